From an optimization exercise on the open Yosys and OpenROAD flow, aimed at small area; shortcuts taken in it are not production practice. Function was checked by simulation only, so behaviour that the tests miss may differ from the original. The runs stand in the order in which they began. Some may have run side by side, so a run need not build on the results above it, and the first need not be the original design. The series may have gaps, and a smaller design here may also do less where the tests do not look. In runs 9 and 10 the design's own scripts or RTL, not TritonCTS, make the clock network. The clock port is modelled as an ideal driver, which makes a skipped or thinned clock tree look cheaper than it is; a real chip needs a root buffer or a tree.

**flow/config.mk**
```make
export PLATFORM = sky130hd
export DESIGN_NAME = top
export DESIGN_NICKNAME = top
export VERILOG_FILES = /design/flow/design.v
export SDC_FILE = /design/flow/constraint.sdc
export NUM_CORES = 4
export LEC_CHECK = 0
export CAP_MARGIN = 20
export CORE_MARGIN = 2
export CORE_UTILIZATION = 40
export SLEW_MARGIN = 20
```
**flow/run.sh**
```bash
#!/bin/bash
# synth_recipe.tcl (not shown) runs the flow's synth.tcl, then flattens the netlist and writes it again
# the make line also repeats each setting of config.mk as NAME=value (left out here)
make -C /OpenROAD-flow-scripts/flow DESIGN_CONFIG=/design/flow/config.mk WORK_HOME=/design/flow/orfs CLKGATE_MAP_FILE= SYNTH_SCRIPT=/design/flow/synth_recipe.tcl finish
```
**flow/constraint.sdc**
```tcl
create_clock -name core_clock -period 5.0 [get_ports {clk}]
set_input_delay 1.0000 -clock core_clock [delete_from_list [all_inputs] [get_ports {clk}]]
set_output_delay 1.0000 -clock core_clock [all_outputs]
set_load 0.01 [all_outputs]
```
**flow/design.v**
```verilog
module receiver(
    input clk,
    input rst,
    input read_enable,
    input uart_rx,
    output reg [9:0] data_out,
    output reg rx_status
);
parameter BIT_TIMER_MAX = 5860;
parameter BIT_TIMER_MAX_HALF = 2930;
parameter BIT_INDEX_MAX = 10;
reg [13:0] bittimer;
wire bitdone;
wire waitdone;
integer bitindex;
wire rxbit;
reg [9:0] rxdata;
reg [1:0] state;
localparam READY     = 2'b00;
localparam WAIT_BIT  = 2'b01;
localparam LOAD_BIT  = 2'b10;
localparam READ_BIT  = 2'b11;
always@(posedge clk) begin 
    if (rst) begin
        state <= READY;
        data_out <= 10'b0000000000;
        rx_status <= 1'b0;
    end else
    case (state)
        READY     : begin
            if (read_enable) begin rx_status <= 1'b0; if(uart_rx == 1'b0) state <= WAIT_BIT; end end
        WAIT_BIT  : begin if(waitdone) begin if(uart_rx == 1'b0) state <= LOAD_BIT; end end
        LOAD_BIT  : state <= READ_BIT;
        READ_BIT  : begin
            if(bitdone) begin 
                if(bitindex == BIT_INDEX_MAX) 
                    begin data_out <= rxdata; state <= READY; rx_status <= 1'b1; end
                else state <= LOAD_BIT;
                end
            end
        default : state <= READY;            
    endcase
end
always@(posedge clk) begin
    if(rst || state == READY) 
        bittimer <= "00000000000000";
    else if (state == WAIT_BIT) begin
        if(waitdone)
            bittimer <= "00000000000000";
        else
            bittimer <= bittimer + 1'b1;
    end
    else begin
        if(bitdone)
            bittimer <= "00000000000000";
        else 
            bittimer <= bittimer + 1'b1;
    end        
end
assign bitdone = (bittimer == BIT_TIMER_MAX)? 1'b1 : 1'b0;
assign waitdone = (bittimer == BIT_TIMER_MAX_HALF)? 1'b1 : 1'b0;
always @(posedge clk) begin
    if(rst) begin
        bitindex <= 0;
        rxdata <= 10'b0000000000;
    end
    else if(state == READY) begin
        bitindex <= 0;
    end
    else if (state == LOAD_BIT) begin
        rxdata[bitindex] <= rxbit;
        bitindex <= bitindex + 1;
    end
end
assign rxbit = uart_rx;
endmodule
module encryptor(
    input clk,
    input rst,
    input encrypt_enable,
    input [9:0] data_in,
    output reg [7:0] data_out,
    output reg cy_status
);
localparam READY = 2'b00;
localparam CRYPT = 2'b01;
localparam SEND  = 2'b10;
localparam LFSR  = 2'b11;
reg [1:0] state;
reg [7:0] lfsr_reg;       
reg [7:0] prev_output;    
always@(posedge clk) begin 
    if (rst) begin
        state <= READY;
        cy_status <= 1'b0;
    end else
    case (state)
        READY : begin cy_status <= 1'b0; if (encrypt_enable) state <= LFSR; end 
        LFSR : state <= CRYPT;
        CRYPT : state <= SEND;
        SEND  : begin state <= READY; cy_status <= 1'b1; end
        default : state <= READY;            
    endcase
end
always @(posedge clk) begin
    if (rst) begin
        data_out <= 8'b00000000;
        prev_output <= 8'b10101110;
    end else
    if(state == CRYPT) begin
        data_out <= lfsr_reg ^ prev_output ^ data_in;
        prev_output <= data_out;
    end  
end
always @(posedge clk) begin
    if (rst)
        lfsr_reg <= 8'b10111011;
    else
    if(state == LFSR) begin
        lfsr_reg <= {lfsr_reg[6:0], lfsr_reg[7] ^ lfsr_reg[5] ^ lfsr_reg[4] ^ lfsr_reg[3] };
    end  
end
endmodule
module transmitter(
    input clk,
    input rst,
    input send_enable,
    input [7:0] data,
    output reg uart_tx,
    output reg tx_status
);
parameter BIT_TIMER_MAX = 14'd10416;
parameter BIT_INDEX_MAX = 10;
reg [13:0] bittimer;
wire bitdone;
integer bitindex;
reg [9:0] txdata;
reg [1:0] state;
localparam READY    = 2'b00;
localparam LOAD_BIT = 2'b01;
localparam SEND_BIT = 2'b10;
always@(posedge clk) begin 
    if (rst) begin
        state <= READY;
        tx_status <= 1'b0;
    end else
    case (state)
        READY    : begin   
            tx_status <= 1'b0;
            if(send_enable == 1'b1)
                begin
                    tx_status <= 1'b0;
                    state <= LOAD_BIT;
                end
            end         
        LOAD_BIT : state <= SEND_BIT;
        SEND_BIT : begin
            if(bitdone) begin 
                if(bitindex == BIT_INDEX_MAX) 
                    begin
                        state <= READY;
                        tx_status <= 1'b1;
                    end
                else
                    state <= LOAD_BIT;
                end
            end
        default : state <= READY;            
    endcase
end
always@(posedge clk) begin
    if(rst || state == READY) 
        bittimer <= 14'b0;
    else begin
        if(bitdone)
            bittimer <= 14'b0;
        else 
            bittimer <= bittimer + 1;
    end        
end 
assign bitdone = (bittimer == BIT_TIMER_MAX)? 1'b1 : 1'b0 ;
always @(posedge clk) begin
    if(send_enable) 
        txdata <= {1'b1, data, 1'b0};
    end
always @(posedge clk) begin
    if(rst || state == READY) begin
        uart_tx <= 1'b1;
        bitindex <= 0;
    end 
    else if (state == LOAD_BIT) begin
        uart_tx <= txdata[bitindex];
        bitindex <= bitindex +1;
    end 
end
endmodule
module top(
    input clk,
    input rst,
    input read_enable,
    input uart_rx,
    output uart_tx,
    output status
);
wire send_enable;
wire encrypt_enable;
wire [9:0] received_data;
wire [7:0] encrypted_data;
receiver    rx (clk, rst, read_enable,     uart_rx,         received_data,   encrypt_enable);
encryptor   cy (clk, rst, encrypt_enable,  received_data,   encrypted_data,  send_enable);
transmitter tx (clk, rst, send_enable,     encrypted_data,  uart_tx,         status);
endmodule
```
==> qor.yml, run 1 <==
outcome: "complete, no violations"
postCtsSetupBuffers: 0
grt_antenna_before_repair: 0
syn_inst: 923
num_rows: 51
die_area_um2: 21200
vias_per_cell: 5.24
yosys_warnings: 3
die_h_um: 146
fin_util_pct: 44.2
critPathCaptureType: "flip-flop"
hp-class: "reg2reg"
timing.rr.start: "rx.bitindex[0]$_SDFFE_PP0P_"
wl_per_cell_um: 13.6
worst-r2r-cell-count: 11
grt_pass1_vias: 5662
syn2layout_area_growth_pct: 7.96
synth_seq_cells: 150
critPathLaunchType: "flip-flop"
crit_type: "reg2reg"
r2r_setup_slack_ns: 1.37
drt_wl_total_mm: 15.9
period_needed_ns: 3.63
cts-root-buf: "clkbuf_16"
cts_tree: "yes"
layout.nets: 912
synth_edf_count: 8
numCtsBuffers: 17
drv_slew: 0
synth_area_um2: 8020
synth_cell_types: 77
routabilityCongestion: 0.923
setup_violations: 0
synthArstFlopShare_pct: 0
grt_max_degree: 57
avgSynthCellArea_um2: 8.69
dp_hpwl_mm: 11.0
place_area_um2: 8090
clk_pin_slew_worst_paths_ns: 0.07
ant_nets: 0
critPathLaunch: "rx.bitindex[0]$_SDFFE_PP0P_"
synthFlopType: "dfxtp_1"
yosysSeqAreaShare_pct: 38.5
grt_pass1_wl_mm: 27.6
fin_setup_tns_ns: 0
top_regs: "rx.bitindex x32, tx.bitindex x32"
drtIter0Drc: 327
cts_resized: 0
vias: 6136
endpoint: "rx.rxdata[4]$_SDFFE_PP0P_"
core_area_um2: 19600
worst_pin_slew_ns: 1.00
fmax_mhz: 276
dr.pass1.iters: 5
rsz0062_at_grt: "false"
post-route-period-util_pct: 72.6
cp_max_fo: 13
clock_sinks: 150
antenna_cells: 0
r2r-end: "rx.rxdata[4]$_SDFFE_PP0P_"
cts_htree_levels: 4
cp.arrival_ns: 3.92
pin_count: 6
grt_overflow: 0
cts_hold_buf: 0
portBuffers: 5
cp_data_required_time_ns: 5.30
final_area_um2: 8660
post_route_cells_drive_above_1_share_pct: 7.83
drc: 0
grt_util_all_layers_pct: 15.5
hold_violations: 0
hold_path_depth: 1
fp.dieW_um: 146
clock_latency_ns: 0.43
clock_skew_ns: 0.0154
start_util_pct: 40.9
clock_path_buffers: 2
max_cap_violations: 0
relSlewSlack_pct: 33.1
## kinds of logic after synthesis
| group | Yosys count | synth area share, % |
|---|---|---|
| AOI/OAI and AO/OA | 104 | 8.86 |
| xor gates and xnor gates | 107 | 11.7 |
| adders and majority gates | 14 | 2.18 |
| buffers and inverters | 80 | 5.29 |
| DFF | 150 | 38.5 |
| muxes | 37 | 4.82 |
| and+or+nand+nor | 431 | 28.7 |
## synth_stat cells (6+ instances only)
master / count / area share (%)
a211o_1: 10 / 1.1
and4_1: 6 / 0.66
or3_1: 15 / 1.2
nor2b_1: 14 / 1.1
xor2_1: 60 / 6.6
edfxtp_1: 8 / 3.0
nand4_1: 35 / 2.7
a21oi_1: 29 / 1.8
clkbuf_1: 33 / 1.5
nor4b_1: 8 / 0.87
ha_1: 14 / 2.2
mux2i_1: 33 / 4.1
nor3_1: 24 / 1.5
buf_2: 8 / 0.50
nand2b_1: 12 / 0.94
nor4_1: 20 / 1.6
nand2_1: 65 / 3.0
or4_1: 6 / 0.56
xnor2_1: 47 / 5.1
dfxtp_1: 142 / 35
inv_1: 23 / 1.1
nor2_1: 138 / 6.5
nand3_1: 36 / 2.2
and3_1: 12 / 0.94
o21ai_0: 23 / 1.4
buf_6: 7 / 0.98
## layer usage
| metal | GRT usage (%) | vias up | routed length (um) |
|---|---|---|---|
| met5 | 0 | - | 0 |
| li1 | - | 3173 | - |
| met2 | 23.6 | 96 | 7050 |
| met4 | 4.95 | 0 | 197 |
| met3 | 3.89 | 20 | 541 |
| met1 | 21.6 | 2847 | 8120 |
## cell usage in the layout, fill, tap and decap left out, types with 5 or more instances in the layout
| cell type | n |
|---|---|
| nor2_1 | 138 |
| o21ai_0 | 23 |
| inv_1 | 23 |
| mux2i_1 | 33 |
| nand4_1 | 35 |
| nor2b_1 | 14 |
| dfxtp_1 | 142 |
| a21oi_1 | 29 |
| or3_1 | 15 |
| nand2_1 | 65 |
| clkbuf_16 | 17 |
| and3_1 | 12 |
| a211o_1 | 10 |
| nor4_1 | 20 |
| a22oi_1 | 5 |
| xnor2_1 | 47 |
| nand2b_1 | 12 |
| ha_1 | 14 |
| edfxtp_1 | 8 |
| nor3_1 | 24 |
| inv_6 | 5 |
| or4_1 | 6 |
| xor2_1 | 60 |
| nor4b_1 | 8 |
| nand3_1 | 36 |
| and4_1 | 6 |
## how the worst min path moves through the flow
stage                                            from                   endpoint  slack (ns)
after floorplan           cy.data_out[0]$_SDFFE_PP0P_     tx.txdata[1]$_DFFE_PP_        0.43
final                       tx.bittimer[0]$_SDFF_PP0_  tx.bittimer[0]$_SDFF_PP0_        0.46
after global placement      tx.bittimer[0]$_SDFF_PP0_  tx.bittimer[0]$_SDFF_PP0_        0.45
after global routing        tx.bittimer[0]$_SDFF_PP0_  tx.bittimer[0]$_SDFF_PP0_        0.48
after CTS                   tx.bittimer[0]$_SDFF_PP0_  tx.bittimer[0]$_SDFF_PP0_        0.47
after detailed placement    tx.bittimer[0]$_SDFF_PP0_  tx.bittimer[0]$_SDFF_PP0_        0.46
## critical path, cell delays in order (launching register included)
cell     delay [ns]
dfxtp_1        0.46
inv_1          0.19
ha_1           0.36
nor3b_2        0.61
xnor2_1        0.12
or3_1          0.32
a221o_1        0.32
mux2i_1        0.18
nand3_1        0.15
nor4_4         0.45
nand4_1        0.18
mux2i_1        0.15
## final cells by class
cell class / instances / area [um^2]
fill: 1921 / 10900
multi-input combinational: 693 / 4520
sequential: 150 / 3080
clock buffer: 18 / 429
tap: 265 / 332
clock inverter: 14 / 133
inverter: 23 / 86.3
timing repair buffer: 9 / 75.1
## per-stage QoR
stage	setup WS [ns]	hold slack, ns	std cells
finish	1.37	0.464	1172
global route	1.08	0.480	1172
CTS	1.43	0.472	1172
detailed placement	1.48	0.456	1140
global placement	1.50	0.445	1140
floorplan	1.90	0.429	923
Power of run 1 is not shown: the default activity estimate is doubtful for this run.
==> run 2: changes to the inputs <==
==> flow/design.v (replaced) <==
module receiver(
    input clk,
    input rst,
    input read_enable,
    input uart_rx,
    output [7:0] data_out,
    output reg rx_status
);
localparam [13:0] CB = 14'd0;
localparam [13:0] CW = 14'd19;
localparam READY    = 2'b00;
localparam WAIT_BIT = 2'b01;
localparam LOAD_BIT = 2'b10;
localparam READ_BIT = 2'b11;
reg [1:0] state;
reg [13:0] t;
reg [10:0] sr;
wire hit = ~t[0] & ~t[1] & ~t[2] & ~t[3] & ~t[4] & t[5] & ~t[6] & ~t[7] & t[8] &
           t[11] & ~t[12] & ~t[13];
wire ready = (state == READY);
wire wt    = (state == WAIT_BIT);
wire load  = (state == LOAD_BIT);
wire rd    = (state == READ_BIT);
always @(posedge clk) begin
    if (rst) begin
        state <= READY;
        rx_status <= 1'b0;
    end else
    case (state)
        READY    : if (read_enable) begin rx_status <= 1'b0; if (!uart_rx) state <= WAIT_BIT; end
        WAIT_BIT : if (hit && !uart_rx) state <= LOAD_BIT;
        LOAD_BIT : state <= READ_BIT;
        READ_BIT : if (hit) begin
                       if (sr[0]) begin state <= READY; rx_status <= 1'b1; end
                       else state <= LOAD_BIT;
                   end
    endcase
end
wire ldw = ready | (wt & hit & uart_rx);
wire ldb = (wt & hit & ~uart_rx) | (rd & hit);
always @(posedge clk) begin
    if (ldw)
        t <= CW;
    else if (ldb)
        t <= CB;
    else
        t <= ~{t[12:0], t[12] ^ t[13]};
end
always @(posedge clk) begin
    if (wt & hit)
        sr <= 11'b10000000000;
    else if (load)
        sr <= {uart_rx, sr[10:1]};
end
assign data_out = sr[8:1];
endmodule
module encryptor(
    input clk,
    input rst,
    input encrypt_enable,
    input [7:0] data_in,
    output reg [7:0] data_out,
    output cy_status
);
reg [2:0] s;
reg [7:0] lfsr_reg;
reg [7:0] prev_output;
always @(posedge clk) begin
    if (rst)
        s <= 3'b000;
    else begin
        s[0] <= ~s[0] & (s[1] | encrypt_enable);
        s[1] <= s[1] ^ s[0];
        s[2] <= s[1] & s[0];
    end
end
assign cy_status = s[2];
wire [7:0] key = {lfsr_reg[6:0], lfsr_reg[7] ^ lfsr_reg[5] ^ lfsr_reg[4] ^ lfsr_reg[3]};
always @(posedge clk) begin
    if (rst) begin
        lfsr_reg <= 8'b10111011;
        prev_output <= 8'b10101110;
        data_out <= 8'b00000000;
    end else if (cy_status) begin
        lfsr_reg <= key;
        data_out <= key ^ prev_output ^ data_in;
        prev_output <= data_out;
    end
end
endmodule
module transmitter(
    input clk,
    input rst,
    input send_enable,
    input [7:0] data,
    output reg uart_tx,
    output tx_status
);
localparam READY    = 2'b00;
localparam LOAD_BIT = 2'b01;
localparam SEND_BIT = 2'b10;
reg [1:0] state;
reg [13:0] t;
reg [3:0] idx;
wire hit = ~t[0] & t[1] & t[2] & t[3] & ~t[4] & t[5] & ~t[6] & ~t[7] & ~t[8] &
           t[10] & ~t[12] & ~t[13];
wire ready = (state == READY);
wire load  = (state == LOAD_BIT);
wire snd   = (state == SEND_BIT);
always @(posedge clk) begin
    if (rst)
        state <= READY;
    else
    case (state)
        READY    : if (send_enable) state <= LOAD_BIT;
        LOAD_BIT : state <= SEND_BIT;
        default  : if (hit) state <= (idx == 4'd9) ? READY : LOAD_BIT;
    endcase
end
always @(posedge clk) begin
    if (ready | (snd & hit))
        t <= 14'd0;
    else
        t <= ~{t[12:0], t[0] ^ t[13]};
end
always @(posedge clk) begin
    if (rst | ready)
        idx <= 4'd15;
    else if (load)
        idx <= idx + 1'b1;
end
wire bit_out = idx[3] ? ~idx[0] : data[idx[2:0]];
always @(posedge clk) begin
    if (rst)
        uart_tx <= 1'b1;
    else if (load)
        uart_tx <= bit_out;
end
assign tx_status = ready & (idx == 4'd9);
endmodule
module top(
    input clk,
    input rst,
    input read_enable,
    input uart_rx,
    output uart_tx,
    output status
);
wire send_enable;
wire encrypt_enable;
wire [7:0] received_data;
wire [7:0] encrypted_data;
receiver    rx (clk, rst, read_enable,     uart_rx,         received_data,   encrypt_enable);
encryptor   cy (clk, rst, encrypt_enable,  received_data,   encrypted_data,  send_enable);
transmitter tx (clk, rst, send_enable,     encrypted_data,  uart_tx,         status);
endmodule
==> qor.yml, run 2 <==
hold_violations: 0  # unchanged
top_regs: "rx.t x14, tx.t x14, rx.sr x11"
synth.largest_area_cell: "dfxtp_1"
critPathCaptureType: "primary output"
yosysSeqAreaShare_pct: 52.8  # +14 points
synthArstFlopShare_pct: 0  # unchanged
cts_htree_levels: 3  # -1
ant_nets: 0  # unchanged
fp.dieW_um: 88.9  # -39%
cp_data_required_time_ns: 4.00  # -1.30 ns
start_util_pct: 41.9  # +1.0 points
synth_cell_types: 43  # -44%
vias: 1890  # -69%
drtIter0Drc: 125  # -62%
drc: 0  # unchanged
max_cap_violations: 0  # unchanged
layout_common_cells: "76 x dfxtp_1, 49 x nor2_1, 26 x nand2_1, 19 x xnor2_1, 14 x mux2i_1"
portBuffers: 5  # unchanged
dp_hpwl_mm: 2.89  # -74%
pin_count: 6  # unchanged
cp.arrival_ns: 1.78  # -2.14 ns
clock_sinks: 76  # -49%
core_area_um2: 6870  # -65%
clock_path_buffers: 2  # unchanged
fin_setup_tns_ns: 0  # unchanged
synth_edf_count: 0  # -8
dr.pass1.iters: 4  # -1
drv_slew: 0  # unchanged
synthFlopType: "dfxtp_1"
cp_max_fo: 8  # -5
num_rows: 30  # -41%
mostFrequentLayoutCell: "dfxtp_1"
post_route_cells_drive_above_1_share_pct: 9.24  # +1.4 points
antenna_cells: 0  # unchanged
grt_pass1_wl_mm: 7.69  # -72%
numCtsBuffers: 9  # -8
crit_type: "reg2out"
cts-root-buf: "clkbuf_8"
yosysMostFrequentCell: "dfxtp_1"
critPathLaunchType: "flip-flop"
layout.nets: 305  # -67%
outcome: "complete, no violations"
syn_inst: 296  # -68%
grt_pass1_vias: 1710  # -70%
vias_per_cell: 4.74  # -9.5%
worst_pin_slew_ns: 0.817  # -0.187 ns
die_area_um2: 7900  # -63%
yosys-top-cells-area: "dfxtp_1 53%, nor2_1 6.4%, xnor2_1 5.8%"
r2r_setup_slack_ns: 3.09  # +1.72 ns
synth_common_cells: "76 x dfxtp_1, 49 x nor2_1, 26 x nand2_1"
clock_latency_ns: 0.34  # -0.09 ns
yosys_warnings: 3  # unchanged
wl_per_cell_um: 11.2  # -17%
synth_area_um2: 2880  # -64%
cts_tree: "yes"
synth_seq_cells: 76  # -49%
post-route-period-util_pct: 55.6  # -17 points
setup_violations: 0  # unchanged
grt_util_all_layers_pct: 12.8  # -2.7 points
grt_antenna_before_repair: 0  # unchanged
postCtsSetupBuffers: 0  # unchanged
relSlewSlack_pct: 45.3  # +12 points
grt_overflow: 0  # unchanged
drt_wl_total_mm: 4.47  # -72%
fmax_mhz: 359  # +30%
cts_hold_buf: 0  # unchanged
synth_top_area_share_pct: 52.8  # +17 points
syn2layout_area_growth_pct: 11.6
clk_pin_slew_worst_paths_ns: 0.07  # about the same
hp-class: "reg2reg"
period_needed_ns: 2.78  # -0.846 ns
routabilityCongestion: 0.703  # -24%
fillerInstances: 677  # -65%
rsz0062_at_grt: "false"
grt_max_degree: 39  # -32%
cts_resized: 0  # unchanged
die_h_um: 88.9  # -39%
avgSynthCellArea_um2: 9.73  # +12%
clock_skew_ns: 0.0103  # -0.00515 ns
[run 2: stage by stage]
step	instance area (um^2)	util [%]	std cells	hold WS, ns	setup slack [ns]
final	3220	46.8	399	0.384	2.22
after global placement	2990	43.5	383	0.370	2.59
after global routing	3220	46.8	399	0.396	2.07
after CTS	3220	46.8	399	0.385	2.18
after floorplan	2880	-	296	0.368	2.98
after detailed placement	2990	43.5	383	0.375	2.57
[run 2: worst paths after layout]
path                         endpoint                   start  depth (start not counted)
setup reg to reg   rx.t[0]$_SDFF_PP1_      rx.t[6]$_SDFF_PP0_                          4
hold reg to reg   rx.t[11]$_SDFF_PP0_     rx.t[10]$_SDFF_PP0_                          1
hold / removal    rx.t[11]$_SDFF_PP0_     rx.t[10]$_SDFF_PP0_                          1
setup / recovery               status  tx.idx[0]$_SDFFE_PP1P_                          4
[run 2: cell type report]
type	instances	area, um^2	share of cell area, %
clock buffer	11	131	4.08
clock inverter	5	100	3.11
inverter	7	26.3	0.817
multi-input combinational	197	1250	38.9
sequential	76	1520	47.3
tap	96	120	3.73
timing repair buffer	7	65.1	2.02
[run 2: critical path, cell delays in order (launching register included)]
cell and delay, ns:
dfxtp_1 0.46, ha_1 0.19, nand3b_1 0.10, nor3_1 0.15
clkdlybuf4s50_1 0.56
[run 2: kinds of logic (layout without fill, tap and decap cells)]
group	Yosys count	in the layout	synth area share, %
AND/OR/NAND/NOR	116	116	20.3
flip-flops	76	76	52.8
AO/OA/AOI/OAI	41	41	9.81
buffers and inverters	23	30	3.73
XOR/XNOR	21	21	6.38
multiplexers	16	16	5.64
adder cells (fa/ha/maj)	3	3	1.30
[run 2: layer usage]
| metal | track usage, % | share of wire (%) | up-vias |
|---|---|---|---|
| met2 | 18.7 | 43 | 12 |
| met4 | 6.61 | 2.2 | 0 |
| met3 | 3.92 | 3.0 | 8 |
| li1 | - | - | 992 |
| met1 | 17.0 | 52 | 878 |
| met5 | 0 | 0 | - |
Power of run 2 is not shown: the default activity estimate is doubtful for this run.
==> run 3: changes to the inputs <==
--- a/flow/design.v
+++ b/flow/design.v
@@ -4,7 +4,7 @@
     input read_enable,
     input uart_rx,
     output [7:0] data_out,
-    output reg rx_status
+    output rx_status
 );
 localparam [13:0] CB = 14'd0;
 localparam [13:0] CW = 14'd19;
@@ -14,7 +14,8 @@
 localparam READ_BIT = 2'b11;
 reg [1:0] state;
 reg [13:0] t;
-reg [10:0] sr;
+reg [8:0] sr;
+reg x;
 wire hit = ~t[0] & ~t[1] & ~t[2] & ~t[3] & ~t[4] & t[5] & ~t[6] & ~t[7] & t[8] &
            t[11] & ~t[12] & ~t[13];
 wire ready = (state == READY);
@@ -22,20 +23,23 @@
 wire load  = (state == LOAD_BIT);
 wire rd    = (state == READ_BIT);
 always @(posedge clk) begin
-    if (rst) begin
+    if (rst)
         state <= READY;
-        rx_status <= 1'b0;
-    end else
+    else
     case (state)
-        READY    : if (read_enable) begin rx_status <= 1'b0; if (!uart_rx) state <= WAIT_BIT; end
+        READY    : if (read_enable && !uart_rx) state <= WAIT_BIT;
         WAIT_BIT : if (hit && !uart_rx) state <= LOAD_BIT;
         LOAD_BIT : state <= READ_BIT;
-        READ_BIT : if (hit) begin
-                       if (sr[0]) begin state <= READY; rx_status <= 1'b1; end
-                       else state <= LOAD_BIT;
-                   end
+        READ_BIT : if (hit) state <= (x && !sr[0]) ? READY : LOAD_BIT;
     endcase
 end
+always @(posedge clk) begin
+    if (rst || (ready && read_enable))
+        x <= 1'b0;
+    else if (load && sr[0])
+        x <= 1'b1;
+end
+assign rx_status = ready & x;
 wire ldw = ready | (wt & hit & uart_rx);
 wire ldb = (wt & hit & ~uart_rx) | (rd & hit);
 always @(posedge clk) begin
@@ -48,9 +52,13 @@
 end
 always @(posedge clk) begin
     if (wt & hit)
-        sr <= 11'b10000000000;
-    else if (load)
-        sr <= {uart_rx, sr[10:1]};
+        sr <= 9'b100000000;
+    else if (load) begin
+        if (!sr[0])
+            sr <= {uart_rx, sr[8:1]};
+        else if (x)
+            sr[0] <= 1'b0;
+    end
 end
 assign data_out = sr[8:1];
 endmodule
@@ -96,26 +104,26 @@
     output reg uart_tx,
     output tx_status
 );
-localparam READY    = 2'b00;
-localparam LOAD_BIT = 2'b01;
-localparam SEND_BIT = 2'b10;
-reg [1:0] state;
 reg [13:0] t;
 reg [3:0] idx;
+reg ld;
 wire hit = ~t[0] & t[1] & t[2] & t[3] & ~t[4] & t[5] & ~t[6] & ~t[7] & ~t[8] &
            t[10] & ~t[12] & ~t[13];
-wire ready = (state == READY);
-wire load  = (state == LOAD_BIT);
-wire snd   = (state == SEND_BIT);
+wire ready = idx[3] & ~idx[2] & idx[0];
+wire snd   = ~ready & ~ld;
 always @(posedge clk) begin
-    if (rst)
-        state <= READY;
-    else
-    case (state)
-        READY    : if (send_enable) state <= LOAD_BIT;
-        LOAD_BIT : state <= SEND_BIT;
-        default  : if (hit) state <= (idx == 4'd9) ? READY : LOAD_BIT;
-    endcase
+    if (rst) begin
+        idx <= 4'd11;
+        ld <= 1'b0;
+    end else if (ready) begin
+        idx <= send_enable ? 4'd15 : 4'd11;
+        ld <= send_enable;
+    end else if (ld)
+        ld <= 1'b0;
+    else if (hit) begin
+        idx <= idx + 1'b1;
+        ld <= ~(idx[3] & ~idx[0]);
+    end
 end
 always @(posedge clk) begin
     if (ready | (snd & hit))
@@ -123,20 +131,14 @@
     else
         t <= ~{t[12:0], t[0] ^ t[13]};
 end
-always @(posedge clk) begin
-    if (rst | ready)
-        idx <= 4'd15;
-    else if (load)
-        idx <= idx + 1'b1;
-end
 wire bit_out = idx[3] ? ~idx[0] : data[idx[2:0]];
 always @(posedge clk) begin
     if (rst)
         uart_tx <= 1'b1;
-    else if (load)
+    else if (ld)
         uart_tx <= bit_out;
 end
-assign tx_status = ready & (idx == 4'd9);
+assign tx_status = idx[3] & ~idx[1] & idx[0];
 endmodule
 module top(
     input clk,
==> flow/flow/run.sh (new file) <==
#!/bin/bash
# Own flow: the standard ORFS flow, with ABC's buffers removed at
# floorplan, small port buffers and no CTS dummy loads.
export REMOVE_ABC_BUFFERS=1
export BUFFER_PORTS_ARGS="-buffer_cell sky130_fd_sc_hd__buf_1"
export CTS_ARGS="-sink_clustering_enable -repair_clock_nets -dont_use_dummy_load"
bash standard.sh > standard.log 2>&1
==> flow/standard.sh (new file) <==
#!/bin/bash
# synth_recipe.tcl (not shown) runs the flow's synth.tcl, then flattens the netlist and writes it again
# the make line also repeats each setting of config.mk as NAME=value (left out here)
make -C /OpenROAD-flow-scripts/flow DESIGN_CONFIG=/design/flow/config.mk WORK_HOME=/design/flow/orfs CLKGATE_MAP_FILE= SYNTH_SCRIPT=/design/flow/synth_recipe.tcl "${@:-finish}"
removed: flow/run.sh
==> qor.yml, run 3 <==
yosys_warnings: 3  # unchanged
die_area_um2: 7690  # -2.7%
grt_pass1_wl_mm: 7.57  # -1.6%
routabilityCongestion: 0.722  # +2.8%
worst_pin_slew_ns: 0.442  # -0.375 ns
cp.arrival_ns: 1.24  # -0.54 ns
cts_resized: 0  # unchanged
cts-root-buf: "clkbuf_8"
mostFrequentLayoutCell: "dfxtp_1"
antenna_cells: 0  # unchanged
synth_common_cells: "73 x dfxtp_1, 55 x nor2_1, 23 x mux2i_1"
critPathCaptureType: "primary output"
synth_seq_cells: 73  # -3.9%
clock_path_buffers: 2  # unchanged
worst-r2r-cell-count: 4  # unchanged
numCtsBuffers: 9  # unchanged
timing.rr.start: "rx.t[11]$_SDFF_PP0_"
post-route-period-util_pct: 44.9  # -11 points
dr.pass1.iters: 4  # unchanged
ant_nets: 0  # unchanged
core_area_um2: 6790  # -1.1%
period_needed_ns: 2.24  # -0.538 ns
start_util_pct: 41.2  # -0.73 points
synth.largest_area_cell: "dfxtp_1"
avgSynthCellArea_um2: 10.3  # +5.8%
pin_count: 6  # unchanged
outcome: "complete, no violations"
dp_hpwl_mm: 2.85  # -1.5%
fin_util_pct: 44.1  # -2.7 points
setup_violations: 0  # unchanged
num_rows: 30  # unchanged
critPathLaunchType: "flip-flop"
postCtsSetupBuffers: 0  # unchanged
post_route_cells_drive_above_1_share_pct: 6.99  # -2.3 points
final_area_um2: 3000  # -6.9%
cts_tree: "yes"
fillerInstances: 663  # -2.1%
yosys-top-cells-area: "dfxtp_1 52%, mux2i_1 8.2%, nor2_1 7.4%"
syn_inst: 272  # -8.1%
cp_max_fo: 10  # +2
rsz0062_at_grt: "false"
clk_pin_slew_worst_paths_ns: 0.06  # about the same
timing.hold.ws_ns: 0.383  # -0.000680 ns
cp_data_required_time_ns: 4.00  # about the same
clock_latency_ns: 0.33  # about the same
grt_max_degree: 39  # unchanged
r2r-end: "rx.sr[3]$_SDFFE_PN0P_"
synth_cell_types: 42  # -2.3%
layout.nets: 280  # -8.2%
synthFlopType: "dfxtp_1"
syn2layout_area_growth_pct: 6.97
drt_wl_total_mm: 4.32  # -3.3%
drc: 0  # unchanged
synth_area_um2: 2800  # -2.8%
hold_path_end: "tx.t[12]$_SDFF_PP0_"
place_area_um2: 2870  # -3.8%
relSlewSlack_pct: 70.5  # +25 points
fp.dieW_um: 87.7  # -1.4%
max_cap_violations: 0  # unchanged
yosysMostFrequentCell: "dfxtp_1"
crit_type: "reg2out"
grt_pass1_vias: 1626  # -4.9%
hold_violations: 0  # unchanged
grt_util_all_layers_pct: 12.8  # +0.044 points
clock_skew_ns: 0.0204  # +0.0101 ns
layout_common_cells: "73 x dfxtp_1, 55 x nor2_1, 23 x mux2i_1, 19 x xnor2_1, 15 x nor2b_1"
hp-class: "reg2reg"
synth_edf_count: 0  # unchanged
hold_path_depth: 1  # unchanged
synthArstFlopShare_pct: 0  # unchanged
fmax_mhz: 446  # +24%
vias: 1754  # -7.2%
die_h_um: 87.7  # -1.4%
synth_top_area_share_pct: 52.2  # -0.61 points
wl_per_cell_um: 11.8  # +4.9%
grt_overflow: 0  # unchanged
cts_htree_levels: 3  # unchanged
min_from: "tx.t[11]$_SDFF_PP0_"
r2r_setup_slack_ns: 3.40  # +0.31 ns
vias_per_cell: 4.77  # +0.62%
critPathLaunch: "tx.idx[0]$_SDFFE_PP1P_"
top_regs: "rx.t x14, tx.t x14, rx.sr x9"
portBuffers: 5  # unchanged
drtIter0Drc: 72  # -42%
drv_slew: 0  # unchanged
grt_antenna_before_repair: 0  # unchanged
yosysSeqAreaShare_pct: 52.2  # -0.61 points
clock_sinks: 73  # -3.9%
cts_hold_buf: 0  # unchanged
fin_setup_tns_ns: 0  # unchanged
run 3: cell count changes after synthesis, sizes merged, moves of 4 or more:
| cell | previous run | this run |
|---|---|---|
| a21oi | 15 | 5 |
| buf | 5 | 9 |
| inv | 7 | 3 |
| mux2i | 14 | 23 |
| nand2 | 26 | 2 |
| nor2 | 49 | 55 |
run 3: cell families after synthesis:
group | count (synthesis) | share of synthesized area, %
fa+ha+maj | 2 | 0.894
flops | 73 | 52.2
buf+inv | 20 | 3.62
mux | 25 | 9.83
simple gates | 94 | 17.3
xor+xnor | 21 | 6.57
compound gates | 37 | 9.56
run 3: worst max path at each step:
| stage | cells after the start | slack, ns | endpoint |
|---|---|---|---|
| after floorplan | 3 | 3.08 | rx.sr[8]$_SDFFE_PN1P_ |
| after global placement | 3 | 3.10 | status |
| after CTS | 3 | 2.74 | status |
| final | 3 | 2.76 | status |
| after detailed placement | 3 | 3.09 | status |
| after global routing | 3 | 2.63 | status |
run 3: layout make-up:
cell class	count	area (um^2)	area share (%)
multi-input combinational	179	1240	41.3
tap	96	120	4.01
timing repair buffer	8	41.3	1.38
clock buffer	9	124	4.14
inverter	3	11.3	0.376
sequential	73	1460	48.8
run 3: routing by layer:
layer,GRT usage (%),vias up,share of wire [%]
li1,-,922,-
met1,17.0,809,53
met2,18.5,17,42
met3,5.09,6,2.7
met4,5.87,0,1.8
met5,0,-,0
run 3: through the flow:
| step | instances | setup WS, ns |
|---|---|---|
| after floorplan | 255 | 3.08 |
| after global placement | 359 | 3.10 |
| after detailed placement | 359 | 3.09 |
| after CTS | 368 | 2.74 |
| after global routing | 368 | 2.63 |
| final | 368 | 2.76 |
run 3: critical path, cell delays in order (launching register included):
cell and delay, ns:
dfxtp_1 0.52, nand2_1 0.15, nor2_1 0.11, buf_1 0.15
Power of run 3 is not shown: the default activity estimate is doubtful for this run.
==> run 4: changes to the inputs <==
==> flow/flow/run.sh (replaced) <==
#!/bin/bash
# Own flow: the standard ORFS flow (standard.sh) with three changes:
#  - after the standard synthesis, the combinational logic between the
#    registers is re-mapped by ABC for area (registers, their names and cells
#    are kept as the standard synthesis made them);
#  - port buffers are buf_1 cells;
#  - CTS builds the clock tree of clkbuf_4 cells and inserts no dummy loads.
set -euo pipefail
W=$(pwd)
R=$W/orfs/results/sky130hd/top/base
export REMOVE_ABC_BUFFERS=1
export BUFFER_PORTS_ARGS="-buffer_cell sky130_fd_sc_hd__buf_1"
export CTS_ARGS="${CTS_ARGS_OVERRIDE:--sink_clustering_enable -repair_clock_nets -dont_use_dummy_load -buf_list sky130_fd_sc_hd__clkbuf_4}"
bash standard.sh synth > $W/standard_synth.log 2>&1
cp $R/1_2_yosys.v $W/standard_1_2_yosys.v
LIB=$FLOW_HOME/platforms/sky130hd/lib/sky130_fd_sc_hd__tt_025C_1v80.lib
# sequential cells of the standard synthesis: kept as they are
SEQ=$(grep -o "sky130_fd_sc_hd__[a-z0-9_]*" $W/standard_1_2_yosys.v | sort -u | grep -E "__(df|edf|sdf|sedf|dl)" | tr '\n' ' ')
DU=$(sed -n '/DONT_USE_CELLS +=/,/^#/p' $FLOW_HOME/platforms/sky130hd/config.mk | grep -o "sky130_fd_sc_hd__[a-z0-9_]*" | sed 's/^/-dont_use /' | tr '\n' ' ')
cat > $W/resynth.ys <<EOS
read_liberty -ignore_miss_func $LIB
read_verilog $W/standard_1_2_yosys.v
hierarchy -top top
setattr -mod -set keep_hierarchy 1 $SEQ
flatten
delete t:\\\$scopeinfo
rename -hide w:_*_.*
opt_clean
abc -liberty $LIB $DU -script $W/flow/resynth.abc
opt_clean -purge
hierarchy -top top
blackbox $SEQ
tee -o $W/resynth_stat.txt stat -liberty $LIB
write_verilog -noattr -nohex -nodec $W/resynth_1_2_yosys.v
EOS
yosys -s $W/resynth.ys > $W/resynth.log 2>&1
yosys -p "read_liberty -lib $LIB; read_verilog $W/resynth_1_2_yosys.v; hierarchy -check -top top; check -assert" > $W/resynth_check.log 2>&1
# keep the standard synthesis unless the re-mapped netlist has exactly its
# registers (same instance names and cells) and nothing unmapped
regs() { python3 - "$1" <<'EOP'
import re,sys
t=open(sys.argv[1]).read()
for c,n in sorted(re.findall(r'(sky130_fd_sc_hd__(?:df|edf|sdf|sedf|dl)\w*)\s+(\S+)\s*\(',t)): print(c,n)
EOP
}
if [[ -s $W/resynth_1_2_yosys.v ]] && ! grep -qE "always|reg " $W/resynth_1_2_yosys.v \
   && [[ "$(regs $W/standard_1_2_yosys.v)" == "$(regs $W/resynth_1_2_yosys.v)" ]] \
   && grep -q "No problems found\|Found and reported 0 problems" $W/resynth_check.log; then
  echo "using re-mapped netlist" > $W/resynth_used.txt
  cp $W/resynth_1_2_yosys.v $R/1_2_yosys.v
  touch $R/1_2_yosys.v
else
  echo "using standard netlist" > $W/resynth_used.txt
fi
bash standard.sh > $W/standard.log 2>&1
==> flow/flow/resynth.abc (new file) <==
strash
dch -f
amap -F 10 -A 10 -C 1000
topo
--- a/flow/config.mk
+++ b/flow/config.mk
@@ -7,5 +7,5 @@
 export LEC_CHECK = 0
 export CAP_MARGIN = 20
 export CORE_MARGIN = 2
-export CORE_UTILIZATION = 40
+export CORE_UTILIZATION = 70
 export SLEW_MARGIN = 20
==> qor.yml, run 4 <==
core_area_um2: 3390  # -50%
clock_path_buffers: 2  # unchanged
drt_wl_total_mm: 4.73  # +9.4%
layout.nets: 295  # +5.4%
period_needed_ns: 2.39  # +0.150 ns
clock_skew_ns: 0.0165  # -0.00396 ns
wl_per_cell_um: 14.1  # +20%
rsz0062_at_grt: "false"
r2r_setup_slack_ns: 2.61  # -0.79 ns
drc: 0  # unchanged
cts-root-buf: "clkbuf_4"
drv_slew: 0  # unchanged
post-route-period-util_pct: 47.9  # +3.0 points
cp.arrival_ns: 2.66  # +1.42 ns
fp.dieW_um: 64.0  # -27%
cts_tree: "yes"
grt_overflow: 0  # unchanged
syn_inst: 273  # +0.37%
grt_pass1_wl_mm: 8.38  # +11%
relSlewSlack_pct: 40.4  # -30 points
worst_pin_slew_ns: 0.887  # +0.444 ns
vias: 2011  # +15%
dp_hpwl_mm: 3.36  # +18%
post_route_cells_drive_above_1_share_pct: 3.81  # -3.2 points
place_area_um2: 2610  # -9.0%
fmax_mhz: 418  # -6.3%
portBuffers: 5  # unchanged
dr.pass1.iters: 4  # unchanged
top_regs: "rx.t x14, tx.t x14, rx.sr x9"
setup_violations: 0  # unchanged
hp-class: "reg2reg"
die_h_um: 64.0  # -27%
fin_setup_tns_ns: 0  # unchanged
outcome: "complete, no violations"
final.setup.worst_slack_ns: 2.61  # -0.150 ns
ant_nets: 0  # unchanged
cts_hold_buf: 0  # unchanged
clock_latency_ns: 0.40  # +0.07 ns
num_rows: 21  # -30%
grt_max_degree: 31  # -21%
avgSynthCellArea_um2: 9.24  # -10%
grt_antenna_before_repair: 0  # unchanged
yosys_warnings: 3  # unchanged
final_area_um2: 2680  # -10%
postCtsSetupBuffers: 0  # unchanged
cp_data_required_time_ns: 5.27  # +1.27 ns
max_cap_violations: 0  # unchanged
cp_max_fo: 11  # +1
mostFrequentLayoutCell: "dfxtp_1"
vias_per_cell: 6.00  # +26%
crit_type: "reg2reg"
drtIter0Drc: 131  # +82%
critPathCaptureType: "flip-flop"
syn2layout_area_growth_pct: 6.30
post-place-ws_ns: 2.61  # -0.481 ns
layout_common_cells: "73 x dfxtp_1, 59 x nor2_1, 25 x clkinv_1, 17 x nand2_1"
grt_util_all_layers_pct: 26.7  # +14 points
clk_pin_slew_worst_paths_ns: 0.09  # +0.03 ns
hold_violations: 0  # unchanged
clock_sinks: 73  # unchanged
die_area_um2: 4100  # -47%
synth_area_um2: 2520  # -9.9%
cts_resized: 0  # unchanged
numCtsBuffers: 9  # unchanged
pin_count: 6  # unchanged
critPathLaunchType: "flip-flop"
antenna_cells: 0  # unchanged
start_util_pct: 74.4  # +33 points
cts_htree_levels: 3  # unchanged
routabilityCongestion: 0.794  # +9.9%
grt_pass1_vias: 1901  # +17%
[run 4: cell type report]
type,count,area (um^2)
clock buffers,9,67.6
repair buffers,7,33.8
fillers,245,708
inverters,25,93.8
flip-flops and latches,73,1460
multi-input cells,175,967
well taps,46,57.6
[run 4: critical path, stage by stage, from the launching register on]
cell,delay (ns)
dfxtp_1,0.32
or4b_1,0.51
or3_1,0.43
nor2b_1,0.40
or2_0,0.53
nor2_1,0.09
[run 4: metrics by stage]
| stage | util (%) | hold slack (ns) | instances |
|---|---|---|---|
| 5_1_grt | 79.1 | 0.407 | 335 |
| 4_1_cts | 79.1 | 0.396 | 335 |
| 3_5_place_dp | 77.1 | 0.371 | 326 |
| 3_3_place_gp | 77.1 | 0.372 | 326 |
| 2_1_floorplan | - | 0.368 | 273 |
| 6_report | 79.1 | 0.393 | 335 |
[run 4: path summary, 6_finish.rpt]
path / startpoint / end / depth (start not counted)
worst max register to register: rx.t[1]$_SDFF_PP1_ / rx.t[11]$_SDFF_PP0_ / 5
worst min register to register: tx.t[11]$_SDFF_PP0_ / tx.t[12]$_SDFF_PP0_ / 1
worst max-delay path: rx.t[1]$_SDFF_PP1_ / rx.t[11]$_SDFF_PP0_ / 5
worst min-delay path: tx.t[11]$_SDFF_PP0_ / tx.t[12]$_SDFF_PP0_ / 1
[run 4: layer usage]
layer	GRT usage [%]	up-vias	part of all wire, %
met5	0	-	0
met1	33.3	912	44
li1	-	1034	-
met2	43.0	52	49
met3	7.92	13	4.7
met4	11.4	0	2.1
Power of run 4 is not shown: the default activity estimate is doubtful for this run.
==> run 5: changes to the inputs <==
==> flow/flow/run.sh (replaced) <==
#!/bin/bash
# Own flow: the standard ORFS flow (standard.sh) with these changes:
#  - after the standard synthesis, the combinational logic between the
#    registers is re-mapped by ABC for area with each abc_*.script here; the
#    smallest netlist that keeps the standard synthesis's registers (names
#    and cells) and that Yosys proves equivalent to it is laid out;
#  - ABC's buffers are removed at floorplan (REMOVE_ABC_BUFFERS);
#  - port buffers are buf_1 cells;
#  - CTS builds the clock tree of clkbuf_4 cells and inserts no dummy loads.
# Each tool's output goes to a log file in this folder.
set -euo pipefail
W=$(pwd)
R=$W/orfs/results/sky130hd/top/base
export REMOVE_ABC_BUFFERS=1
export BUFFER_PORTS_ARGS="-buffer_cell sky130_fd_sc_hd__buf_1"
export CTS_ARGS="${CTS_ARGS_OVERRIDE:--sink_clustering_enable -repair_clock_nets -dont_use_dummy_load -buf_list sky130_fd_sc_hd__clkbuf_4}"
bash standard.sh synth > $W/standard_synth.log 2>&1
cp $R/1_2_yosys.v $W/standard_1_2_yosys.v
LIB=$FLOW_HOME/platforms/sky130hd/lib/sky130_fd_sc_hd__tt_025C_1v80.lib
# sequential cells of the standard synthesis: kept as they are
SEQ=$(grep -o "sky130_fd_sc_hd__[a-z0-9_]*" $W/standard_1_2_yosys.v | sort -u | grep -E "__(df|edf|sdf|sedf|dl)" | tr '\n' ' ')
DU=$(sed -n '/DONT_USE_CELLS +=/,/^#/p' $FLOW_HOME/platforms/sky130hd/config.mk | grep -o "sky130_fd_sc_hd__[a-z0-9_]*" | sed 's/^/-dont_use /' | tr '\n' ' ')
regs() { python3 - "$1" <<'EOP'
import re,sys
t=open(sys.argv[1]).read()
for c,n in sorted(re.findall(r'(sky130_fd_sc_hd__(?:df|edf|sdf|sedf|dl)\w*)\s+(\S+)\s*\(',t)): print(c,n)
EOP
}
REGS_STD=$(regs $W/standard_1_2_yosys.v)
best=""; best_area=""
for S in $W/flow/abc_*.script; do
  k=$(basename $S .script)
  cat > $W/resynth_$k.ys <<EOS
read_liberty -ignore_miss_func $LIB
read_verilog $W/standard_1_2_yosys.v
hierarchy -top top
setattr -mod -set keep_hierarchy 1 $SEQ
flatten
delete t:\\\$scopeinfo
rename -hide w:_*_.*
opt_clean
abc -liberty $LIB $DU -script $S
opt_clean -purge
hierarchy -top top
blackbox $SEQ
tee -o $W/resynth_$k.stat stat -liberty $LIB
write_verilog -noattr -nohex -nodec $W/resynth_$k.v
EOS
  yosys -s $W/resynth_$k.ys > $W/resynth_$k.log 2>&1 || continue
  yosys -p "read_liberty -lib $LIB; read_verilog $W/resynth_$k.v; hierarchy -check -top top; check -assert" > $W/resynth_${k}_check.log 2>&1 || continue
  [[ -s $W/resynth_$k.v ]] || continue
  ! grep -qE "always|reg " $W/resynth_$k.v || continue
  [[ "$(regs $W/resynth_$k.v)" == "$REGS_STD" ]] || continue
  # equivalence with the standard synthesis, registers paired by name
  yosys -p "read_liberty -ignore_miss_func $LIB; read_verilog $W/standard_1_2_yosys.v; rename top gold;
    read_verilog $W/resynth_$k.v; rename top gate; hierarchy -check;
    flatten gold gate; rename -hide w:_*; opt_clean gold gate;
    equiv_make gold gate eq; hierarchy -top eq; equiv_simple -seq 2; equiv_induct; equiv_status -assert" > $W/resynth_${k}_equiv.log 2>&1 || continue
  a=$(grep "Chip area" $W/resynth_$k.stat | awk '{print $NF}')
  echo "$k $a" >> $W/resynth_areas.txt
  if [[ -z "$best" ]] || python3 -c "import sys; sys.exit(0 if $a < $best_area else 1)"; then
    best=$k; best_area=$a
  fi
done
if [[ -n "$best" ]]; then
  echo "using re-mapped netlist $best ($best_area)" > $W/resynth_used.txt
  cp $W/resynth_$best.v $R/1_2_yosys.v
  touch $R/1_2_yosys.v
else
  echo "using standard netlist" > $W/resynth_used.txt
fi
bash standard.sh > $W/standard.log 2>&1
==> flow/flow/abc_s1.script (new file) <==
strash
dch -f
amap -F 10 -A 10 -C 1000
topo
==> flow/flow/abc_s12.script (new file) <==
&get -n
&st
&dch -f
&nf -a -F 10 -A 10
&put
mfs2
strash
dch -f
amap -F 10 -A 10 -C 1000
topo
==> flow/flow/abc_s13.script (new file) <==
strash
dch -f
amap -F 10 -A 10 -C 1000
mfs2
strash
dch -f
amap -F 10 -A 10 -C 1000
mfs2
strash
dch -f
amap -F 10 -A 10 -C 1000
topo
==> flow/flow/abc_s15.script (new file) <==
strash
dch -f
amap -F 10 -A 10 -C 1000
mfs2
strash
dch -f
amap -F 10 -A 10 -C 1000
mfs2
strash
dch -f
amap -F 10 -A 10 -C 1000
mfs2
strash
dch -f
amap -F 10 -A 10 -C 1000
mfs2
strash
dch -f
amap -F 10 -A 10 -C 1000
topo
==> flow/flow/abc_s16.script (new file) <==
&get -n
&st
&dch -f
&nf -a -F 10 -A 10
&put
mfs2
strash
dch -f
amap -F 10 -A 10 -C 1000
mfs2
strash
dch -f
amap -F 10 -A 10 -C 1000
mfs2
strash
dch -f
amap -F 10 -A 10 -C 1000
topo
==> flow/flow/abc_s8.script (new file) <==
strash
dc2
strash
dch -f
amap -F 10 -A 10 -C 1000
mfs2 -a
strash
dch -f
amap -F 10 -A 10 -C 1000
topo
removed: flow/flow/resynth.abc
==> qor.yml, run 5 <==
cts_resized: 0  # unchanged
wl_per_cell_um: 14.0  # -0.76%
mostFrequentLayoutCell: "dfxtp_1"
hold_violations: 0  # unchanged
drt_wl_total_mm: 4.60  # -2.8%
r2r-end: "rx.state[1]$_SDFFE_PP0P_"
numCtsBuffers: 9  # unchanged
drtIter0Drc: 164  # +25%
portBuffers: 5  # unchanged
fmax_mhz: 363  # -13%
worst-r2r-cell-count: 8  # +3
avgSynthCellArea_um2: 9.35  # +1.2%
start_util_pct: 73.9  # -0.50 points
final_area_um2: 2650  # -1.4%
synth_area_um2: 2490  # -1.4%
yosys_warnings: 3  # unchanged
place_area_um2: 2580  # -1.4%
crit_type: "reg2reg"
vias_per_cell: 5.92  # -1.4%
syn2layout_area_growth_pct: 6.39  # about the same
cts-root-buf: "clkbuf_4"
fin_util_pct: 78.6  # -0.46 points
syn_inst: 266  # -2.6%
worst_pin_slew_ns: 0.839  # -0.0471 ns
fp.dieW_um: 63.6  # -0.68%
clk_pin_slew_worst_paths_ns: 0.11  # +0.02 ns
post_route_cells_drive_above_1_share_pct: 3.90  # +0.094 points
grt_pass1_vias: 1861  # -2.1%
antenna_cells: 0  # unchanged
top_regs: "rx.t x14, tx.t x14, rx.sr x9"
vias: 1942  # -3.4%
clock_path_buffers: 2  # unchanged
clock_skew_ns: 0.0364  # +0.0200 ns
layout.nets: 288  # -2.4%
grt_overflow: 0  # unchanged
critPathLaunch: "rx.t[12]$_SDFF_PP0_"
cts_tree: "yes"
setup_violations: 0  # unchanged
die_h_um: 63.6  # -0.68%
cts_hold_buf: 0  # unchanged
endpoint: "rx.state[1]$_SDFFE_PP0P_"
critPathCaptureType: "flip-flop"
core_area_um2: 3360  # -0.78%
relSlewSlack_pct: 44.0  # +3.5 points
r2r_setup_slack_ns: 2.24  # -0.36 ns
postCtsSetupBuffers: 0  # unchanged
clock_latency_ns: 0.41  # about the same
period_needed_ns: 2.76  # +0.363 ns
cp_data_required_time_ns: 5.35  # +0.08 ns
fin_setup_tns_ns: 0  # unchanged
timing.hold.ws_ns: 0.371  # -0.0224 ns
cts_htree_levels: 3  # unchanged
grt_max_degree: 27  # -13%
layout_common_cells: "73 x dfxtp_1, 67 x nor2_1, 22 x clkinv_1, 21 x o22ai_1, 18 x a21oi_1"
routabilityCongestion: 0.829  # +4.4%
grt_pass1_wl_mm: 8.14  # -3.0%
timing.rr.start: "rx.t[12]$_SDFF_PP0_"
pin_count: 6  # unchanged
drc: 0  # unchanged
cp_max_fo: 9  # -2
grt_util_all_layers_pct: 26.0  # -0.70 points
max_cap_violations: 0  # unchanged
dr.pass1.iters: 4  # unchanged
die_area_um2: 4040  # -1.4%
clock_sinks: 73  # unchanged
hp-class: "reg2reg"
rsz0062_at_grt: "false"
outcome: "complete, no violations"
num_rows: 21  # unchanged
cp.arrival_ns: 3.11  # +0.45 ns
critPathLaunchType: "flip-flop"
post-route-period-util_pct: 55.1  # +7.3 points
grt_antenna_before_repair: 0  # unchanged
ant_nets: 0  # unchanged
dp_hpwl_mm: 3.19  # -4.8%
drv_slew: 0  # unchanged
-- run 5: changes by cell type in the layout (fill, tap and decap cells not counted), moves of 2 or more --
| cell | delta |
|---|---|
| nand4_1 | -2 |
| nand4b_1 | +2 |
| nor3_1 | -2 |
| a22oi_1 | -4 |
| clkinv_1 | -3 |
| o22ai_1 | +6 |
| nand2_1 | -10 |
| o21ai_0 | -5 |
| a21oi_1 | +4 |
| xor2_1 | +2 |
| a31oi_1 | +2 |
| o221ai_1 | -3 |
| o22a_1 | +2 |
| nor2_1 | +8 |
-- run 5: layout make-up --
type,count,area (um^2)
inverters,22,82.6
flip-flops and latches,73,1460
well taps,46,57.6
fillers,237,718
repair buffers,7,33.8
multi-input cells,171,942
clock buffers,9,67.6
-- run 5: per-layer routing --
layer / vias up / routed length, um / track usage (%) / part of all wire, %
met5: - / 0 / 0 / 0
met4: 0 / 45 / 11.1 / 0.98
met3: 7 / 198 / 6.61 / 4.3
met2: 33 / 2220 / 42.2 / 48
met1: 895 / 2130 / 32.8 / 46
li1: 1007 / - / - / -
-- run 5: worst min path at each step --
stage	cells after the start	startpoint	slack (ns)	end
finish	1	rx.t[10]$_SDFF_PP0_	0.37	rx.t[11]$_SDFF_PP0_
global route	1	rx.t[10]$_SDFF_PP0_	0.41	rx.t[11]$_SDFF_PP0_
global placement	1	rx.t[9]$_SDFF_PP0_	0.38	rx.t[10]$_SDFF_PP0_
floorplan	1	rx.t[9]$_SDFF_PP0_	0.37	rx.t[10]$_SDFF_PP0_
detailed placement	1	rx.t[9]$_SDFF_PP0_	0.38	rx.t[10]$_SDFF_PP0_
CTS	1	rx.t[10]$_SDFF_PP0_	0.38	rx.t[11]$_SDFF_PP0_
-- run 5: per-stage QoR --
step,std cells,worst slack [ns]
6_report,328,2.24
5_1_grt,328,2.04
4_1_cts,328,2.31
3_5_place_dp,319,2.31
3_3_place_gp,318,2.55
2_1_floorplan,266,2.80
-- run 5: critical path, cell delays in order (launching register included) --
cell      delay [ns]
dfxtp_1         0.33
nor2_1          0.16
nand2_1         0.10
or4_1           0.48
nor4_1          0.58
clkinv_1        0.27
nor2_1          0.51
o21ai_0         0.18
nor2_1          0.12
Power of run 5 is not shown: the default activity estimate is doubtful for this run.
==> run 6: changes to the inputs <==
--- a/flow/design.v
+++ b/flow/design.v
@@ -104,32 +104,29 @@
     output reg uart_tx,
     output tx_status
 );
+localparam [13:0] C = 14'd143;
+localparam [13:0] E = 14'd6;
+localparam [13:0] D = C ^ E;
 reg [13:0] t;
 reg [3:0] idx;
-reg ld;
-wire hit = ~t[0] & t[1] & t[2] & t[3] & ~t[4] & t[5] & ~t[6] & ~t[7] & ~t[8] &
-           t[10] & ~t[12] & ~t[13];
+wire same = ((t ^ C) & ~D) == 14'd0;
+wire hit  = same & (((t ^ E) & D) == 14'd0);
+wire atc  = same & (((t ^ C) & D) == 14'd0);
 wire ready = idx[3] & ~idx[2] & idx[0];
-wire snd   = ~ready & ~ld;
+wire ld    = ~ready & atc;
 always @(posedge clk) begin
-    if (rst) begin
+    if (rst)
         idx <= 4'd11;
-        ld <= 1'b0;
-    end else if (ready) begin
+    else if (ready)
         idx <= send_enable ? 4'd15 : 4'd11;
-        ld <= send_enable;
-    end else if (ld)
-        ld <= 1'b0;
-    else if (hit) begin
+    else if (hit)
         idx <= idx + 1'b1;
-        ld <= ~(idx[3] & ~idx[0]);
-    end
 end
 always @(posedge clk) begin
-    if (ready | (snd & hit))
-        t <= 14'd0;
+    if (ready | hit)
+        t <= C;
     else
-        t <= ~{t[12:0], t[0] ^ t[13]};
+        t <= {~t[12:0], t[0] ^ t[4] ^ t[13]};
 end
 wire bit_out = idx[3] ? ~idx[0] : data[idx[2:0]];
 always @(posedge clk) begin
==> qor.yml, run 6 <==
outcome: "complete, no violations"
pin_count: 6  # unchanged
cp.arrival_ns: 2.69  # -0.42 ns
grt_util_all_layers_pct: 25.5  # -0.53 points
period_needed_ns: 2.41  # -0.351 ns
clock_path_buffers: 2  # unchanged
critPathCaptureType: "flip-flop"
vias: 1909  # -1.7%
synth_area_um2: 2480  # -0.30%
syn_inst: 272  # +2.3%
yosys_warnings: 3  # unchanged
cts-root-buf: "clkbuf_4"
crit_type: "reg2reg"
grt_pass1_vias: 1838  # -1.2%
clock_latency_ns: 0.40  # about the same
clock_skew_ns: 0.0261  # -0.0103 ns
ant_nets: 0  # unchanged
numCtsBuffers: 9  # unchanged
relSlewSlack_pct: 30.6  # -13 points
critPathLaunchType: "flip-flop"
grt_pass1_wl_mm: 8.00  # -1.7%
die_h_um: 63.5  # -0.14%
antenna_cells: 0  # unchanged
cts_hold_buf: 0  # unchanged
post-route-period-util_pct: 48.1  # -7.0 points
fin_setup_tns_ns: 0  # unchanged
post_route_cells_drive_above_1_share_pct: 3.48  # -0.42 points
start_util_pct: 73.7  # -0.22 points
worst_pin_slew_ns: 1.03  # +0.193 ns
drt_wl_total_mm: 4.41  # -4.2%
hp-class: "reg2reg"
dr.pass1.iters: 4  # unchanged
cts_resized: 0  # unchanged
postCtsSetupBuffers: 0  # unchanged
setup_violations: 0  # unchanged
fmax_mhz: 416  # +15%
cts_htree_levels: 3  # unchanged
rsz0062_at_grt: "false"
final_area_um2: 2630  # -0.57%
drv_slew: 0  # unchanged
syn2layout_area_growth_pct: 6.11
top_regs: "rx.t x14, tx.t x14, rx.sr x9"
routabilityCongestion: 0.790  # -4.7%
wl_per_cell_um: 13.2  # -5.6%
fp.dieW_um: 63.5  # -0.14%
drc: 0  # unchanged
cts_tree: "yes"
clock_sinks: 72  # -1.4%
cp_max_fo: 25  # +16
grt_max_degree: 27  # unchanged
grt_antenna_before_repair: 0  # unchanged
mostFrequentLayoutCell: "dfxtp_1"
core_area_um2: 3360  # unchanged
max_cap_violations: 0  # unchanged
place_area_um2: 2560  # -0.58%
timing.hold.ws_ns: 0.395  # +0.0238 ns
drtIter0Drc: 145  # -12%
clk_pin_slew_worst_paths_ns: 0.11  # about the same
grt_overflow: 0  # unchanged
layout_common_cells: "72 x dfxtp_1, 60 x nor2_1, 25 x clkinv_1, 22 x o22ai_1, 19 x o21ai_0"
dp_hpwl_mm: 3.13  # -2.2%
die_area_um2: 4030  # -0.28%
vias_per_cell: 5.73  # -3.2%
hold_violations: 0  # unchanged
cp_data_required_time_ns: 5.28  # -0.07 ns
layout.nets: 293  # +1.7%
portBuffers: 5  # unchanged
num_rows: 21  # unchanged
avgSynthCellArea_um2: 9.11  # -2.5%
-- run 6: final timing paths --
check        cells after the start                start  slack [ns]                endpoint
min                              1  rx.t[10]$_SDFF_PP0_        0.39     rx.t[11]$_SDFF_PP0_
max                              3   cy.s[2]$_SDFF_PP0_        2.59  tx.idx[2]$_SDFFE_PP0P_
min reg2reg                      1  rx.t[10]$_SDFF_PP0_        0.39     rx.t[11]$_SDFF_PP0_
max reg2reg                      3   cy.s[2]$_SDFF_PP0_        2.59  tx.idx[2]$_SDFFE_PP0P_
-- run 6: layout make-up --
cell class / instances / area [um^2]
clock buffer: 9 / 67.6
fill: 236 / 733
inverter: 25 / 93.8
multi-input combinational: 175 / 943
sequential: 72 / 1440
tap: 46 / 57.6
timing repair buffer: 6 / 26.3
-- run 6: metal layers --
metal  track usage, %  vias up  share of wire [%]
met5                0        -                  0
met4             11.7        0                1.4
met3             5.89       10                3.2
met2             42.1       36                 49
met1             31.5      865                 46
li1                 -      998                  -
-- run 6: critical path, cell delays in order, from the launching register on --
cell	delay, ns
dfxtp_1	0.84
clkinv_1	0.77
o221a_1	0.49
a211oi_1	0.18
-- run 6: stage by stage --
step	setup WS, ns	std cells	utilization (%)
CTS	2.58	333	78.2
detailed placement	2.61	324	76.2
floorplan	3.14	272	-
global route	2.33	333	78.2
finish	2.59	333	78.2
global placement	2.75	324	76.2
Power of run 6 is not shown: the default activity estimate is doubtful for this run.
==> run 7: changes to the inputs <==
==> flow/flow/abc_s17.script (new file) <==
&get -n
&st
&deepsyn -T 30
&put
strash
dch -f
amap -F 10 -A 10 -C 1000
mfs2
strash
dch -f
amap -F 10 -A 10 -C 1000
mfs2
strash
dch -f
amap -F 10 -A 10 -C 1000
mfs2
strash
dch -f
amap -F 10 -A 10 -C 1000
topo
==> flow/flow/abc_s21.script (new file) <==
&get -n
&st
&deepsyn -T 60 -S 13
&put
strash
dch -f
amap -F 10 -A 10 -C 1000
mfs2
strash
dch -f
amap -F 10 -A 10 -C 1000
mfs2
strash
dch -f
amap -F 10 -A 10 -C 1000
mfs2
strash
dch -f
amap -F 10 -A 10 -C 1000
topo
==> qor.yml, run 7 <==
drv_slew: 0  # unchanged
cts_hold_buf: 0  # unchanged
die_h_um: 63.2  # -0.45%
grt_overflow: 0  # unchanged
clock_path_buffers: 2  # unchanged
grt_antenna_before_repair: 0  # unchanged
critPathCaptureType: "flip-flop"
fp.dieW_um: 63.2  # -0.45%
synth_area_um2: 2450  # -0.96%
relSlewSlack_pct: 45.4  # +15 points
die_area_um2: 4000  # -0.90%
start_util_pct: 73.0  # -0.71 points
wl_per_cell_um: 12.5  # -5.5%
num_rows: 21  # unchanged
vias_per_cell: 5.59  # -2.6%
vias: 1871  # -2.0%
critPathMaxStageDelay_ns: 0.63  # -0.21 ns
top_regs: "rx.t x14, tx.t x14, rx.sr x9"
postCtsSetupBuffers: 0  # unchanged
drtIter0Drc: 81  # -44%
grt_pass1_vias: 1736  # -5.5%
fmax_mhz: 448  # +7.9%
min_from: "rx.t[10]$_SDFF_PP0_"
ant_nets: 0  # unchanged
cts_tree: "yes"
clock_sinks: 72  # unchanged
syn_inst: 274  # +0.74%
core_area_um2: 3360  # unchanged
post_route_cells_drive_above_1_share_pct: 3.46  # -0.024 points
crit_type: "in2reg"
antenna_cells: 0  # unchanged
clock_skew_ns: 0.0328  # +0.00668 ns
stdcell_count: 335  # +0.60%
hp-class: "reg2reg"
post-route-period-util_pct: 44.6  # -3.5 points
portBuffers: 5  # unchanged
mostFrequentLayoutCell: "dfxtp_1"
place_area_um2: 2540  # -0.93%
cp_data_required_time_ns: 5.23  # -0.05 ns
syn2layout_area_growth_pct: 6.17  # about the same
critPathLaunchType: "primary input"
setup_violations: 0  # unchanged
pin_count: 6  # unchanged
dr.pass1.iters: 4  # unchanged
final_area_um2: 2610  # -0.90%
layout.nets: 295  # +0.68%
period_needed_ns: 2.23  # -0.176 ns
path_cells: "buf_1, clkinv_1, nand2_1, or3_1, o221ai_1"
grt_util_all_layers_pct: 23.4  # -2.1 points
rsz0062_at_grt: "false"
drt_wl_total_mm: 4.19  # -5.0%
dpl.cell_count: 326  # +0.62%
drc: 0  # unchanged
critPathLaunch: "rst"
slowest_stage: "nand2_1"
clock_latency_ns: 0.40  # about the same
grt_max_degree: 27  # unchanged
fin_setup_tns_ns: 0  # unchanged
cts_htree_levels: 3  # unchanged
max_cap_violations: 0  # unchanged
cts-root-buf: "clkbuf_4"
grt_pass1_wl_mm: 7.21  # -9.8%
dp_hpwl_mm: 3.01  # -3.6%
avgSynthCellArea_um2: 8.96  # -1.7%
yosys_warnings: 3  # unchanged
routabilityCongestion: 0.845  # +7.0%
cp_max_fo: 26  # +4.0%
clk_pin_slew_worst_paths_ns: 0.11  # about the same
numCtsBuffers: 9  # unchanged
timing.rr.start: "rx.t[0]$_SDFF_PP1_"
worst_pin_slew_ns: 0.811  # -0.222 ns
cp.arrival_ns: 2.47  # -0.22 ns
cts_resized: 0  # unchanged
hold_violations: 0  # unchanged
layout_common_cells: "72 x dfxtp_1, 40 x clkinv_1, 40 x nor2_1, 27 x o22ai_1, 19 x o21ai_0"
outcome: "complete, no violations"
run 7: area by class of cell:
| cell class | count | area (um^2) |
|---|---|---|
| timing repair buffer | 6 | 26.3 |
| inverter | 40 | 150 |
| fill | 262 | 757 |
| sequential | 72 | 1440 |
| clock buffer | 9 | 67.6 |
| multi-input combinational | 162 | 863 |
| tap | 46 | 57.6 |
run 7: final timing paths:
path                                 end  slack [ns]  cells after the start
max          cy.data_out[6]$_SDFFE_PP0P_        2.77                      5
min                  rx.t[11]$_SDFF_PP0_        0.37                      1
max reg2reg        rx.sr[3]$_SDFFE_PN0P_        2.94                      7
min reg2reg          rx.t[11]$_SDFF_PP0_        0.37                      1
run 7: through the flow:
stage | hold WS [ns] | worst slack (ns) | utilization, %
2_1_floorplan | 0.368 | 2.99 | -
3_3_place_gp | 0.369 | 2.43 | 75.5
3_5_place_dp | 0.385 | 2.38 | 75.5
4_1_cts | 0.381 | 2.80 | 77.5
5_1_grt | 0.399 | 2.59 | 77.5
6_report | 0.375 | 2.77 | 77.5
run 7: worst max-delay path: cells and delay by family:
kind | cells | cell delay [ns]
buffers and inverters | 2 | 0.52
AO/OA/AOI/OAI | 1 | 0.10
AND/OR/NAND/NOR | 2 | 0.84
run 7: metal layers:
layer / up-vias / GRT usage, % / share of wire, %
li1: 986 / - / -
met1: 855 / 29.8 / 51
met2: 26 / 36.4 / 44
met3: 4 / 9.11 / 3.8
met4: 0 / 8.15 / 0.91
met5: - / 0 / 0
Power of run 7 is not shown: the default activity estimate is doubtful for this run.
==> run 8: changes to the inputs <==
--- a/flow/design.v
+++ b/flow/design.v
@@ -77,9 +77,9 @@
     if (rst)
         s <= 3'b000;
     else begin
-        s[0] <= ~s[0] & (s[1] | encrypt_enable);
-        s[1] <= s[1] ^ s[0];
-        s[2] <= s[1] & s[0];
+        s[0] <= ~s[1] & (s[0] | encrypt_enable);
+        s[1] <= s[0];
+        s[2] <= s[1] & ~s[0];
     end
 end
 assign cy_status = s[2];
--- a/flow/flow/run.sh
+++ b/flow/flow/run.sh
@@ -27,9 +27,9 @@
 EOP
 }
 REGS_STD=$(regs $W/standard_1_2_yosys.v)
-best=""; best_area=""
-for S in $W/flow/abc_*.script; do
-  k=$(basename $S .script)
+# one re-map per ABC script, four at a time
+remap() {
+  S=$1; k=$(basename $S .script)
   cat > $W/resynth_$k.ys <<EOS
 read_liberty -ignore_miss_func $LIB
 read_verilog $W/standard_1_2_yosys.v
@@ -46,22 +46,27 @@
 tee -o $W/resynth_$k.stat stat -liberty $LIB
 write_verilog -noattr -nohex -nodec $W/resynth_$k.v
 EOS
-  yosys -s $W/resynth_$k.ys > $W/resynth_$k.log 2>&1 || continue
-  yosys -p "read_liberty -lib $LIB; read_verilog $W/resynth_$k.v; hierarchy -check -top top; check -assert" > $W/resynth_${k}_check.log 2>&1 || continue
-  [[ -s $W/resynth_$k.v ]] || continue
-  ! grep -qE "always|reg " $W/resynth_$k.v || continue
-  [[ "$(regs $W/resynth_$k.v)" == "$REGS_STD" ]] || continue
+  timeout 900 yosys -s $W/resynth_$k.ys > $W/resynth_$k.log 2>&1 || return 0
+  yosys -p "read_liberty -lib $LIB; read_verilog $W/resynth_$k.v; hierarchy -check -top top; check -assert" > $W/resynth_${k}_check.log 2>&1 || return 0
+  [[ -s $W/resynth_$k.v ]] || return 0
+  ! grep -qE "always|reg " $W/resynth_$k.v || return 0
+  [[ "$(regs $W/resynth_$k.v)" == "$REGS_STD" ]] || return 0
   # equivalence with the standard synthesis, registers paired by name
-  yosys -p "read_liberty -ignore_miss_func $LIB; read_verilog $W/standard_1_2_yosys.v; rename top gold;
+  timeout 900 yosys -p "read_liberty -ignore_miss_func $LIB; read_verilog $W/standard_1_2_yosys.v; rename top gold;
     read_verilog $W/resynth_$k.v; rename top gate; hierarchy -check;
     flatten gold gate; rename -hide w:_*; opt_clean gold gate;
-    equiv_make gold gate eq; hierarchy -top eq; equiv_simple -seq 2; equiv_induct; equiv_status -assert" > $W/resynth_${k}_equiv.log 2>&1 || continue
-  a=$(grep "Chip area" $W/resynth_$k.stat | awk '{print $NF}')
-  echo "$k $a" >> $W/resynth_areas.txt
-  if [[ -z "$best" ]] || python3 -c "import sys; sys.exit(0 if $a < $best_area else 1)"; then
-    best=$k; best_area=$a
-  fi
+    equiv_make gold gate eq; hierarchy -top eq; equiv_simple -seq 2; equiv_induct; equiv_status -assert" > $W/resynth_${k}_equiv.log 2>&1 || return 0
+  echo "$k $(grep "Chip area" $W/resynth_$k.stat | awk '{print $NF}')" > $W/resynth_$k.ok
+}
+n=0
+for S in $W/flow/abc_*.script; do
+  remap $S &
+  n=$((n+1)); if (( n % 4 == 0 )); then wait; fi
 done
+wait
+cat $W/resynth_*.ok > $W/resynth_areas.txt 2>/dev/null || true
+best=$(sort -k2 -g $W/resynth_areas.txt 2>/dev/null | head -1 | awk '{print $1}')
+best_area=$(sort -k2 -g $W/resynth_areas.txt 2>/dev/null | head -1 | awk '{print $2}')
 if [[ -n "$best" ]]; then
   echo "using re-mapped netlist $best ($best_area)" > $W/resynth_used.txt
   cp $W/resynth_$best.v $R/1_2_yosys.v
==> flow/flow/abc_d1.script (new file) <==
&get -n
&st
&deepsyn -T 45 -S 1
&put
strash
dch -f
amap -F 10 -A 10 -C 1000
mfs2
strash
dch -f
amap -F 10 -A 10 -C 1000
mfs2
strash
dch -f
amap -F 10 -A 10 -C 1000
mfs2
strash
dch -f
amap -F 10 -A 10 -C 1000
topo
==> flow/flow/abc_d2.script (new file) <==
&get -n
&st
&deepsyn -T 45 -S 2
&put
strash
dch -f
amap -F 10 -A 10 -C 1000
mfs2
strash
dch -f
amap -F 10 -A 10 -C 1000
mfs2
strash
dch -f
amap -F 10 -A 10 -C 1000
mfs2
strash
dch -f
amap -F 10 -A 10 -C 1000
topo
==> flow/flow/abc_d3.script (new file) <==
&get -n
&st
&deepsyn -T 45 -S 3
&put
strash
dch -f
amap -F 10 -A 10 -C 1000
mfs2
strash
dch -f
amap -F 10 -A 10 -C 1000
mfs2
strash
dch -f
amap -F 10 -A 10 -C 1000
mfs2
strash
dch -f
amap -F 10 -A 10 -C 1000
topo
==> flow/flow/abc_d4.script (new file) <==
&get -n
&st
&deepsyn -T 45 -S 4
&put
strash
dch -f
amap -F 10 -A 10 -C 1000
mfs2
strash
dch -f
amap -F 10 -A 10 -C 1000
mfs2
strash
dch -f
amap -F 10 -A 10 -C 1000
mfs2
strash
dch -f
amap -F 10 -A 10 -C 1000
topo
==> qor.yml, run 8 <==
top_regs: "rx.t x14, tx.t x14, rx.sr x9"
mostFrequentLayoutCell: "dfxtp_1"
start_util_pct: 73.3  # +0.27 points
antenna_cells: 0  # unchanged
grt_pass1_wl_mm: 7.74  # +7.4%
vias: 1908  # +2.0%
numCtsBuffers: 9  # unchanged
syn2layout_area_growth_pct: 5.89
drt_wl_total_mm: 4.42  # +5.5%
num_rows: 21  # unchanged
outcome: "complete, no violations"
pin_count: 6  # unchanged
setup_violations: 0  # unchanged
cp_max_fo: 15  # -42%
syn_inst: 284  # +3.6%
hp-class: "reg2reg"
path_cells: "buf_1, clkinv_1, nand2_1, clkinv_1, nand2_1, o21ai_0"
die_area_um2: 3980  # -0.38%
cts_hold_buf: 0  # unchanged
avgSynthCellArea_um2: 8.61  # -3.9%
ant_nets: 0  # unchanged
clock_latency_ns: 0.41  # about the same
portBuffers: 5  # unchanged
clk_pin_slew_worst_paths_ns: 0.10  # about the same
wl_per_cell_um: 12.8  # +2.7%
critPathCaptureType: "flip-flop"
rsz0062_at_grt: "false"
cts-root-buf: "clkbuf_4"
slowest_stage: "clkinv_1"
critPathMaxStageDelay_ns: 0.40  # -0.23 ns
layout_common_cells: "72 x dfxtp_1, 52 x nor2_1, 42 x clkinv_1, 28 x a21oi_1, 24 x o21ai_0"
dp_hpwl_mm: 3.24  # +7.5%
clock_skew_ns: 0.0262  # -0.00661 ns
cts_resized: 0  # unchanged
clock_path_buffers: 2  # unchanged
dr.pass1.iters: 5  # +1
fillerInstances: 256  # -2.3%
fp.dieW_um: 63.1  # -0.19%
drv_slew: 0  # unchanged
cp.arrival_ns: 2.54  # +0.07 ns
max_cap_violations: 0  # unchanged
synth_area_um2: 2440  # -0.41%
period_needed_ns: 2.28  # +0.0506 ns
core_area_um2: 3340  # -0.78%
hold_violations: 0  # unchanged
cts_tree: "yes"
yosys_warnings: 3  # unchanged
crit_type: "in2reg"
grt_pass1_vias: 1831  # +5.5%
drtIter0Drc: 114  # +41%
cp_data_required_time_ns: 5.26  # +0.03 ns
grt_util_all_layers_pct: 25.7  # +2.3 points
routabilityCongestion: 0.778  # -7.9%
post_route_cells_drive_above_1_share_pct: 3.02  # -0.44 points
die_h_um: 63.1  # -0.19%
vias_per_cell: 5.55  # -0.69%
grt_max_degree: 25  # -7.4%
postCtsSetupBuffers: 0  # unchanged
clock_sinks: 72  # unchanged
grt_antenna_before_repair: 0  # unchanged
drc: 0  # unchanged
relSlewSlack_pct: 46.5  # +1.1 points
fmax_mhz: 438  # -2.2%
post-route-period-util_pct: 45.6  # +1.0 points
layout.nets: 304  # +3.1%
critPathLaunchType: "primary input"
worst_pin_slew_ns: 0.795  # -0.0160 ns
cts_htree_levels: 3  # unchanged
grt_overflow: 0  # unchanged
fin_setup_tns_ns: 0  # unchanged
run 8: worst max-delay path: cells and delay by family:
family,cells,cell delay [ns]
compound gates,1,0.08
buf+inv,3,0.87
simple gates,2,0.57
run 8: metrics by stage:
stage               hold slack (ns)  setup WS [ns]  instance area (um^2)  std cells  utilization [%]
floorplan                     0.368           3.02                  2440        284                -
global placement              0.370           2.38                  2520        335             75.6
detailed placement            0.377           2.31                  2520        335             75.6
CTS                           0.391           2.73                  2590        344             77.6
global route                  0.415           2.45                  2590        344             77.6
finish                        0.390           2.72                  2590        344             77.6
run 8: final cells by class:
| type | count | area (um^2) | share of cell area [%] |
|---|---|---|---|
| timing repair buffer | 5 | 18.8 | 0.725 |
| sequential | 72 | 1440 | 55.7 |
| clock buffer | 9 | 67.6 | 2.61 |
| multi-input combinational | 170 | 846 | 32.7 |
| tap | 46 | 57.6 | 2.22 |
| inverter | 42 | 158 | 6.09 |
run 8: final timing paths:
| check | start | endpoint | slack (ns) | cells after the start |
|---|---|---|---|---|
| min | rx.t[9]$_SDFF_PP0_ | rx.t[10]$_SDFF_PP0_ | 0.39 | 1 |
| max reg2reg | rx.state[0]$_SDFFE_PP0P_ | rx.sr[1]$_SDFFE_PN0P_ | 2.79 | 7 |
| max | rst | cy.lfsr_reg[2]$_SDFFE_PP0P_ | 2.72 | 6 |
| min reg2reg | rx.t[9]$_SDFF_PP0_ | rx.t[10]$_SDFF_PP0_ | 0.39 | 1 |
run 8: routing by layer:
layer	vias up	track usage, %	part of all wire [%]
met5	-	0	0
met4	0	13.3	2.4
met3	10	7.14	3.5
met2	35	40.0	45
met1	860	32.5	50
li1	1003	-	-
Power of run 8 is not shown: the default activity estimate is doubtful for this run.
==> run 9: changes to the inputs <==
--- a/flow/flow/run.sh
+++ b/flow/flow/run.sh
@@ -6,7 +6,8 @@
 #    and cells) and that Yosys proves equivalent to it is laid out;
 #  - ABC's buffers are removed at floorplan (REMOVE_ABC_BUFFERS);
 #  - port buffers are buf_1 cells;
-#  - CTS builds the clock tree of clkbuf_4 cells and inserts no dummy loads.
+#  - CTS inserts no dummy loads, and its tree is then replaced by four
+#    clkbuf_8 cells fed from the clock port (clock_tree.tcl).
 # Each tool's output goes to a log file in this folder.
 set -euo pipefail
 W=$(pwd)
@@ -14,6 +15,7 @@
 export REMOVE_ABC_BUFFERS=1
 export BUFFER_PORTS_ARGS="-buffer_cell sky130_fd_sc_hd__buf_1"
 export CTS_ARGS="${CTS_ARGS_OVERRIDE:--sink_clustering_enable -repair_clock_nets -dont_use_dummy_load -buf_list sky130_fd_sc_hd__clkbuf_4}"
+export POST_CTS_TCL=$W/flow/clock_tree.tcl
 bash standard.sh synth > $W/standard_synth.log 2>&1
 cp $R/1_2_yosys.v $W/standard_1_2_yosys.v
 LIB=$FLOW_HOME/platforms/sky130hd/lib/sky130_fd_sc_hd__tt_025C_1v80.lib
==> flow/flow/clock_tree.tcl (new file) <==
# POST_CTS hook: replace the clock tree CTS built (clkbuf_4 H-tree) by four
# clkbuf_8 buffers fed from the clock port, each driving one cluster of
# registers (k-means on their locations), then legalize.
set cell_name sky130_fd_sc_hd__clkbuf_8
set K 4
set block [ord::get_db_block]
set db [ord::get_db]
set clk_port_net [[$block findBTerm clk] getNet]
set ::sinks {}; set ::old_insts {}; set ::old_nets {}
proc walk {net} {
  global sinks old_insts old_nets
  foreach it [$net getITerms] {
    if {[$it isOutputSignal]} continue
    set inst [$it getInst]
    set mname [[$inst getMaster] getName]
    if {[string match "*clkbuf*" $mname] || [string match "*clkinv*" $mname]} {
      if {[lsearch $old_insts $inst] >= 0} continue
      lappend old_insts $inst
      foreach ot [$inst getITerms] {
        if {[$ot isOutputSignal]} { set on [$ot getNet]; if {$on != "NULL"} { lappend old_nets $on; walk $on } }
      }
    } else { lappend sinks $it }
  }
}
walk $clk_port_net
set sinks $::sinks; set old_insts $::old_insts; set old_nets $::old_nets
set pts {}
foreach it $sinks { set b [[$it getInst] getBBox]; lappend pts [list [expr {([$b xMin]+[$b xMax])/2}] [expr {([$b yMin]+[$b yMax])/2}]] }
set n [llength $pts]
# k-means, deterministic start: sinks sorted by x then picked evenly

set cents {}
set sorted [lsort -real -index 0 $pts]
for {set k 0} {$k < $K} {incr k} { lappend cents [lindex $sorted [expr {int(($k + 0.5) * $n / $K)}]] }
for {set iter 0} {$iter < 50} {incr iter} {
  set asg {}
  foreach p $pts {
    set best 0; set bd 1e18
    for {set k 0} {$k < $K} {incr k} {
      set c [lindex $cents $k]
      set d [expr {pow([lindex $p 0]-[lindex $c 0],2)+pow([lindex $p 1]-[lindex $c 1],2)}]
      if {$d < $bd} { set bd $d; set best $k }
    }
    lappend asg $best
  }
  set newc {}
  for {set k 0} {$k < $K} {incr k} {
    set sx 0; set sy 0; set m 0
    foreach p $pts a $asg { if {$a == $k} { set sx [expr {$sx+[lindex $p 0]}]; set sy [expr {$sy+[lindex $p 1]}]; incr m } }
    if {$m > 0} { lappend newc [list [expr {$sx/$m}] [expr {$sy/$m}]] } else { lappend newc [lindex $cents $k] }
  }
  set cents $newc
}
foreach it $sinks { $it disconnect }
foreach inst $old_insts { odb::dbInst_destroy $inst }
foreach net $old_nets { if {[$net getITermCount] == 0 && [$net getBTermCount] == 0} { odb::dbNet_destroy $net } }
set master [$db findMaster $cell_name]
for {set k 0} {$k < $K} {incr k} {
  set buf [odb::dbInst_create $block $master clkbuf_k$k]
  set c [lindex $cents $k]
  $buf setLocation [expr {int([lindex $c 0])}] [expr {int([lindex $c 1])}]
  $buf setPlacementStatus PLACED
  set net [odb::dbNet_create $block clknet_k$k]
  $net setSigType CLOCK
  [$buf findITerm A] connect $clk_port_net
  [$buf findITerm X] connect $net
  set bufs($k) $net
}
foreach it $sinks a $asg { $it connect $bufs($a) }
puts "kbuf: $n sinks, [llength $old_insts] old buffers replaced by $K $cell_name"
detailed_placement
check_placement -verbose
estimate_parasitics -placement
report_worst_slack -max
report_worst_slack -min
==> qor.yml, run 9 <==
vias_per_cell: 5.62  # +1.4%
start_util_pct: 73.3  # unchanged
worst_pin_slew_ns: 0.794  # -0.00106 ns
fmax_mhz: 397  # -9.5%
num_rows: 21  # unchanged
drtIter0Drc: 128  # +12%
critPathMaxStageDelay_ns: 0.40  # about the same
layout.nets: 299  # -1.6%
routabilityCongestion: 0.778  # unchanged
top_regs: "rx.t x14, tx.t x14, rx.sr x9"
fp.dieW_um: 63.1  # unchanged
max_cap_violations: 0  # unchanged
dp_hpwl_mm: 3.24  # unchanged
cp.arrival_ns: 2.54  # about the same
die_h_um: 63.1  # unchanged
clock_skew_ns: 0.0244  # -0.00182 ns
drt_wl_total_mm: 4.36  # -1.2%
relSlewSlack_pct: 46.5  # +0.072 points
fin_setup_tns_ns: 0  # unchanged
outcome: "complete, no violations"
grt_pass1_wl_mm: 7.69  # -0.62%
drv_slew: 0  # unchanged
die_area_um2: 3980  # unchanged
mostFrequentLayoutCell: "dfxtp_1"
hold_violations: 0  # unchanged
cp_data_required_time_ns: 5.02  # -0.24 ns
grt_pass1_vias: 1831  # unchanged
grt_max_degree: 25  # unchanged
hp-class: "reg2reg"
dr.pass1.iters: 4  # -1
antenna_cells: 0  # unchanged
slowest_stage: "nand2_1"
synth_area_um2: 2440  # unchanged
cp_max_fo: 15  # unchanged
avgSynthCellArea_um2: 8.61  # unchanged
path_cells: "buf_1, clkinv_1, nand2_1, clkinv_1, nand2_1, o21ai_0"
setup_violations: 0  # unchanged
clock_sinks: 72  # unchanged
period_needed_ns: 2.52  # +0.240 ns
ant_nets: 0  # unchanged
vias: 1906  # -0.10%
drc: 0  # unchanged
grt_overflow: 0  # unchanged
grt_util_all_layers_pct: 24.4  # -1.3 points
syn2layout_area_growth_pct: 5.37
layout_common_cells: "72 x dfxtp_1, 52 x nor2_1, 42 x clkinv_1, 28 x a21oi_1, 24 x o21ai_0"
crit_type: "in2reg"
clock_latency_ns: 0.17  # -0.24 ns
grt_antenna_before_repair: 0  # unchanged
critPathCaptureType: "flip-flop"
critPathLaunchType: "primary input"
core_area_um2: 3340  # unchanged
wl_per_cell_um: 12.9  # +0.21%
yosys_warnings: 3  # unchanged
pin_count: 6  # unchanged
rsz0062_at_grt: "false"
syn_inst: 284  # unchanged
post_route_cells_drive_above_1_share_pct: 1.37  # -1.7 points
fillerInstances: 250  # -2.3%
clk_pin_slew_worst_paths_ns: 0.10  # about the same
portBuffers: 5  # unchanged
post-route-period-util_pct: 50.4  # +4.8 points
## run 9: worst max-delay path, delay by kind of cell
family / cells / cell delay, ns
and+or+nand+nor: 2 / 0.57
buffers and inverters: 3 / 0.88
AOI/OAI and AO/OA: 1 / 0.09
## run 9: path summary, 6_finish.rpt
check,start,to,slack [ns],depth (start not counted)
worst min-delay path,rx.t[10]$_SDFF_PP0_,rx.t[11]$_SDFF_PP0_,0.39,1
worst max-delay path,rst,cy.lfsr_reg[2]$_SDFFE_PP0P_,2.48,6
worst min register to register,rx.t[10]$_SDFF_PP0_,rx.t[11]$_SDFF_PP0_,0.39,1
worst max register to register,rx.state[0]$_SDFFE_PP0P_,rx.sr[8]$_SDFFE_PN1P_,2.77,8
## run 9: cell type report
| type | count | area (um^2) | area share, % |
|---|---|---|---|
| buffer | 4 | 55.1 | 2.14 |
| inverter | 42 | 158 | 6.12 |
| multi-input combinational | 170 | 846 | 32.8 |
| sequential | 72 | 1440 | 55.9 |
| tap | 46 | 57.6 | 2.23 |
| timing repair buffer | 5 | 18.8 | 0.729 |
## run 9: stage by stage
step	worst slack [ns]	util (%)	cells	hold WS [ns]	instance area [um^2]
2_1_floorplan	3.02	-	284	0.368	2440
3_3_place_gp	2.38	75.6	335	0.370	2520
3_5_place_dp	2.31	75.6	335	0.377	2520
5_1_grt	2.18	77.2	339	0.406	2580
6_report	2.48	77.2	339	0.389	2580
## run 9: layer usage
| layer | up-vias | GRT usage [%] | routed length, um |
|---|---|---|---|
| li1 | 988 | - | - |
| met1 | 882 | 32.2 | 2120 |
| met2 | 30 | 40.8 | 2040 |
| met3 | 6 | 6.07 | 157 |
| met4 | 0 | 5.00 | 43 |
| met5 | - | 0 | 0 |
Power of run 9 is not shown: the default activity estimate is doubtful for this run.
==> run 10: changes to the inputs <==
==> flow/flow/abc_d5.script (new file) <==
&get -n
&st
&deepsyn -T 60 -S 5
&put
strash
dch -f
amap -F 10 -A 10 -C 1000
mfs2
strash
dch -f
amap -F 10 -A 10 -C 1000
mfs2
strash
dch -f
amap -F 10 -A 10 -C 1000
mfs2
strash
dch -f
amap -F 10 -A 10 -C 1000
topo
==> flow/flow/abc_d6.script (new file) <==
&get -n
&st
&deepsyn -T 60 -S 6
&put
strash
dch -f
amap -F 10 -A 10 -C 1000
mfs2
strash
dch -f
amap -F 10 -A 10 -C 1000
mfs2
strash
dch -f
amap -F 10 -A 10 -C 1000
mfs2
strash
dch -f
amap -F 10 -A 10 -C 1000
topo
==> flow/flow/abc_d7.script (new file) <==
&get -n
&st
&deepsyn -T 60 -S 7
&put
strash
dch -f
amap -F 10 -A 10 -C 1000
mfs2
strash
dch -f
amap -F 10 -A 10 -C 1000
mfs2
strash
dch -f
amap -F 10 -A 10 -C 1000
mfs2
strash
dch -f
amap -F 10 -A 10 -C 1000
topo
==> flow/flow/abc_d8.script (new file) <==
&get -n
&st
&deepsyn -T 60 -S 8
&put
strash
dch -f
amap -F 10 -A 10 -C 1000
mfs2
strash
dch -f
amap -F 10 -A 10 -C 1000
mfs2
strash
dch -f
amap -F 10 -A 10 -C 1000
mfs2
strash
dch -f
amap -F 10 -A 10 -C 1000
topo
==> flow/flow/abc_s32.script (new file) <==
&get -n
&st
&deepsyn -T 120 -S 21
&put
strash
dch -f
amap -F 10 -A 10 -C 1000
mfs2
strash
dch -f
amap -F 10 -A 10 -C 1000
mfs2
strash
dch -f
amap -F 10 -A 10 -C 1000
mfs2
strash
dch -f
amap -F 10 -A 10 -C 1000
topo
removed: flow/flow/abc_s1.script
removed: flow/flow/abc_s16.script
==> qor.yml, run 10 <==
outcome: "complete, no violations"
critPathMaxStageDelay_ns: 0.64  # +0.24 ns
critPathCaptureType: "flip-flop"
max_cap_violations: 0  # unchanged
die_h_um: 63.1  # about the same
slowest_stage: "nor2_1"
drv_slew: 0  # unchanged
antenna_cells: 0  # unchanged
grt_antenna_before_repair: 0  # unchanged
core_area_um2: 3340  # unchanged
grt_pass1_wl_mm: 7.73  # +0.45%
post-route-period-util_pct: 55.0  # +4.5 points
syn_inst: 275  # -3.2%
path_cells: "buf_1, nor2_1, clkinv_1, a32o_1"
clk_pin_slew_worst_paths_ns: 0.10  # about the same
dp_hpwl_mm: 3.26  # +0.61%
layout.nets: 290  # -3.0%
dpl.cell_count: 326  # -2.7%
die_area_um2: 3980  # -0.14%
drtIter0Drc: 137  # +7.0%
met1_usage_pct: 31.6  # -0.63 points
fp.dieW_um: 63.1  # about the same
grt-busiest-layer: "met2"
fin_util_pct: 77.1  # -0.11 points
routabilityCongestion: 0.809  # +3.9%
fin_setup_tns_ns: 0  # unchanged
syn2layout_area_growth_pct: 5.38  # about the same
critPathLaunchType: "primary input"
mostFrequentLayoutCell: "dfxtp_1"
synth_area_um2: 2440  # -0.15%
clock_skew_ns: 0.00701  # -0.0174 ns
grt_overflow: 0  # unchanged
vias_per_cell: 5.66  # +0.73%
relSlewSlack_pct: 29.6  # -17 points
start_util_pct: 73.2  # -0.11 points
portBuffers: 5  # unchanged
fmax_mhz: 364  # -8.2%
rsz0062_at_grt: "false"
grt_use_met2_pct: 40.6  # -0.27 points
post_route_cells_drive_above_1_share_pct: 1.41  # +0.043 points
cp_max_fo: 15  # unchanged
yosys_warnings: 3  # unchanged
hold_violations: 0  # unchanged
setup_violations: 0  # unchanged
drt_wl_total_mm: 4.44  # +1.9%
cp_data_required_time_ns: 5.07  # +0.05 ns
cp_num_buf_inv: 2  # -1
grt_pass1_vias: 1769  # -3.4%
pin_count: 6  # unchanged
top_regs: "rx.t x14, tx.t x14, rx.sr x9"
wl_per_cell_um: 13.5  # +4.6%
final.setup.worst_slack_ns: 2.25  # -0.226 ns
clock_latency_ns: 0.16  # about the same
crit_type: "in2reg"
post-place-ws_ns: 2.08  # -0.232 ns
ant_nets: 0  # unchanged
layout_common_cells: "72 x dfxtp_1, 46 x nor2_1, 38 x clkinv_1, 22 x o22ai_1, 21 x a21oi_1"
avgSynthCellArea_um2: 8.88  # +3.1%
drc: 0  # unchanged
clock_sinks: 72  # unchanged
cp_top_family: "buffers and inverters"
period_needed_ns: 2.75  # +0.226 ns
use_met3_pct: 5.71  # -0.36 points
cp.arrival_ns: 2.81  # +0.27 ns
worst_pin_slew_ns: 1.05  # +0.252 ns
vias: 1869  # -1.9%
grt_max_degree: 22  # -12%
dr.pass1.iters: 4  # unchanged
num_rows: 21  # unchanged
grt_util_all_layers_pct: 24.7  # +0.29 points
stdcell_count: 330  # -2.7%
hp-class: "reg2reg"
-- run 10: path summary, 6_finish.rpt --
| path | from | to | slack [ns] | cells past startpoint |
|---|---|---|---|---|
| setup / recovery | rst | cy.data_out[3]$_SDFFE_PP0P_ | 2.25 | 4 |
| hold / removal | rx.t[9]$_SDFF_PP0_ | rx.t[10]$_SDFF_PP0_ | 0.39 | 1 |
| setup reg to reg | cy.s[2]$_SDFF_PP0_ | cy.data_out[3]$_SDFFE_PP0P_ | 2.84 | 4 |
| hold reg to reg | rx.t[9]$_SDFF_PP0_ | rx.t[10]$_SDFF_PP0_ | 0.39 | 1 |
-- run 10: layout make-up --
class,count,area [um^2]
Multi-Input combinational cell,165,857
Timing Repair Buffer,5,18.8
Fill cell,250,764
Buffer,4,55.1
Tap cell,46,57.6
Sequential cell,72,1440
Inverter,38,143
-- run 10: metal layers --
metal | wire (um) | vias up | part of all wire [%]
met5 | 0 | - | 0
met3 | 128 | 12 | 2.9
li1 | - | 975 | -
met4 | 127 | 0 | 2.9
met2 | 2140 | 24 | 48
met1 | 2040 | 858 | 46
-- run 10: stage by stage --
step,hold WS (ns),area [um^2]
floorplan,0.368,2440
global placement,0.369,2520
detailed placement,0.386,2520
global route,0.422,2570
finish,0.393,2570
Power of run 10 is not shown: the default activity estimate is doubtful for this run.

[port drivers added, routing unchanged]
No port has a modelled driver above. Below, the same layouts with a new extraction and two added sets of constraints.
Step 1 sets driving cells, clkbuf_16 on the clock port and buf_2 on the other inputs (assumed; they add their load-dependent delay and slew).
Step 2 adds t to the input delays and takes it off the output delays; t is the mean of the earliest and latest rising clock arrival at the registers after step 1. Input paths then give back, and output paths get back, about the clock's delay inside the block.
Three values: ideal ports, drivers, drivers and shift; two values: the first two.
run	t (ns)	slack for setup (ns)	worst hold slack (ns)	worst register clock-pin slew, ns	worst slew at a driven data input, ns
run 1	0.467	1.372 / 1.372 / 1.372	0.464 / 0.464 / 0.464	0.07 / 0.07	0.03
run 2	0.364	2.218 / 2.189 / 2.554	0.384 / 0.384 / 0.384	0.08 / 0.08	0.03
run 3	0.352	2.756 / 2.727 / 3.079	0.383 / 0.383 / 0.383	0.08 / 0.08	0.03
run 4	0.412	2.606 / 2.606 / 2.606	0.393 / 0.393 / 0.393	0.10 / 0.10	0.03
run 5	0.410	2.243 / 2.243 / 2.243	0.371 / 0.371 / 0.371	0.11 / 0.11	0.03
run 6	0.406	2.594 / 2.594 / 2.594	0.395 / 0.395 / 0.395	0.11 / 0.11	0.03
run 7	0.403	2.770 / 2.771 / 2.368	0.375 / 0.375 / 0.375	0.11 / 0.11	0.03
run 8	0.418	2.719 / 2.721 / 2.303	0.390 / 0.390 / 0.390	0.11 / 0.11	0.03
run 9	0.212	2.478 / 2.512 / 2.300	0.389 / 0.389 / 0.389	0.12 / 0.12	0.03
run 10	0.212	2.252 / 2.290 / 2.078	0.393 / 0.393 / 0.393	0.10 / 0.10	0.03
After both steps setup and hold are still met in every run listed. The setup slack of run 8, which loses most, moves by +0.002 ns with the drivers and by -0.416 ns with both steps.
